This design comes from an exercise in tuning for small area on the open sky130 flow, not from production work.
Where RTL was checked, it was by simulation tests only, not by an equivalence proof against the original.
Runs are listed by start time; runs that overlapped did not see each other's results, and the first one shown may already differ from the original design.
Some runs may be left out. An edit can pass the tests and still lose a function that they never use.
For run 1, only the layout was checked, not whether the RTL still works.
The clock cells of runs 5 to 9 come from the design's own scripts or RTL, not from TritonCTS.
No driver is modelled on the clock port, so clock power and skew are understated where the tree is cut down; a real chip needs a root buffer or a tree.
Power and IR drop assume default switching activity.

**design.v**
```verilog
package memory_sub_system_param;
    localparam byte WORD_SIZE           = 32;        
    localparam integer CACHE_SIZE       = 1024;      
    localparam byte CACHE_LINE_SIZE     = 16;        
    localparam integer NUM_CACHE_LINES  = CACHE_SIZE / CACHE_LINE_SIZE;
    localparam integer MEMORY_SIZE      = 64 * 1024;     
    localparam byte ADDR_LENGTH     = $clog2(MEMORY_SIZE);       
    localparam byte INDEX_LENGTH    = $clog2(NUM_CACHE_LINES);
    localparam byte TAG_LENGTH      = $clog2(MEMORY_SIZE / CACHE_SIZE);
    localparam byte OFFSET_LENGTH   = ADDR_LENGTH - INDEX_LENGTH - TAG_LENGTH;
endpackage
import memory_sub_system_param::*;
module tag_mem #(
    parameter byte INDEX_LEN        = INDEX_LENGTH,
    parameter byte TAG_LEN          = TAG_LENGTH,
    parameter integer NUM_CACHE_L   = NUM_CACHE_LINES
    )(
    input                       clk,   
    input                       resetn,  
    input                       write,
    input [INDEX_LEN-1:0]       index,
    input [TAG_LEN-1:0]         tag_in,
    output logic [TAG_LEN-1:0]  tag_out
    );
    logic [NUM_CACHE_L-1:0][TAG_LEN-1:0] tag_memory;
    always_ff @(posedge clk)
    begin
        if (!resetn) begin       
            tag_memory = 0;
        end
        else begin
            if (write) begin
                tag_memory[index] = tag_in;
            end
            else begin
                tag_out = tag_memory[index];
            end
        end
    end
endmodule
import memory_sub_system_param::*;
module valid_mem #(
    parameter byte INDEX_LEN        = INDEX_LENGTH,
    parameter byte TAG_LEN          = TAG_LENGTH,
    parameter integer NUM_CACHE_L   = NUM_CACHE_LINES
    )(
    input                       clk,   
    input                       resetn,  
    input                       write,
    input [INDEX_LEN-1:0]    index,
    output logic                valid_out
    );
    logic [NUM_CACHE_L-1:0]     valid_memory;
    always_ff @(posedge clk)
    begin
        if (!resetn) begin       
            valid_memory = 0;
        end
        else begin
            if (write) begin
                valid_memory[index] = 1'b1;
            end
            else begin
                valid_out = valid_memory[index];
            end
        end
    end
endmodule
import memory_sub_system_param::*;
module cache #(
    parameter byte INDEX_LEN        = INDEX_LENGTH,
    parameter byte OFFSET_LEN       = OFFSET_LENGTH,
    parameter byte WORD_S           = WORD_SIZE,
    parameter integer NUM_CACHE_L   = NUM_CACHE_LINES,
    parameter integer CACHE_L_SIZE  = CACHE_LINE_SIZE
    )(
    input                       clk,   
    input                       resetn,  
    input                       select,
    input                       write,
    input [INDEX_LEN-1:0]       index,
    input [OFFSET_LEN-1:0]      offset,
    input [WORD_S-1:0]          mem_write,
    input [CACHE_L_SIZE-1:0]    mem_read,
    output logic [CACHE_L_SIZE-1:0] dout
    );
    logic [NUM_CACHE_L-1:0][CACHE_L_SIZE-1:0] cache_memory;
    always_ff @(posedge clk)
    begin
        if (!resetn) begin       
            cache_memory = 0;
        end
        else begin
            if (write) begin
                if (select) begin
                    cache_memory[index] = mem_read;      
                end
                else begin
                    cache_memory[index] = mem_write[CACHE_L_SIZE-1:0];     
                end
            end
            else begin
                dout = cache_memory[index];
            end
        end
    end
endmodule
import memory_sub_system_param::*;
module dm_cache (
    input                       clk,
    input                       resetn,
    input                       write,
    input                       select,
    input  [INDEX_LENGTH-1:0]   index,
    input  [TAG_LENGTH-1:0]     tag_in,
    input  [CACHE_LINE_SIZE-1:0] mem_write,
    input  [CACHE_LINE_SIZE-1:0] mem_read,
    output [CACHE_LINE_SIZE-1:0] dout,
    output [TAG_LENGTH-1:0]     tag_out,
    output                      valid_out
    );
    cache c0 (
        .clk(clk),
        .resetn(resetn),
        .select(select),
        .write(write),
        .index(index),
        .offset('0),
        .mem_write({{(WORD_SIZE-CACHE_LINE_SIZE){1'b0}}, mem_write}),
        .mem_read(mem_read),
        .dout(dout)
    );
    tag_mem tm0 (
        .clk(clk),
        .resetn(resetn),
        .write(write),
        .index(index),
        .tag_in(tag_in),
        .tag_out(tag_out)
    );
    valid_mem vm0 (
        .clk(clk),
        .resetn(resetn),
        .write(write),
        .index(index),
        .valid_out(valid_out)
    );
endmodule
```
**run.sh**
```bash
#!/bin/bash
# synth_recipe.tcl (not shown) runs the flow's synth.tcl, then flattens the netlist and writes it again
# the make line also repeats each setting of config.mk as NAME=value (left out here)
make -C /OpenROAD-flow-scripts/flow DESIGN_CONFIG=/design/flow/config.mk WORK_HOME=/design/flow/orfs CLKGATE_MAP_FILE= SYNTH_SCRIPT=/design/flow/synth_recipe.tcl finish
```
**config.mk**
```make
export PLATFORM = sky130hd
export DESIGN_NAME = dm_cache
export DESIGN_NICKNAME = dm_cache
export VERILOG_FILES = /design/flow/design.v
export SDC_FILE = /design/flow/constraint.sdc
export NUM_CORES = 4
export LEC_CHECK = 0
export CAP_MARGIN = 20
export CORE_MARGIN = 2
export CORE_UTILIZATION = 35
export SLEW_MARGIN = 20
```
**constraint.sdc**
```tcl
create_clock -name core_clock -period 6.0 [get_ports {clk}]
set_input_delay 1.2000 -clock core_clock [delete_from_list [all_inputs] [get_ports {clk}]]
set_output_delay 1.2000 -clock core_clock [all_outputs]
set_load 0.01 [all_outputs]
```
==> run_results.csv, run 1 <==
group,metric,value,unit
outcome,outcome,"no timing/DRC/antenna violations",
hold_path,min_path_type,"reg -> reg",
synthesis,avgSynthCellArea,9.64,um2
critical_path,worst-r2r-setup-slack,3.56,ns
synthesis,synth-seq-cells,1495,
synthesis,syn-num-nets,6854,
layout,drive_gt1_share,16.1,%
hold_path,whs_path_depth,2,
synthesis,synth_edf_count,23,
global_route,antenna_found_initial,27,
global_route,grt_first_pass_wirelength,391000,um
cts,cts_tree,"yes",
global_route,grt_pass1_vias,54314,
power_and_ir_drop,clockPowerShare,44.6,%
cts,clock-sinks,1495,
cts,cts_buffers,162,
sta,tns,0,ns
drt,wl_per_cell,29.2,um
hold_path,min_to,"tm0.tag_memory[215]",
layout,nFillCells,17879,
die,fp.dieW,436,um
cts,clk_pin_slew,0.06,ns
global_route,overflow,0,
critical_path,criticalPathCategory,"in -> reg",
critical_path,crit_required,6.71,ns
synthesis,async_flop_share,0,%
critical_path,r2r-start,"tm0.tag_memory[173]",
sta,period_minus_slack,5.14,ns
layout,finalInstanceArea,74800,um2
synthesis,synth-main-ff-cell,"dfxtp_1",
sta,clock_skew,0.0612,ns
placed_design,preCtsSetupSlack,0.281,ns
critical_path,arrival,5.84,ns
global_route,grt_max_degree,224,
die,rows,158,
synthesis,synth_warnings,3,
placed_design,numPortBuffers,70,
synthesis,synthTopCellsByArea,"dfxtp_1 (45%), mux4_2 (17%), a22oi_1 (11%), nor2_1 (9.6%), clkbuf_1 (3.1%)",
sta,fin_crit_sh,85.7,%
synthesis,ys_seq_area_share,46.1,%
sta,drv_slew,0,
synthesis,synth_top_area_share,45.1,%
run,maxCapViolCount,0,
power_and_ir_drop,intPower,16400,uW
power_and_ir_drop,combPwrFrac,11.1,%
die,io_pins,71,
synthesis,synthCells,6787,
power_and_ir_drop,pwr-share-seq,44.3,%
power_and_ir_drop,power_density,304,nW/um2
cts,clock_latency,0.85,ns
placed_design,dpl.hpwl,180000,um
cts,hold_buffers,0,
die,start_util,35.2,%
cts,root_buffer,"clkbuf_16",
synthesis,yosysTopAreaCell,"dfxtp_1",
cts,clockBufferDepth,3,
drt,drt_pass1_iterations,9,
power_and_ir_drop,finalPower,22700,uW
synthesis,synth_cell_types,80,
sta,setup_viol,0,
sta,setup_ws,0.861,ns
synthesis,syn_area,65400,um2
critical_path,timing.critical_path.from_type,"primary input",
sta,fmax,195,MHz
power_and_ir_drop,sw_frac_of_total,27.7,%
cts,ctsResizeCount,0,
sta,hold_ws,0.451,ns
layout,layout.nets,6747,
drt,drtIter0Drc,9211,
global_route,grt_usage,27.6,%
sta,finalHoldViolations,0,
drt,ant_nets,0,
placed_design,place_area,69400,um2
sta,grt_setup_unrepaired,"false",
critical_path,r2r_cells,3,
cts,post_cts_buffers,0,
power_and_ir_drop,p_switching,6300,uW
sta,max_slew_margin,16.6,%
drt,vias_per_cell,6.30,
critical_path,path_max_fanout,18,
cts,cts_max_level,4,
die,chipHeight,436,um
drt,drc,0,
die,core_area,186000,um2
placed_design,finalWeightedCongestion,0.980,
hold_path,hold_start,"tm0.tag_memory[215]",
sta,worstMarginPinSlew,1.25,ns
drt,vias,58570,
power_and_ir_drop,total_leakage_power,0.0252,uW
die,design.die.area,190000,um2
critical_path,cp-end-kind,"register",
power_and_ir_drop,max-vdd-ir-drop,0.314,mV
layout,area.growth.synth_to_final,14.3,%
critical_path,r2r_end,"tm0.tag_out[5]",
drt,totalWireLength,272000,um
==> logic make-up (layout without fill, tap and decap cells) <==
kind of cell,Yosys count,count (layout),share of synthesized area (%)
simple gates,2437,2437,14.9
compound gates,1679,1679,17.6
flops,1495,1495,46.1
buf+inv,640,654,3.76
mux,501,501,16.9
fa+ha+maj,19,19,0.375
xor+xnor,16,16,0.270
other cells,0,12,0
==> worst max-delay path, stage by stage <==
cell and delay (ns):
clkdlybuf4s50_1 0.67, inv_6 0.07, ha_1 0.23, nand3b_1 0.21, inv_1 0.09, ha_1 0.21, o21bai_1 0.36, nand2b_1 0.38
nor2_1 0.94, nand2_1 0.94, a22oi_1 0.43, nor2_1 0.07
==> how the worst max path moves through the flow <==
stage	startpoint	to	cells past startpoint
final	index[2]	c0.cache_memory[357]	12
after global routing	index[2]	c0.cache_memory[357]	12
after floorplan	index[1]	tm0.tag_memory[10]	16
after detailed placement	index[2]	c0.cache_memory[357]	12
after CTS	index[2]	c0.cache_memory[357]	12
after global placement	index[2]	tm0.tag_memory[254]	13
==> registers in the layout, summed over array words and instances, names as in the netlist <==
name / flops
c0.cache_memory: 1024
tm0.tag_memory: 384
vm0.valid_out: 1
c0.dout: 16
vm0.valid_memory: 64
tm0.tag_out: 6
==> cells in the mapped netlist, types with 4 or more instances <==
library cell	instances
a211oi_1	18
a21o_1	4
a21oi_1	275
a22oi_1	964
a2bb2oi_1	10
a311oi_1	6
a31oi_1	11
a32o_1	8
a32oi_1	39
and2_0	9
and2_1	11
and3_1	16
buf_1	45
buf_2	45
clkbuf_1	534
dfxtp_1	1472
edfxtp_1	23
ha_1	18
inv_1	13
mux2_2	15
mux4_2	483
nand2_1	451
nand2b_1	13
nand3_1	142
nand4_1	11
nor2_1	1681
nor2b_1	11
nor3_1	46
nor3b_1	5
nor4_1	13
o211ai_1	37
o21ai_0	146
o21ai_1	53
o22ai_1	43
o311ai_0	4
o31ai_1	18
o32ai_1	13
or2_2	4
or3_1	5
xnor2_1	9
==> cell usage in the layout (no fill, tap or decap), drive strengths merged, types with 20 or more instances in the layout <==
master         netlist  final
a211oi              21     21
a21oi              277    277
a22oi              964    964
a32oi               39     39
and2                20     20
buf                 90    288
clkbuf             534    243
clkdlybuf4s50        0     65
clkinv               1     29
dfxtp             1472   1472
edfxtp              23     23
inv                 15     20
mux4               483    483
nand2              454    454
nand3              142    142
nor2              1685   1685
nor3                47     47
o211ai              37     37
o21ai              199    199
o22ai               43     43
==> layer usage <==
metal | vias up | global-route usage [%] | routed length, um
li1 | 24632 | - | -
met1 | 29215 | 37.1 | 106000
met2 | 3955 | 39.7 | 114000
met3 | 750 | 9.27 | 37300
met4 | 18 | 13.1 | 14500
met5 | - | 0 | 115
==> power groups by stage <==
stage	logic, uW	clock network (uW)	registers, uW
final	2520	10100	10100
after global routing	2550	10600	10100
after CTS	2410	10200	10100
after detailed placement	2400	0	10300
after global placement	2410	0	10300
after floorplan	1280	0	10300
==> final cells by class <==
| cell class | count | area, um2 | share of cell area (%) |
|---|---|---|---|
| diodes | 12 | 30.0 | 0.0402 |
| well taps | 2480 | 3100 | 4.15 |
| flip-flops and latches | 1495 | 30200 | 40.3 |
| inverters | 16 | 72.6 | 0.0971 |
| multi-input cells | 4652 | 33000 | 44.1 |
| repair buffers | 353 | 3050 | 4.09 |
| clock inverters | 42 | 542 | 0.725 |
| clock buffers | 243 | 4800 | 6.42 |
==> metrics by stage <==
step                      instances  util [%]
final                          9293      40.3
after global routing           9282      40.3
after CTS                      9280      40.2
after detailed placement       8995      37.4
after global placement         8995      37.4
after floorplan                6787         -
==> inputs of run 2 (changes only) <==
==> design.v (replaced) <==
package memory_sub_system_param;
    localparam byte WORD_SIZE           = 32;        
    localparam integer CACHE_SIZE       = 1024;      
    localparam byte CACHE_LINE_SIZE     = 16;        
    localparam integer NUM_CACHE_LINES  = CACHE_SIZE / CACHE_LINE_SIZE;
    localparam integer MEMORY_SIZE      = 64 * 1024;     
    localparam byte ADDR_LENGTH     = $clog2(MEMORY_SIZE);       
    localparam byte INDEX_LENGTH    = $clog2(NUM_CACHE_LINES);
    localparam byte TAG_LENGTH      = $clog2(MEMORY_SIZE / CACHE_SIZE);
    localparam byte OFFSET_LENGTH   = ADDR_LENGTH - INDEX_LENGTH - TAG_LENGTH;
endpackage
import memory_sub_system_param::*;
module tag_mem #(
    parameter byte TAG_LEN          = TAG_LENGTH,
    parameter integer NUM_CACHE_L   = NUM_CACHE_LINES
    )(
    input                       clk,
    input [NUM_CACHE_L-1:0]     we_line,     
    input [NUM_CACHE_L-1:0]     we_line_n,   
    input [TAG_LEN-1:0]         tag_in,
    output logic [NUM_CACHE_L-1:0][TAG_LEN-1:0] tag_memory
    );
    logic [NUM_CACHE_L-1:0][TAG_LEN-1:0] nxt;
    for (genvar i = 0; i < NUM_CACHE_L; i++) begin : g_line
        for (genvar b = 0; b < TAG_LEN; b++) begin : g_bit
            hold_cell hc (.we(we_line[i]), .we_n(we_line_n[i]), .d(tag_in[b]), .q(tag_memory[i][b]), .nxt(nxt[i][b]));
        end
    end
    always_ff @(posedge clk)
        tag_memory <= nxt;
endmodule
import memory_sub_system_param::*;
module valid_mem #(
    parameter integer NUM_CACHE_L   = NUM_CACHE_LINES
    )(
    input                       clk,
    input                       resetn,
    input [NUM_CACHE_L-1:0]     we_line,     
    output logic [NUM_CACHE_L-1:0] valid_memory
    );
    logic [NUM_CACHE_L-1:0] nxt;
    for (genvar i = 0; i < NUM_CACHE_L; i++) begin : g_line
        valid_cell vc (.resetn(resetn), .we(we_line[i]), .q(valid_memory[i]), .nxt(nxt[i]));
    end
    always_ff @(posedge clk)
        valid_memory <= nxt;
endmodule
module valid_cell (
    input  resetn,
    input  we,
    input  q,
    output nxt
    );
    assign nxt = resetn & (q | we);
endmodule
import memory_sub_system_param::*;
module cache #(
    parameter integer NUM_CACHE_L   = NUM_CACHE_LINES,
    parameter integer CACHE_L_SIZE  = CACHE_LINE_SIZE
    )(
    input                       clk,
    input [NUM_CACHE_L-1:0]     we_line,     
    input [NUM_CACHE_L-1:0]     we_line_n,   
    input [CACHE_L_SIZE-1:0]    din,
    output logic [NUM_CACHE_L-1:0][CACHE_L_SIZE-1:0] cache_memory
    );
    logic [NUM_CACHE_L-1:0][CACHE_L_SIZE-1:0] nxt;
    for (genvar i = 0; i < NUM_CACHE_L; i++) begin : g_line
        for (genvar b = 0; b < CACHE_L_SIZE; b++) begin : g_bit
            hold_cell hc (.we(we_line[i]), .we_n(we_line_n[i]), .d(din[b]), .q(cache_memory[i][b]), .nxt(nxt[i][b]));
        end
    end
    always_ff @(posedge clk)
        cache_memory <= nxt;
endmodule
module hold_cell (
    input  we,
    input  we_n,
    input  d,
    input  q,
    output nxt
    );
    assign nxt = (we & d) | (we_n & q);
endmodule
import memory_sub_system_param::*;
module dm_cache (
    input                       clk,
    input                       resetn,
    input                       write,
    input                       select,
    input  [INDEX_LENGTH-1:0]   index,
    input  [TAG_LENGTH-1:0]     tag_in,
    input  [CACHE_LINE_SIZE-1:0] mem_write,
    input  [CACHE_LINE_SIZE-1:0] mem_read,
    output logic [CACHE_LINE_SIZE-1:0] dout,
    output logic [TAG_LENGTH-1:0]     tag_out,
    output logic                      valid_out
    );
    localparam integer N = NUM_CACHE_LINES;
    localparam integer W = CACHE_LINE_SIZE + TAG_LENGTH + 1;    
    wire       wr = resetn & write;
    wire [3:0] pa = 4'b1 << index[1:0];
    wire [3:0] pb = 4'b1 << index[3:2];
    wire [3:0] pc = 4'b1 << index[5:4];
    wire [3:0] pcw = pc & {4{wr}};
    logic [N-1:0] line, we_line, we_line_n;
    for (genvar i = 0; i < N; i++) begin : g_dec
        assign line[i]    = pa[i%4] & pb[(i/4)%4] & pc[i/16];
        assign we_line[i] = pa[i%4] & pb[(i/4)%4] & pcw[i/16];
        assign we_line_n[i] = ~we_line[i];
    end
    logic [N-1:0][CACHE_LINE_SIZE-1:0] cache_memory;
    logic [N-1:0][TAG_LENGTH-1:0] tag_memory;
    logic [N-1:0]               valid_memory;
    cache c0 (
        .clk(clk),
        .we_line(we_line),
        .we_line_n(we_line_n),
        .din(select ? mem_read : mem_write),
        .cache_memory(cache_memory)
    );
    tag_mem tm0 (
        .clk(clk),
        .we_line(we_line),
        .we_line_n(we_line_n),
        .tag_in(tag_in),
        .tag_memory(tag_memory)
    );
    valid_mem vm0 (
        .clk(clk),
        .resetn(resetn),
        .we_line(we_line),
        .valid_memory(valid_memory)
    );
    logic [W-1:0] rd;
    for (genvar b = 0; b < W; b++) begin : g_col
        logic [N-1:0] col;
        for (genvar i = 0; i < N; i++) begin : g_row
            if (b < CACHE_LINE_SIZE)                 assign col[i] = cache_memory[i][b];
            else if (b < CACHE_LINE_SIZE+TAG_LENGTH) assign col[i] = tag_memory[i][b-CACHE_LINE_SIZE];
            else                                     assign col[i] = valid_memory[i];
        end
        logic [5:0] part;
        read_col rc (.sel(line), .col(col), .part(part));
        assign rd[b] = |part;
    end
    wire v = rd[W-1];
    always_ff @(posedge clk)
        if (resetn && !write) begin
            dout      <= rd[CACHE_LINE_SIZE-1:0] & {CACHE_LINE_SIZE{v}};
            tag_out   <= rd[W-2:CACHE_LINE_SIZE] & {TAG_LENGTH{v}};
            valid_out <= v;
        end
endmodule
module read_col (
    input  [63:0] sel,
    input  [63:0] col,
    output [5:0]  part
    );
    logic [21:0] n;      
    for (genvar k = 0; k < 21; k++) begin : g_aoi
        aoi222 a (.a0(sel[3*k]), .b0(col[3*k]), .a1(sel[3*k+1]), .b1(col[3*k+1]),
                  .a2(sel[3*k+2]), .b2(col[3*k+2]), .y(n[k]));
    end
    nand2 n63 (.a(sel[63]), .b(col[63]), .y(n[21]));
    for (genvar j = 0; j < 5; j++) begin : g_nand
        nand4 g (.a(n[4*j]), .b(n[4*j+1]), .c(n[4*j+2]), .d(n[4*j+3]), .y(part[j]));
    end
    nand2 n5 (.a(n[20]), .b(n[21]), .y(part[5]));
endmodule
module aoi222 (
    input  a0, b0, a1, b1, a2, b2,
    output y
    );
    assign y = ~((a0 & b0) | (a1 & b1) | (a2 & b2));
endmodule
module nand4 (
    input  a, b, c, d,
    output y
    );
    assign y = ~(a & b & c & d);
endmodule
module nand2 (
    input  a, b,
    output y
    );
    assign y = ~(a & b);
endmodule
--- a/config.mk
+++ b/config.mk
@@ -8,4 +8,6 @@
 export CAP_MARGIN = 20
 export CORE_MARGIN = 2
-export CORE_UTILIZATION = 35
+export CORE_UTILIZATION = 60
 export SLEW_MARGIN = 20
+export SYNTH_HIERARCHICAL = 1
+export SYNTH_MINIMUM_KEEP_SIZE = 0
==> run 2 against run 1 <==
Against the previous run: combinational power down 47%; setup slack improved by 0.15 ns; critical path depth decreased by 4; wire length is 32% lower; global-route usage rose by 14 points.
==> run_results.csv, run 2 <==
group,metric,value,unit
run,maxCapViolCount,0,
drt,highest_layer,"met5",
global_route,grt_max_degree,65,
power_and_ir_drop,combPwrFrac,6.1,%
synthesis,synth_cell_types,31,
cts,clockBufferDepth,3,
die,rows,106,
power_and_ir_drop,clockPowerShare,42.6,%
critical_path,timing.critical_path.from_type,"primary input",
drt,drc,0,
synthesis,yosysTopAreaCell,"dfxtp_1",
sta,period_minus_slack,4.99,ns
cts,clock-sinks,1495,
placed_design,dp_cells,5296,
drt,totalWireLength,186000,um
die,core_area,83800,um2
cts,cts_buffers,148,
critical_path,cp.depth,8,
synthesis,syn-num-nets,4034,
critical_path,arrival,5.48,ns
cts,root_buffer,"clkbuf_16",
outcome,outcome,"no timing/DRC/antenna violations",
global_route,overflow,0,
cts,post_cts_buffers,0,
critical_path,path_max_fanout,32,
power_and_ir_drop,power_density,373,nW/um2
critical_path,cp-end-kind,"register",
sta,grt_setup_unrepaired,"false",
synthesis,syn_area,50900,um2
sta,setup_viol,0,
cts,clk_pin_slew,0.06,ns
global_route,grt_usage,41.2,%
synthesis,avgSynthCellArea,12.8,um2
synthesis,synthTopCellsByCount,"dfxtp_1 (1472), a22o_1 (1408), a222oi_1 (483), nand4_1 (117)",
placed_design,numPortBuffers,70,
synthesis,async_flop_share,0,%
critical_path,crit_required,6.49,ns
die,design.die.area,87100,um2
cts,cts_tree,"yes",
critical_path,max_stage_delay,1.13,ns
layout,drive_gt1_share,11.1,%
drt,drt_pass1_iterations,13,
drt,vias_per_cell,7.71,
global_route,antenna_found_initial,15,
drt,vias,42961,
power_and_ir_drop,sw_frac_of_total,23.3,%
layout,largest_reg_flops,1024,
synthesis,synth_top_area_share,57.9,%
placed_design,finalWeightedCongestion,0.995,
layout,layout.nets,4362,
drt,wl_met1,74700,um
layout,area.growth.synth_to_final,16.0,%
layout,final_common_cell,"dfxtp_1",
synthesis,synthCells,3986,
die,start_util,60.7,%
critical_path,crit_family,"simple AND/OR/NAND/NOR gates",
sta,worstMarginPinSlew,1.32,ns
die,chipHeight,295,um
drt,wl_met2,75500,um
synthesis,synth.most_common_cell,"dfxtp_1",
sta,clock_skew,0.0205,ns
global_route,grt_pass1_vias,38945,
sta,tns,0,ns
layout,nFillCells,6082,
drt,drtIter0Drc,7912,
synthesis,synth-main-ff-cell,"dfxtp_1",
synthesis,synth_warnings,10,
cts,ctsResizeCount,0,
power_and_ir_drop,intPower,16900,uW
cts,clock_latency,0.77,ns
power_and_ir_drop,total_leakage_power,0.0228,uW
critical_path,worst-r2r-setup-slack,3.31,ns
critical_path,worstPathCellList,"clkdlybuf4s50_1 > nand4bb_1 > nor2_1 > buf_4 > a222oi_1 > nand4_1 > nor4_1 > a22oi_1",
critical_path,criticalPathCategory,"in -> reg",
sta,fin_crit_sh,83.2,%
sta,drv_slew,0,
synthesis,synthTopCellsByArea,"dfxtp_1 (58%), a22o_1 (24%), a222oi_1 (9.5%), nand4_1 (1.4%), edfxtp_1 (1.4%)",
drt,ant_nets,0,
placed_design,dpl.hpwl,113000,um
synthesis,synth_edf_count,23,
sta,finalHoldViolations,0,
cts,hold_buffers,0,
power_and_ir_drop,max-vdd-ir-drop,0.301,mV
synthesis,ys_seq_area_share,59.3,%
power_and_ir_drop,pwr-share-seq,51.4,%
global_route,grt_first_pass_wirelength,270000,um
power_and_ir_drop,p_switching,5110,uW
critical_path,r2r_cells,4,
layout,final_cell_mix,"dfxtp_1 (1472), a22o_1 (1408), a222oi_1 (483)",
die,fp.dieW,295,um
drt,route.met3.wl,26200,um
cts,cts_max_level,4,
hold_path,whs_path_depth,1,
hold_path,min_path_type,"reg -> reg",
critical_path,slowest_stage,"clkdlybuf4s50_1",
sta,max_slew_margin,12.0,%
synthesis,synth-seq-cells,1495,
sta,fmax,200,MHz
drt,wl_per_cell,33.3,um
die,io_pins,71,
critical_path,crit_buf_inv,2,
layout,final-instance-count-excl-fill,5571,
## run 2: changes by cell type after synthesis, moves of 63 or more
| cell | before | now |
|---|---|---|
| nor2_1 | 1681 | 112 |
| a22o_1 | 0 | 1408 |
| a22oi_1 | 964 | 22 |
| clkbuf_1 | 534 | 18 |
| a222oi_1 | 0 | 483 |
| mux4_2 | 483 | 0 |
| nand2_1 | 451 | 112 |
| a21oi_1 | 275 | 0 |
| o21ai_0 | 146 | 0 |
| nand3_1 | 142 | 0 |
| nand4_1 | 11 | 117 |
| o21a_1 | 1 | 64 |
## run 2: Yosys stat by module (local to each module, per instance), a selection
module      copies in the design  cell area (um2)
cache                          1            20500
tag_mem                        1             7690
dm_cache                       1             2850
valid_mem                      1             1280
aoi222                       483             10.0
hold_cell                   1408             8.76
valid_cell                    64             7.51
nand4                        115             6.26
nand2                         46             3.75
## run 2: path summary, 6_finish.rpt
| check | start | end |
|---|---|---|
| setup / recovery | index[1] | dout[13] |
| hold / removal | vm0.valid_memory[4] | vm0.valid_memory[4] |
| setup reg to reg | c0.cache_memory[733] | dout[13] |
| hold reg to reg | vm0.valid_memory[4] | vm0.valid_memory[4] |
## run 2: kinds of logic after synthesis
family	Yosys count	share of synthesized area [%]
compound gates	1977	35.0
simple gates	445	4.76
mux	16	0.354
flops	1495	59.3
buf+inv	53	0.554
## run 2: through the flow
| stage | instance area, um2 | hold slack (ns) | setup slack [ns] | total power (uW) | util, % |
|---|---|---|---|---|---|
| final | 59000 | 0.455 | 1.01 | 22000 | 70.4 |
| after global routing | 59000 | 0.466 | 1.07 | 22600 | 70.4 |
| after CTS | 58900 | 0.454 | 1.26 | 21900 | 70.3 |
| after detailed placement | 54000 | 0.441 | 0.474 | 12700 | 64.5 |
| after global placement | 54000 | 0.435 | 0.551 | 12700 | 64.4 |
| after floorplan | 50900 | 0.427 | 2.29 | 12200 | - |
## run 2: final cells by class
class / count / area, um2 / share of cell area (%)
Timing Repair Buffer: 231 / 1900 / 3.22
Antenna cell: 7 / 17.5 / 0.0297
Clock inverter: 39 / 440 / 0.747
Clock buffer: 227 / 4450 / 7.54
Sequential cell: 1495 / 30200 / 51.1
Multi-Input combinational cell: 2438 / 20600 / 34.9
Tap cell: 1134 / 1420 / 2.41
## run 2: power groups by stage
stage	Sequential (uW)	Combinational [uW]	Clock, uW
floorplan	11300	870	0
global placement	11500	1240	0
detailed placement	11500	1290	0
CTS	11300	1290	9360
global route	11400	1410	9790
finish	11300	1330	9350
## run 2: layer usage
| layer | up-vias | track usage [%] |
|---|---|---|
| li1 | 18035 | - |
| met1 | 21281 | 59.7 |
| met2 | 3177 | 55.7 |
| met3 | 454 | 13.1 |
| met4 | 14 | 18.6 |
| met5 | - | 0 |
==> inputs of run 3 (changes only) <==
--- a/config.mk
+++ b/config.mk
@@ -8,5 +8,9 @@
 export CAP_MARGIN = 20
 export CORE_MARGIN = 2
-export CORE_UTILIZATION = 60
+export CORE_UTILIZATION = 70
+export CTS_BUF_LIST = sky130_fd_sc_hd__clkbuf_16
+export CTS_CLUSTER_DIAMETER = 60
+export CTS_CLUSTER_SIZE = 25
+export PLACE_DENSITY = 0.75
 export SLEW_MARGIN = 20
 export SYNTH_HIERARCHICAL = 1
==> run 3 against run 2 <==
Against the previous run: still clean; critical path depth grew 2; final cell count shrank 6.3%; design area shrank 4.6%; flip-flop and latch count is the same; critical path type unchanged; largest power group unchanged.
==> run_results.csv, run 3 <==
group,metric,value,unit
outcome,outcome,"no timing/DRC/antenna violations",
drt,vias,43595,
power_and_ir_drop,intPower,14100,uW
cts,root_buffer,"clkbuf_16",
cts,cts_tree,"yes",
sta,fin_crit_sh,85.8,%
hold_path,whs_path_depth,1,
drt,wl_met1,66400,um
sta,clock_skew,0.0369,ns
power_and_ir_drop,total_leakage_power,0.0216,uW
die,core_area,71700,um2
global_route,grt_first_pass_wirelength,268000,um
synthesis,avgSynthCellArea,12.8,um2
sta,finalHoldViolations,0,
power_and_ir_drop,combPwrFrac,7.1,%
cts,clock_latency,0.69,ns
power_and_ir_drop,power_density,334,nW/um2
drt,highest_layer,"met5",
layout,finalInstanceArea,56300,um2
die,chipHeight,274,um
drt,ant_nets,0,
drt,route.met3.wl,30000,um
layout,final_core_util,78.4,%
die,design.die.area,74800,um2
power_and_ir_drop,sw_frac_of_total,24.8,%
cts,clock-sinks,1495,
synthesis,synth_cell_types,31,
power_and_ir_drop,clockPowerShare,32.7,%
cts,ctsResizeCount,0,
layout,multi_input_area,20700,um2
layout,area.growth.synth_to_final,10.6,%
synthesis,synthTopCellsByCount,"dfxtp_1 (1472), a22o_1 (1408), a222oi_1 (483), nand4_1 (117)",
synthesis,syn_area,50900,um2
drt,drtIter0Drc,9344,
layout,nFillCells,4611,
sta,max_slew_margin,18.6,%
drt,drt_pass1_iterations,14,
die,rows,98,
die,io_pins,71,
sta,worstMarginPinSlew,1.22,ns
placed_design,finalWeightedCongestion,1.02,
drt,wl_per_cell,35.0,um
critical_path,r2r_cells,5,
drt,totalWireLength,183000,um
critical_path,arrival,5.53,ns
critical_path,timing.critical_path.from_type,"primary input",
sta,tns,0,ns
layout,final_cell_mix,"dfxtp_1 (1472), a22o_1 (1408), a222oi_1 (483)",
power_and_ir_drop,max-vdd-ir-drop,0.375,mV
die,start_util,70.9,%
layout,seqCellArea,30200,um2
cts,cts_max_level,3,
global_route,grt_max_degree,74,
layout,final_common_cell,"dfxtp_1",
synthesis,synth-main-ff-cell,"dfxtp_1",
drt,drc,0,
sta,setup_viol,0,
cts,clk_pin_slew,0.09,ns
critical_path,criticalPathCategory,"in -> reg",
layout,largest_reg_flops,1024,
power_and_ir_drop,p_switching,4660,uW
synthesis,ys_seq_area_share,59.3,%
critical_path,crit_required,6.38,ns
synthesis,yosysTopAreaCell,"dfxtp_1",
synthesis,synthCells,3986,
sta,hold_ws,0.463,ns
cts,post_cts_buffers,0,
drt,vias_per_cell,8.35,
sta,fmax,194,MHz
run,maxCapViolCount,0,
synthesis,async_flop_share,0,%
placed_design,dpl.hpwl,109000,um
layout,drive_gt1_share,8.74,%
placed_design,place_area,53700,um2
synthesis,synth-seq-cells,1495,
placed_design,numPortBuffers,70,
cts,clockBufferDepth,3,
hold_path,min_path_type,"reg -> reg",
drt,wl_met2,75600,um
global_route,grt_pass1_vias,40051,
synthesis,syn-num-nets,4034,
cts,cts_buffers,80,
power_and_ir_drop,pwr-share-seq,60.2,%
global_route,antenna_found_initial,17,
synthesis,synth_warnings,10,
cts,hold_buffers,0,
synthesis,synthTopCellsByArea,"dfxtp_1 (58%), a22o_1 (24%), a222oi_1 (9.5%), nand4_1 (1.4%), edfxtp_1 (1.4%)",
layout,layout.nets,4271,
sta,drv_slew,0,
critical_path,cp-end-kind,"register",
synthesis,synth_edf_count,23,
global_route,grt_usage,46.9,%
die,fp.dieW,274,um
power_and_ir_drop,finalPower,18800,uW
sta,grt_setup_unrepaired,"false",
critical_path,path_max_fanout,23,
global_route,overflow,0,
sta,period_minus_slack,5.15,ns
critical_path,worst-r2r-setup-slack,3.30,ns
synthesis,synth_top_area_share,57.9,%
synthesis,synth.most_common_cell,"dfxtp_1",
-- run 3: cell counts after synthesis --
Identical to the previous run, type by type.
-- run 3: final timing paths --
kind / from / to
worst min register to register: vm0.valid_memory[10] / vm0.valid_memory[10]
worst min-delay path: vm0.valid_memory[10] / vm0.valid_memory[10]
worst max-delay path: index[2] / tag_out[4]
worst max register to register: tm0.tag_memory[94] / tag_out[4]
-- run 3: area by class of cell --
type	instances	area share (%)
Timing Repair Buffer	208	3.08
Sequential cell	1495	53.6
Tap cell	950	2.11
Clock inverter	47	0.876
Multi-Input combinational cell	2438	36.7
Antenna cell	3	0.0133
Clock buffer	81	3.60
-- run 3: power groups by stage --
stage          combinational [uW]  clock [uW]  sequential [uW]
6_report                     1340        6130            11300
5_1_grt                      1400        6450            11400
4_1_cts                      1290        6080            11300
3_5_place_dp                 1280           0            11500
3_3_place_gp                 1220           0            11500
2_1_floorplan                 870           0            11300
-- run 3: logic make-up (layout without fill, tap and decap cells) --
kind of cell | Yosys count | in the layout | synth area share (%)
flip-flops | 1495 | 1495 | 59.3
AO/OA/AOI/OAI | 1977 | 1977 | 35.0
AND/OR/NAND/NOR | 445 | 445 | 4.76
multiplexers | 16 | 16 | 0.354
buffers and inverters | 53 | 336 | 0.554
other | 0 | 3 | 0
-- run 3: per-module statistics from Yosys (local to each module, per instance), excerpt --
| module | flip-flops and latches | cells |
|---|---|---|
| nand4 | 0 | 1 |
| nand2 | 0 | 1 |
| aoi222 | 0 | 1 |
| tag_mem | 384 | 384 |
| dm_cache | 23 | 398 |
| valid_mem | 64 | 64 |
| cache | 1024 | 1024 |
| hold_cell | 0 | 1 |
-- run 3: worst max-delay path, stage by stage --
cell	delay, ns
clkdlybuf4s50_1	0.85
buf_4	0.39
nand4_1	0.54
nor2_1	0.09
buf_4	0.27
a222oi_1	0.95
nand4_1	0.47
nor4_1	0.48
buf_4	0.18
a22oi_1	0.06
-- run 3: metrics by stage --
stage | cells | setup WS [ns]
finish | 5222 | 0.854
global placement | 5088 | 0.587
global route | 5219 | 0.939
floorplan | 3986 | 2.29
detailed placement | 5090 | 0.617
CTS | 5218 | 1.29
-- run 3: metal layers --
metal / GRT usage, % / up-vias
met4: 21.1 / 28
met5: 0 / -
met1: 64.0 / 21200
li1: - / 17812
met2: 66.7 / 3840
met3: 17.1 / 715
==> inputs of run 4 (changes only) <==
==> flow/run.sh (new file) <==
#!/bin/bash
# The standard layout (standard.sh: the standard flow's synthesis and ORFS flow), with two changes:
#  - port buffers use the smallest buffer cell instead of clkdlybuf4s50_1;
#  - the clock tree uses clkbuf_16 only, larger sink clusters and no dummy loads.
# make's full output goes to finish.log; each ORFS step keeps its own log under orfs/logs/.
set -euo pipefail
B=sky130_fd_sc_hd__clkbuf
bash standard.sh finish \
  "BUFFER_PORTS_ARGS=-buffer_cell sky130_fd_sc_hd__buf_1" \
  "CTS_ARGS=-sink_clustering_enable -repair_clock_nets -dont_use_dummy_load -sink_clustering_size 25 -sink_clustering_max_diameter 60 -buf_list ${B}_16" \
  > finish.log 2>&1
==> standard.sh (new file) <==
#!/bin/bash
# synth_recipe.tcl (not shown) runs the flow's synth.tcl, then flattens the netlist and writes it again
# the make line also repeats each setting of config.mk as NAME=value (left out here)
make -C /OpenROAD-flow-scripts/flow DESIGN_CONFIG=/design/flow/config.mk WORK_HOME=/design/flow/orfs CLKGATE_MAP_FILE= SYNTH_SCRIPT=/design/flow/synth_recipe.tcl "${@:-finish}"
--- a/config.mk
+++ b/config.mk
@@ -9,7 +9,4 @@
 export CORE_MARGIN = 2
 export CORE_UTILIZATION = 70
-export CTS_BUF_LIST = sky130_fd_sc_hd__clkbuf_16
-export CTS_CLUSTER_DIAMETER = 60
-export CTS_CLUSTER_SIZE = 25
 export PLACE_DENSITY = 0.75
 export SLEW_MARGIN = 20
removed: run.sh
==> run 4 against run 3 <==
Against the previous run: still clean; final cell count fell by 0.96%; setup slack improved by 0.74 ns; first-iteration DRC count up 6.6%; utilization is 1.3 points lower; flip-flop and latch count unchanged; critical endpoint is now tag_out[1]; highest routed layer unchanged.
==> run_results.csv, run 4 <==
group,metric,value,unit
die,design.die.area,74800,um2
critical_path,r2r-start,"tm0.tag_memory[271]",
drt,wl_per_cell,35.0,um
layout,drive_gt1_share,7.90,%
critical_path,cp-end-kind,"register",
cts,ctsResizeCount,0,
power_and_ir_drop,finalPower,18200,uW
critical_path,criticalPathCategory,"in -> reg",
die,rows,98,
synthesis,synth-main-ff-cell,"dfxtp_1",
drt,vias,43405,
sta,period_minus_slack,4.40,ns
critical_path,crit_end,"tag_out[1]",
global_route,grt_pass1_vias,39404,
cts,post_cts_buffers,0,
power_and_ir_drop,total_leakage_power,0.0211,uW
cts,cts_buffers,81,
die,core_area,71700,um2
sta,tns,0,ns
critical_path,path_max_fanout,12,
critical_path,startpoint,"index[4]",
critical_path,worst-r2r-setup-slack,3.27,ns
cts,hold_buffers,0,
global_route,grt_max_degree,74,
cts,clk_pin_slew,0.08,ns
layout,largest_reg_flops,1024,
synthesis,async_flop_share,0,%
synthesis,synth_top_area_share,57.9,%
placed_design,numPortBuffers,70,
synthesis,synth_edf_count,23,
outcome,outcome,"no timing/DRC/antenna violations",
sta,fmax,227,MHz
cts,cts_tree,"yes",
drt,vias_per_cell,8.39,
die,start_util,70.9,%
global_route,grt_usage,46.5,%
synthesis,ys_seq_area_share,59.3,%
sta,max_slew_margin,19.5,%
layout,final_common_cell,"dfxtp_1",
layout,area.growth.synth_to_final,8.80,%
layout,nFillCells,4695,
global_route,overflow,0,
synthesis,synth.most_common_cell,"dfxtp_1",
synthesis,synth-seq-cells,1495,
synthesis,syn_area,50900,um2
drt,drt_pass1_iterations,9,
placed_design,dpl.hpwl,108000,um
synthesis,synthTopCellsByCount,"dfxtp_1 (1472), a22o_1 (1408), a222oi_1 (483), nand4_1 (117)",
synthesis,avgSynthCellArea,12.8,um2
critical_path,crit_required,6.33,ns
sta,worstMarginPinSlew,1.20,ns
cts,cts_max_level,3,
synthesis,yosysTopAreaCell,"dfxtp_1",
die,fp.dieW,274,um
drt,drtIter0Drc,9962,
cts,clock_latency,0.68,ns
sta,fin_crit_sh,73.4,%
critical_path,r2r_end,"tag_out[1]",
cts,clockBufferDepth,3,
sta,drv_slew,0,
drt,ant_nets,0,
sta,hold_ws,0.458,ns
sta,grt_setup_unrepaired,"false",
cts,root_buffer,"clkbuf_16",
die,chipHeight,274,um
die,io_pins,71,
sta,finalHoldViolations,0,
sta,clock_skew,0.0629,ns
hold_path,min_path_type,"reg -> reg",
layout,layout.nets,4267,
drt,drc,0,
critical_path,timing.critical_path.from_type,"primary input",
critical_path,r2r_cells,5,
synthesis,synth_cell_types,31,
cts,clock-sinks,1495,
synthesis,synthCells,3986,
synthesis,syn-num-nets,4034,
power_and_ir_drop,power_density,328,nW/um2
power_and_ir_drop,max-vdd-ir-drop,0.344,mV
sta,setup_viol,0,
synthesis,synthTopCellsByArea,"dfxtp_1 (58%), a22o_1 (24%), a222oi_1 (9.5%), nand4_1 (1.4%), edfxtp_1 (1.4%)",
layout,final_cell_mix,"dfxtp_1 (1472), a22o_1 (1408), a222oi_1 (483)",
run,maxCapViolCount,0,
drt,totalWireLength,181000,um
placed_design,finalWeightedCongestion,1.01,
critical_path,arrival,4.73,ns
global_route,antenna_found_initial,15,
global_route,grt_first_pass_wirelength,265000,um
synthesis,synth_warnings,10,
[run 4: cell counts after synthesis]
No cell type changed its count.
[run 4: how the worst min path moves through the flow]
stage	startpoint	endpoint	depth (start not counted)
global placement	vm0.valid_memory[6]	vm0.valid_memory[6]	1
CTS	vm0.valid_memory[2]	vm0.valid_memory[2]	1
finish	vm0.valid_memory[29]	vm0.valid_memory[29]	1
detailed placement	vm0.valid_memory[29]	vm0.valid_memory[29]	1
global route	vm0.valid_memory[33]	vm0.valid_memory[33]	1
floorplan	vm0.valid_memory[0]	vm0.valid_memory[0]	1
[run 4: routing by layer]
layer | track usage [%] | part of all wire, % | up-vias
li1 | - | - | 17748
met1 | 65.0 | 37 | 21228
met2 | 65.2 | 41 | 3804
met3 | 14.0 | 16 | 597
met4 | 23.6 | 5.9 | 28
met5 | 0 | 0.11 | -
[run 4: logic make-up (layout without fill, tap and decap cells)]
group	Yosys count	in the layout	synth area share, %
compound gates	1977	1977	35.0
buf+inv	53	284	0.554
flops	1495	1495	59.3
mux	16	16	0.354
other cells	0	5	0
simple gates	445	445	4.76
[run 4: area by class of cell]
| type | count | area [um2] | share of cell area (%) |
|---|---|---|---|
| well taps | 950 | 1190 | 2.15 |
| diodes | 5 | 12.5 | 0.0226 |
| flip-flops and latches | 1495 | 30200 | 54.5 |
| repair buffers | 203 | 1310 | 2.37 |
| clock buffers | 81 | 2030 | 3.66 |
| multi-input cells | 2438 | 20600 | 37.3 |
[run 4: per-module statistics from Yosys (local to each module, per instance), a selection]
| module | area [um2] | times used | cells |
|---|---|---|---|
| aoi222 | 10.0 | 483 | 1 |
| nand2 | 3.75 | 46 | 1 |
| valid_mem | 1280 | 1 | 64 |
| dm_cache | 2850 | 1 | 398 |
| cache | 20500 | 1 | 1024 |
| valid_cell | 7.51 | 64 | 1 |
| tag_mem | 7690 | 1 | 384 |
| hold_cell | 8.76 | 1408 | 1 |
| nand4 | 6.26 | 115 | 1 |
[run 4: worst max-delay path: stages]
cell and delay, ns:
buf_1 0.41, nand2b_1 0.43, buf_4 0.29, nor2_1 0.23, a222oi_1 0.93, nand4_1 0.54, nor4_1 0.46, buf_4 0.18
a22oi_1 0.05
[run 4: power breakdown]
group / internal [uW] / switching, uW
clock network: 2410 / 3140
logic: 619 / 694
registers: 10800 / 517
total: 13800 / 4350
[run 4: per-stage QoR]
| stage | utilization (%) | instances | area, um2 | setup WS, ns |
|---|---|---|---|---|
| 3_3_place_gp | 74.1 | 5081 | 53200 | 1.09 |
| 5_1_grt | 77.1 | 5167 | 55300 | 1.48 |
| 3_5_place_dp | 74.2 | 5083 | 53200 | 1.27 |
| 6_report | 77.1 | 5172 | 55300 | 1.60 |
| 4_1_cts | 77.0 | 5164 | 55200 | 1.92 |
| 2_1_floorplan | - | 3986 | 50900 | 2.29 |
==> inputs of run 5 (changes only) <==
==> flow/run.sh (replaced) <==
#!/bin/bash
# The standard layout (standard.sh: the standard flow's synthesis and ORFS flow), with two changes:
#  - port buffers use the smallest buffer cell instead of clkdlybuf4s50_1;
#  - the clock tree is built by flow/clock_tree.tcl (a balanced three-stage tree over a
#    recursive bisection of the registers' placement) in place of TritonCTS.
# make's full output goes to finish.log; each ORFS step keeps its own log under orfs/logs/.
set -euo pipefail
here=$(pwd)
bash standard.sh finish \
  "BUFFER_PORTS_ARGS=-buffer_cell sky130_fd_sc_hd__buf_1" \
  "PRE_CTS_TCL=$here/flow/clock_tree.tcl" \
  > finish.log 2>&1
==> flow/clock_tree.tcl (new file) <==
# Builds the clock tree in place of TritonCTS (sourced as PRE_CTS_TCL by ORFS's cts.tcl).
# The clock sinks are split by recursive bisection of their placement. Each level of the
# tree is a bisection depth with one buffer (or inverter) per group at that depth, placed
# at the centre of the group's sinks; a group's buffer drives the buffers of its subgroups
# at the next level, and the last level drives the sinks. Every sink sits behind the same
# number of stages, with an even number of inverters. clock_tree_synthesis is then replaced
# by a no-op so the rest of cts.tcl (legalisation, timing repair) runs as usual.

# {bisection depth, cell} per level, root first
if { ![info exists ::clock_tree_levels] } {
  set ::clock_tree_levels {
    {0 sky130_fd_sc_hd__inv_16}
    {3 sky130_fd_sc_hd__clkbuf_16}
    {6 sky130_fd_sc_hd__inv_12}
  }
}

set block [ord::get_db_block]
set clk_port_net [[$block findBTerm clk] getNet]

set sinks {}
foreach it [$clk_port_net getITerms] {
  set bb [[$it getInst] getBBox]
  lappend sinks [list [expr {([$bb xMin] + [$bb xMax]) / 2}] [expr {([$bb yMin] + [$bb yMax]) / 2}] $it]
}
puts "clock_tree: [llength $sinks] sinks"

proc ct_bisect { items depth } {
  if { $depth == 0 || [llength $items] < 2 } { return [list $items] }
  set xs [lmap s $items { lindex $s 0 }]
  set ys [lmap s $items { lindex $s 1 }]
  set dx [expr {[tcl::mathfunc::max {*}$xs] - [tcl::mathfunc::min {*}$xs]}]
  set dy [expr {[tcl::mathfunc::max {*}$ys] - [tcl::mathfunc::min {*}$ys]}]
  set sorted [lsort -integer -index [expr {$dx >= $dy ? 0 : 1}] $items]
  set h [expr {[llength $sorted] / 2}]
  return [concat [ct_bisect [lrange $sorted 0 [expr {$h - 1}]] [expr {$depth - 1}]] \
                 [ct_bisect [lrange $sorted $h end] [expr {$depth - 1}]]]
}

proc ct_centre { items } {
  set sx 0; set sy 0
  foreach s $items { set sx [expr {$sx + [lindex $s 0]}]; set sy [expr {$sy + [lindex $s 1]}] }
  return [list [expr {$sx / [llength $items]}] [expr {$sy / [llength $items]}]]
}

# a new cell with its centre at (x, y), input on in_net, output on a new clock net
proc ct_add { name master_name x y in_net } {
  set block [ord::get_db_block]
  set master [[ord::get_db] findMaster $master_name]
  set inst [odb::dbInst_create $block $master $name]
  $inst setLocation [expr {$x - [$master getWidth] / 2}] [expr {$y - [$master getHeight] / 2}]
  $inst setPlacementStatus PLACED
  set out_net [odb::dbNet_create $block "${name}_net"]
  $out_net setSigType CLOCK
  foreach it [$inst getITerms] {
    set mt [$it getMTerm]
    if { [$mt getSigType] ne "SIGNAL" } { continue }
    if { [$mt getIoType] eq "INPUT" } { $it connect $in_net } else { $it connect $out_net }
  }
  return $out_net
}

# build the subtree for group items at level lv, fed by net in_net
proc ct_build { items lv in_net name } {
  lassign [lindex $::clock_tree_levels $lv] depth master
  set out [ct_add $name $master {*}[ct_centre $items] $in_net]
  if { $lv == [llength $::clock_tree_levels] - 1 } {
    foreach s $items { [lindex $s 2] connect $out }
    return 1
  }
  set next_depth [lindex [lindex $::clock_tree_levels [expr {$lv + 1}]] 0]
  set n 1
  set k 0
  foreach g [ct_bisect $items [expr {$next_depth - $depth}]] {
    incr n [ct_build $g [expr {$lv + 1}] $out "${name}_$k"]
    incr k
  }
  return $n
}

foreach s $sinks { [lindex $s 2] disconnect }
set n [ct_build $sinks 0 $clk_port_net clkt]
$clk_port_net setSigType CLOCK
puts "clock_tree: $n cells"

set_propagated_clock [all_clocks]

# the tree is built: skip TritonCTS, and keep repair_clock_inverters from cloning the
# tree's inverters at every register
rename clock_tree_synthesis __unused_clock_tree_synthesis
proc clock_tree_synthesis { args } { puts "clock_tree: TritonCTS skipped" }
rename repair_clock_inverters __unused_repair_clock_inverters
proc repair_clock_inverters { args } { puts "clock_tree: repair_clock_inverters skipped" }
==> run 5 against run 4 <==
Against the previous run: hold slack gained 0.0051 ns; largest cell class unchanged; power shrank 6.1%; via count shrank 0.54%; register-to-register slack gained 0.03 ns; design area shrank 1.4%; synthesized cell count is the same; wire length shrank 1.8%; still clean on timing, DRC and antenna; sequential power is essentially flat; flip-flop and latch count is the same; maximum frequency shrank 4.1%; critical path depth grew 1; die area is the same.
==> run_results.csv, run 5 <==
group,metric,value,unit
power_and_ir_drop,power_density,313,nW/um2
placed_design,dpl.hpwl,108000,um
synthesis,async_flop_share,0,%
layout,final_common_cell,"dfxtp_1",
power_and_ir_drop,pwr-share-seq,66.2,%
sta,finalHoldViolations,0,
sta,period_minus_slack,4.59,ns
drt,wl_per_cell,34.4,um
critical_path,crit_buf_inv,4,
critical_path,timing.critical_path.from_type,"primary input",
layout,area.growth.synth_to_final,7.29,%
synthesis,synth-main-ff-cell,"dfxtp_1",
critical_path,crit_required,6.19,ns
synthesis,synthTopCellsByArea,"dfxtp_1 (58%), a22o_1 (24%), a222oi_1 (9.5%), nand4_1 (1.4%), edfxtp_1 (1.4%)",
sta,drv_slew,0,
global_route,grt_first_pass_wirelength,261000,um
cts,clock_latency,0.50,ns
global_route,antenna_found_initial,20,
sta,setup_viol,0,
layout,nFillCells,4786,
critical_path,cp-end-kind,"register",
hold_path,min_path_type,"reg -> reg",
synthesis,synth-seq-cells,1495,
sta,max_slew_margin,19.2,%
die,start_util,70.9,%
synthesis,synth_warnings,10,
synthesis,ys_seq_area_share,59.3,%
cts,clk_pin_slew,0.10,ns
sta,grt_setup_unrepaired,"false",
drt,vias_per_cell,8.36,
power_and_ir_drop,p_switching,4870,uW
synthesis,syn-num-nets,4034,
synthesis,synth_top_area_share,57.9,%
global_route,overflow,0,
sta,tns,0,ns
die,io_pins,71,
sta,fmax,218,MHz
layout,final_core_util,76.1,%
drt,drtIter0Drc,10001,
power_and_ir_drop,max-vdd-ir-drop,0.327,mV
drt,vias,43171,
critical_path,path_max_fanout,23,
critical_path,cp_common_cell,"buf_4",
placed_design,numPortBuffers,70,
power_and_ir_drop,sw_frac_of_total,28.5,%
die,design.die.area,74800,um2
layout,largest_reg_flops,1024,
critical_path,arrival,4.78,ns
die,chipHeight,274,um
run,maxCapViolCount,0,
sta,worstMarginPinSlew,1.21,ns
layout,layout.nets,4259,
drt,drc,0,
synthesis,synth_edf_count,23,
critical_path,max_stage_delay,0.78,ns
global_route,grt_pass1_vias,38698,
synthesis,synth_cell_types,31,
synthesis,synthCells,3986,
die,core_area,71700,um2
sta,clock_skew,0.0295,ns
synthesis,yosysTopAreaCell,"dfxtp_1",
placed_design,finalWeightedCongestion,1.01,
global_route,grt_max_degree,74,
cts,post_cts_buffers,0,
power_and_ir_drop,total_leakage_power,0.0207,uW
synthesis,syn_area,50900,um2
global_route,grt_usage,45.3,%
synthesis,synth.most_common_cell,"dfxtp_1",
critical_path,crit_family,"simple AND/OR/NAND/NOR gates",
critical_path,criticalPathCategory,"in -> reg",
die,rows,98,
power_and_ir_drop,intPower,12200,uW
sta,fin_crit_sh,76.6,%
power_and_ir_drop,clockPowerShare,26.2,%
cts,ctsResizeCount,0,
die,fp.dieW,274,um
layout,drive_gt1_share,7.75,%
synthesis,avgSynthCellArea,12.8,um2
layout,final_cell_mix,"dfxtp_1 (1472), a22o_1 (1408), a222oi_1 (483)",
power_and_ir_drop,combPwrFrac,7.6,%
drt,drt_pass1_iterations,12,
drt,ant_nets,0,
cts,hold_buffers,0,
drt,totalWireLength,178000,um
critical_path,slowest_stage,"nor4_1",
synthesis,synthTopCellsByCount,"dfxtp_1 (1472), a22o_1 (1408), a222oi_1 (483), nand4_1 (117)",
outcome,outcome,"no timing/DRC/antenna violations",
critical_path,worstPathCellList,"buf_1 > buf_4 > nand2b_1 > buf_4 > nor2_1 > buf_4 > a222oi_1 > nand4_1 > nor4_1 > a22oi_1",
## run 5: kinds of logic after synthesis
group	after synthesis	share of synthesized area, %
compound gates	1977	35.0
buf+inv	53	0.554
flops	1495	59.3
mux	16	0.354
simple gates	445	4.76
## run 5: metrics by stage
step	power, uW	cells	hold WS, ns	setup WS [ns]	area [um2]
3_5_place_dp	12700	5083	0.440	1.27	53200
3_3_place_gp	12700	5081	0.434	1.09	53200
5_1_grt	17500	5159	0.475	1.40	54500
4_1_cts	17000	5156	0.463	1.77	54500
2_1_floorplan	12200	3986	0.427	2.29	50900
6_report	17100	5164	0.463	1.41	54600
## run 5: worst reg2reg max path, stage by stage (launching register included)
cell,delay (ns)
dfxtp_1,0.33
a222oi_1,0.58
nand4_1,0.55
nor4_1,0.78
a22oi_1,0.16
## run 5: area by class of cell
class                      count  area, um2  area share, %
sequential                  1495      30200           55.3
antenna                        5       12.5         0.0229
tap                          950       1190           2.18
multi-input combinational   2438      20600           37.8
buffer                         8        200          0.367
inverter                      65       1060           1.94
timing repair buffer         203       1310           2.39
## run 5: power by group through the flow
stage	Sequential, uW	Clock, uW	Combinational [uW]
after floorplan	11300	0	870
after global placement	11500	0	1200
after detailed placement	11500	0	1260
after CTS	11300	4440	1260
after global routing	11400	4770	1370
final	11300	4460	1300
## run 5: worst paths after layout
kind                   startpoint              endpoint  slack, ns  cells after the start
max reg2reg   tm0.tag_memory[166]            tag_out[4]       3.30                      4
min          vm0.valid_memory[42]  vm0.valid_memory[42]       0.46                      1
min reg2reg  vm0.valid_memory[42]  vm0.valid_memory[42]       0.46                      1
max                      index[5]            tag_out[4]       1.41                     10
## run 5: modules after synthesis (local to each module, per instance), a selection
module      cell area, um2  copies in the design
tag_mem               7690                     1
valid_cell            7.51                    64
valid_mem             1280                     1
hold_cell             8.76                  1408
dm_cache              2850                     1
cache                20500                     1
nand2                 3.75                    46
nand4                 6.26                   115
aoi222                10.0                   483
## run 5: routing by layer
| layer | GRT usage (%) | vias up | share of wire [%] |
|---|---|---|---|
| met5 | 0 | - | 0.079 |
| met4 | 20.5 | 24 | 5.7 |
| met3 | 12.7 | 598 | 16 |
| met2 | 63.8 | 3848 | 41 |
| met1 | 64.8 | 20943 | 37 |
| li1 | - | 17758 | - |
==> inputs of run 6 (changes only) <==
--- a/design.v
+++ b/design.v
@@ -99,14 +99,30 @@
     localparam integer N = NUM_CACHE_LINES;
     localparam integer W = CACHE_LINE_SIZE + TAG_LENGTH + 1;    
-    wire       wr = resetn & write;
-    wire [3:0] pa = 4'b1 << index[1:0];
-    wire [3:0] pb = 4'b1 << index[3:2];
-    wire [3:0] pc = 4'b1 << index[5:4];
-    wire [3:0] pcw = pc & {4{wr}};
+    wire [5:0] ix_n;
+    for (genvar k = 0; k < 6; k++) begin : g_inv
+        inv1 u (.a(index[k]), .y(ix_n[k]));
+    end
+    wire wr_n, wr;
+    nand2 u_wrn (.a(resetn), .b(write), .y(wr_n));
+    inv1  u_wr  (.a(wr_n), .y(wr));
+    wire [3:0] pa, pb, pc, pc_n, pcw, pcw_n;
+    for (genvar k = 0; k < 4; k++) begin : g_pre
+        nor2  ua (.a(k[0] ? ix_n[0] : index[0]), .b(k[1] ? ix_n[1] : index[1]), .y(pa[k]));
+        nor2  ub (.a(k[0] ? ix_n[2] : index[2]), .b(k[1] ? ix_n[3] : index[3]), .y(pb[k]));
+        nor2  uc (.a(k[0] ? ix_n[4] : index[4]), .b(k[1] ? ix_n[5] : index[5]), .y(pc[k]));
+        nand2 ucn (.a(k[0] ? index[4] : ix_n[4]), .b(k[1] ? index[5] : ix_n[5]), .y(pc_n[k]));
+        nand2 uwn (.a(pc[k]), .b(wr), .y(pcw_n[k]));
+        nor2  uw  (.a(pc_n[k]), .b(wr_n), .y(pcw[k]));
+    end
+    wire [15:0] ab, ab_n;
+    for (genvar j = 0; j < 16; j++) begin : g_ab
+        nand2 un (.a(pa[j%4]), .b(pb[j/4]), .y(ab_n[j]));
+        inv1  ui (.a(ab_n[j]), .y(ab[j]));
+    end
     logic [N-1:0] line, we_line, we_line_n;
     for (genvar i = 0; i < N; i++) begin : g_dec
-        assign line[i]    = pa[i%4] & pb[(i/4)%4] & pc[i/16];
-        assign we_line[i] = pa[i%4] & pb[(i/4)%4] & pcw[i/16];
-        assign we_line_n[i] = ~we_line[i];
+        nor2  ul (.a(ab_n[i%16]), .b(pc_n[i/16]),  .y(line[i]));
+        nor2  uw (.a(ab_n[i%16]), .b(pcw_n[i/16]), .y(we_line[i]));
+        nand2 un (.a(ab[i%16]),   .b(pcw[i/16]),   .y(we_line_n[i]));
     end
     logic [N-1:0][CACHE_LINE_SIZE-1:0] cache_memory;
@@ -133,5 +149,5 @@
         .valid_memory(valid_memory)
     );
-    logic [W-1:0] rd;
+    logic [W-1:0] q0, q1;        
     for (genvar b = 0; b < W; b++) begin : g_col
         logic [N-1:0] col;
@@ -143,11 +159,18 @@
         logic [5:0] part;
         read_col rc (.sel(line), .col(col), .part(part));
-        assign rd[b] = |part;
-    end
-    wire v = rd[W-1];
+        nor3 u0 (.a(part[0]), .b(part[1]), .c(part[2]), .y(q0[b]));
+        nor3 u1 (.a(part[3]), .b(part[4]), .c(part[5]), .y(q1[b]));
+    end
+    wire v, v_n;                 
+    nand2 u_v  (.a(q0[W-1]), .b(q1[W-1]), .y(v));
+    and2  u_vn (.a(q0[W-1]), .b(q1[W-1]), .y(v_n));
+    logic [W-2:0] rd;            
+    for (genvar b = 0; b < W-1; b++) begin : g_mask
+        aoi21 u (.a1(q0[b]), .a2(q1[b]), .b1(v_n), .y(rd[b]));
+    end
     always_ff @(posedge clk)
         if (resetn && !write) begin
-            dout      <= rd[CACHE_LINE_SIZE-1:0] & {CACHE_LINE_SIZE{v}};
-            tag_out   <= rd[W-2:CACHE_LINE_SIZE] & {TAG_LENGTH{v}};
+            dout      <= rd[CACHE_LINE_SIZE-1:0];
+            tag_out   <= rd[W-2:CACHE_LINE_SIZE];
             valid_out <= v;
         end
@@ -187,2 +210,32 @@
     assign y = ~(a & b);
 endmodule
+module nor2 (
+    input  a, b,
+    output y
+    );
+    assign y = ~(a | b);
+endmodule
+module nor3 (
+    input  a, b, c,
+    output y
+    );
+    assign y = ~(a | b | c);
+endmodule
+module and2 (
+    input  a, b,
+    output y
+    );
+    assign y = a & b;
+endmodule
+module inv1 (
+    input  a,
+    output y
+    );
+    assign y = ~a;
+endmodule
+module aoi21 (
+    input  a1, a2, b1,
+    output y
+    );
+    assign y = ~((a1 & a2) | b1);
+endmodule
==> run 6 against run 5 <==
Against the previous run: hold slack is essentially flat; design area is essentially flat; setup slack gained 0.41 ns; maximum frequency grew 9.7%; global-route usage shrank 1.0 points; wire length shrank 2.7%.
==> run_results.csv, run 6 <==
group,metric,value,unit
outcome,outcome,"no timing/DRC/antenna violations",
layout,final-instance-count-excl-fill,5200,
power_and_ir_drop,max-vdd-ir-drop,0.331,mV
synthesis,synthCells,3956,
critical_path,max_stage_delay,0.73,ns
placed_design,dp_cells,5123,
critical_path,slowest_stage,"nor3_2",
global_route,grt_max_degree,65,
cts,clock_latency,0.48,ns
synthesis,synthTopCellsByCount,"dfxtp_1 (1472), a22o_1 (1408), a222oi_1 (483), nor2_1 (144), nand2_1 (136)",
synthesis,synth_cell_types,17,
critical_path,cp.depth,10,
cts,ctsResizeCount,0,
drt,drc,0,
synthesis,yosysTopAreaCell,"dfxtp_1",
global_route,antenna_found_initial,5,
layout,final_cell_mix,"dfxtp_1 (1472), a22o_1 (1408), a222oi_1 (483)",
layout,final_core_util,76.3,%
sta,clock_skew,0.0174,ns
critical_path,arrival,4.42,ns
layout,largest_reg_flops,1024,
die,rows,98,
drt,vias,42445,
synthesis,avgSynthCellArea,12.8,um2
placed_design,dpl.hpwl,101000,um
drt,vias_per_cell,8.16,
drt,drtIter0Drc,9400,
sta,fmax,239,MHz
critical_path,worstPathCellList,"buf_1 > inv_1 > nand2_1 > buf_4 > nor2_1 > buf_4 > a222oi_1 > nand4_1 > nor3_2 > a21oi_2",
global_route,grt_first_pass_wirelength,253000,um
placed_design,place_area,53200,um2
global_route,grt_usage,44.3,%
sta,tns,0,ns
drt,ant_nets,0,
synthesis,syn-num-nets,4004,
synthesis,synth-seq-cells,1495,
cts,post_cts_buffers,0,
synthesis,synth.most_common_cell,"dfxtp_1",
die,design.die.area,74400,um2
critical_path,crit_required,6.23,ns
drt,drt_pass1_iterations,12,
layout,drive_gt1_share,8.03,%
synthesis,synth_warnings,10,
die,io_pins,71,
critical_path,crit_buf_inv,4,
critical_path,crit_family,"simple AND/OR/NAND/NOR gates",
critical_path,cp_common_cell,"buf_4",
sta,finalHoldViolations,0,
cts,clk_pin_slew,0.10,ns
hold_path,whs_path_depth,1,
sta,drv_slew,0,
sta,grt_setup_unrepaired,"false",
synthesis,synthTopCellsByArea,"dfxtp_1 (58%), a22o_1 (24%), a222oi_1 (9.6%), nand4_1 (1.4%), edfxtp_1 (1.4%)",
synthesis,synth-main-ff-cell,"dfxtp_1",
critical_path,timing.critical_path.from_type,"primary input",
global_route,grt_pass1_vias,38170,
hold_path,min_path_type,"reg -> reg",
placed_design,preCtsSetupSlack,1.48,ns
synthesis,synth_edf_count,23,
layout,layout.nets,4297,
power_and_ir_drop,total_leakage_power,0.0210,uW
placed_design,finalWeightedCongestion,0.990,
critical_path,cp-end-kind,"register",
layout,final_common_cell,"dfxtp_1",
sta,worstMarginPinSlew,1.16,ns
placed_design,numPortBuffers,70,
synthesis,ys_seq_area_share,59.6,%
die,fp.dieW,273,um
drt,wl_per_cell,33.2,um
power_and_ir_drop,power_density,313,nW/um2
sta,setup_ws,1.81,ns
global_route,overflow,0,
sta,period_minus_slack,4.19,ns
cts,hold_buffers,0,
synthesis,syn_area,50600,um2
critical_path,criticalPathCategory,"in -> reg",
die,chipHeight,273,um
drt,totalWireLength,173000,um
critical_path,path_max_fanout,23,
sta,max_slew_margin,22.8,%
sta,setup_viol,0,
layout,area.growth.synth_to_final,7.85,%
synthesis,async_flop_share,0,%
layout,finalInstanceArea,54500,um2
critical_path,r2r_cells,6,
die,start_util,70.8,%
synthesis,synth_top_area_share,58.3,%
run,maxCapViolCount,0,
sta,fin_crit_sh,69.8,%
die,core_area,71500,um2
-- run 6: cell count changes after synthesis, sizes merged, moves of 6 or more --
cell,delta
and4b,-6
inv,+23
and4bb,-6
nand4b,-6
a21oi,+22
nor4,-24
nand4bb,-7
nor2,-7
buf,-33
nand2,+24
clkbuf,-18
a22oi,-22
nor3,+46
-- run 6: routing by layer --
layer / routed length [um] / part of all wire (%) / track usage, % / vias to the layer above
met2: 72400 / 42 / 63.1 / 3494
met4: 10700 / 6.2 / 21.1 / 4
met3: 24700 / 14 / 10.9 / 509
met1: 65100 / 38 / 63.3 / 20724
li1: - / - / - / 17714
met5: 19 / 0.011 / 0 / -
-- run 6: cell families after synthesis --
logic type	after synthesis	synth area share, %
AO/OA/AOI/OAI	1977	35.3
flip-flops	1495	59.6
buffers and inverters	25	0.233
AND/OR/NAND/NOR	443	4.44
multiplexers	16	0.430
-- run 6: worst paths after layout --
kind	to	slack [ns]	startpoint
worst min-delay path	vm0.valid_memory[58]	0.46	vm0.valid_memory[58]
worst max-delay path	dout[6]	1.81	index[5]
worst min register to register	vm0.valid_memory[58]	0.46	vm0.valid_memory[58]
worst max register to register	tag_out[3]	3.54	vm0.valid_memory[57]
-- run 6: stage by stage --
step | hold slack (ns) | power [uW]
finish | 0.463 | 17100
global route | 0.473 | 17500
CTS | 0.463 | 17000
detailed placement | 0.440 | 12700
global placement | 0.433 | 12700
floorplan | 0.427 | 12200
-- run 6: worst register-to-register path, stage by stage (launching register included) --
cell      delay [ns]
dfxtp_1         0.33
a222oi_1        0.76
nand4_1         0.33
nor3_2          0.26
and2_1          0.14
buf_4           0.33
a21oi_2         0.06
-- run 6: final cells by class --
| type | count | area (um2) |
|---|---|---|
| flip-flops and latches | 1495 | 30200 |
| multi-input cells | 2436 | 20400 |
| fillers | 4864 | 16900 |
| diodes | 3 | 7.51 |
| repair buffers | 220 | 1430 |
| plain buffers | 8 | 200 |
| well taps | 950 | 1190 |
| inverters | 88 | 1150 |
-- run 6: where the power goes --
| part | switching [uW] | internal [uW] | leakage [uW] |
|---|---|---|---|
| Combinational | 702 | 613 | 0.00814 |
| Clock | 3690 | 790 | 0.000575 |
| Sequential | 480 | 10800 | 0.0122 |
| Total | 4870 | 12200 | 0.0210 |
-- run 6: modules after synthesis, one instance, submodules excluded, excerpt --
| module | times used | area, um2 |
|---|---|---|
| inv1 | 23 | 3.75 |
| cache | 1 | 20500 |
| nor3 | 46 | 10.0 |
| aoi21 | 22 | 8.76 |
| and2 | 1 | 6.26 |
| aoi222 | 483 | 10.0 |
| valid_mem | 1 | 1280 |
| valid_cell | 64 | 7.51 |
==> inputs of run 7 (changes only) <==
--- a/design.v
+++ b/design.v
@@ -57,8 +57,10 @@
 module cache #(
     parameter integer NUM_CACHE_L   = NUM_CACHE_LINES,
-    parameter integer CACHE_L_SIZE  = CACHE_LINE_SIZE
+    parameter integer CACHE_L_SIZE  = CACHE_LINE_SIZE,
+    parameter integer HALF          = 11
     )(
     input                       clk,
-    input [NUM_CACHE_L-1:0]     we_line,     
+    input [NUM_CACHE_L-1:0]     we_lo,       
+    input [NUM_CACHE_L-1:0]     we_hi,       
     input [NUM_CACHE_L-1:0]     we_line_n,   
     input [CACHE_L_SIZE-1:0]    din,
@@ -68,5 +70,6 @@
     for (genvar i = 0; i < NUM_CACHE_L; i++) begin : g_line
         for (genvar b = 0; b < CACHE_L_SIZE; b++) begin : g_bit
-            hold_cell hc (.we(we_line[i]), .we_n(we_line_n[i]), .d(din[b]), .q(cache_memory[i][b]), .nxt(nxt[i][b]));
+            wire we = (b < HALF) ? we_lo[i] : we_hi[i];
+            hold_cell hc (.we(we), .we_n(we_line_n[i]), .d(din[b]), .q(cache_memory[i][b]), .nxt(nxt[i][b]));
         end
     end
@@ -120,9 +123,12 @@
         inv1  ui (.a(ab_n[j]), .y(ab[j]));
     end
-    logic [N-1:0] line, we_line, we_line_n;
+    localparam integer HALF = 11;    
+    logic [N-1:0] line_lo, line_hi, we_lo, we_hi, we_line_n;
     for (genvar i = 0; i < N; i++) begin : g_dec
-        nor2  ul (.a(ab_n[i%16]), .b(pc_n[i/16]),  .y(line[i]));
-        nor2  uw (.a(ab_n[i%16]), .b(pcw_n[i/16]), .y(we_line[i]));
-        nand2 un (.a(ab[i%16]),   .b(pcw[i/16]),   .y(we_line_n[i]));
+        nor2  ul0 (.a(ab_n[i%16]), .b(pc_n[i/16]),  .y(line_lo[i]));
+        nor2  ul1 (.a(ab_n[i%16]), .b(pc_n[i/16]),  .y(line_hi[i]));
+        nor2  uw0 (.a(ab_n[i%16]), .b(pcw_n[i/16]), .y(we_lo[i]));
+        nor2  uw1 (.a(ab_n[i%16]), .b(pcw_n[i/16]), .y(we_hi[i]));
+        nand2 un  (.a(ab[i%16]),   .b(pcw[i/16]),   .y(we_line_n[i]));
     end
     logic [N-1:0][CACHE_LINE_SIZE-1:0] cache_memory;
@@ -131,5 +137,6 @@
     cache c0 (
         .clk(clk),
-        .we_line(we_line),
+        .we_lo(we_lo),
+        .we_hi(we_hi),
         .we_line_n(we_line_n),
         .din(select ? mem_read : mem_write),
@@ -138,5 +145,5 @@
     tag_mem tm0 (
         .clk(clk),
-        .we_line(we_line),
+        .we_line(we_hi),
         .we_line_n(we_line_n),
         .tag_in(tag_in),
@@ -146,5 +153,5 @@
         .clk(clk),
         .resetn(resetn),
-        .we_line(we_line),
+        .we_line(we_hi),
         .valid_memory(valid_memory)
     );
@@ -158,5 +165,6 @@
         end
         logic [5:0] part;
-        read_col rc (.sel(line), .col(col), .part(part));
+        wire [N-1:0] sel = (b < HALF) ? line_lo : line_hi;
+        read_col rc (.sel(sel), .col(col), .part(part));
         nor3 u0 (.a(part[0]), .b(part[1]), .c(part[2]), .y(q0[b]));
         nor3 u1 (.a(part[3]), .b(part[4]), .c(part[5]), .y(q1[b]));
==> run 7 against run 6 <==
Against the previous run: still clean on timing, DRC and antenna; via count rose by 0.48%; synthesized cell count grew 3.2%; critical path depth unchanged; clock skew fell by 0.0016 ns; design area shrank 0.37%; sequential share of layout area is 0.21 points higher; clock power about the same; final cell count increased by 1.2%; combinational power barely moved; maximum frequency fell by 5.8%; largest power group unchanged; highest routed layer is now met4.
==> run_results.csv, run 7 <==
group,metric,value,unit
layout,largest_reg_flops,1024,
drt,drt_pass1_iterations,9,
synthesis,syn-num-nets,4132,
sta,hold_ws,0.463,ns
synthesis,yosysTopAreaCell,"dfxtp_1",
cts,clock_latency,0.49,ns
die,rows,99,
layout,final_cell_mix,"dfxtp_1 (1472), a22o_1 (1408), a222oi_1 (483)",
synthesis,avgSynthCellArea,12.5,um2
drt,totalWireLength,169000,um
die,design.die.area,75100,um2
layout,final_common_cell,"dfxtp_1",
critical_path,cp-end-kind,"register",
synthesis,synth.most_common_cell,"dfxtp_1",
layout,layout.nets,4349,
power_and_ir_drop,sw_frac_of_total,28.5,%
synthesis,syn_area,51100,um2
cts,hold_buffers,0,
power_and_ir_drop,power_density,314,nW/um2
drt,drtIter0Drc,8894,
sta,clock_skew,0.0157,ns
synthesis,ys_seq_area_share,59.1,%
drt,wl_per_cell,32.1,um
sta,tns,0,ns
sta,fin_crit_sh,74.1,%
layout,final-instance-count-excl-fill,5262,
drt,vias_per_cell,8.10,
power_and_ir_drop,intPower,12200,uW
critical_path,arrival,4.67,ns
sta,period_minus_slack,4.45,ns
drt,ant_nets,0,
global_route,grt_usage,42.9,%
global_route,antenna_found_initial,2,
sta,grt_setup_unrepaired,"false",
power_and_ir_drop,total_leakage_power,0.0206,uW
global_route,grt_pass1_vias,38320,
power_and_ir_drop,max-vdd-ir-drop,0.299,mV
sta,finalHoldViolations,0,
layout,nFillCells,5017,
die,core_area,72600,um2
power_and_ir_drop,p_switching,4860,uW
synthesis,synthTopCellsByArea,"dfxtp_1 (58%), a22o_1 (24%), a222oi_1 (9.5%), nor2_1 (2.0%), nand4_1 (1.4%)",
sta,setup_viol,0,
synthesis,async_flop_share,0,%
drt,vias,42647,
placed_design,dp_cells,5185,
hold_path,whs_path_depth,1,
layout,drive_gt1_share,5.56,%
global_route,grt_max_degree,65,
critical_path,worst-r2r-setup-slack,3.69,ns
synthesis,synth_top_area_share,57.7,%
power_and_ir_drop,pwr-share-seq,66.1,%
die,fp.dieW,274,um
sta,drv_slew,0,
die,io_pins,71,
synthesis,synth_cell_types,17,
outcome,outcome,"no timing/DRC/antenna violations",
cts,post_cts_buffers,0,
critical_path,r2r_cells,6,
sta,fmax,225,MHz
cts,ctsResizeCount,0,
critical_path,criticalPathCategory,"in -> reg",
synthesis,synth_edf_count,23,
global_route,overflow,0,
critical_path,crit_required,6.22,ns
die,chipHeight,274,um
synthesis,synth_warnings,10,
synthesis,synthTopCellsByCount,"dfxtp_1 (1472), a22o_1 (1408), a222oi_1 (483), nor2_1 (272), nand2_1 (136)",
placed_design,numPortBuffers,70,
global_route,grt_first_pass_wirelength,249000,um
hold_path,min_path_type,"reg -> reg",
power_and_ir_drop,clockPowerShare,26.2,%
die,start_util,70.3,%
placed_design,finalWeightedCongestion,0.961,
cts,clk_pin_slew,0.10,ns
sta,worstMarginPinSlew,1.19,ns
critical_path,path_max_fanout,22,
drt,drc,0,
placed_design,dpl.hpwl,105000,um
run,maxCapViolCount,0,
critical_path,timing.critical_path.from_type,"primary input",
synthesis,synthCells,4084,
synthesis,synth-main-ff-cell,"dfxtp_1",
power_and_ir_drop,combPwrFrac,7.7,%
layout,area.growth.synth_to_final,6.44,%
sta,max_slew_margin,20.7,%
synthesis,synth-seq-cells,1495,
-- run 7: cell types whose count changed in the layout (fill, tap and decap cells not counted), moves of 2 or more --
cell	before	now
nor2_1	120	272
mux2_4	16	11
mux2_2	0	5
buf_8	2	0
clkbuf_4	5	0
nor2_4	5	0
buf_4	148	73
nor2_2	19	0
buf_2	2	7
-- run 7: cell type report --
type                    instances  area [um2]  area share, %
flip-flops and latches       1495       30200           55.5
multi-input cells            2564       20800           38.3
well taps                     959        1200           2.21
inverters                      88        1150           2.11
repair buffers                144         840           1.54
plain buffers                   8         200          0.368
diodes                          4        10.0         0.0184
-- run 7: routing by layer --
metal | track usage [%] | routed length [um]
met3 | 9.54 | 24200
met1 | 63.7 | 66600
met2 | 60.4 | 69500
met4 | 17.6 | 8750
met5 | 0 | 0
-- run 7: logic make-up after synthesis --
kind of cell           after synthesis  share of synthesized area (%)
and+or+nand+nor                    571                           5.33
DFF                               1495                           59.1
buffers and inverters               25                          0.230
muxes                               16                          0.426
AOI/OAI and AO/OA                 1977                           34.9
-- run 7: worst max-delay path, stage by stage --
cell      delay (ns)
buf_1           0.20
inv_1           0.12
nand2_1         0.88
nor2_1          0.45
a222oi_1        0.55
nand4_1         0.28
nor3_2          0.33
and2_1          0.19
buf_4           0.38
a21oi_2         0.06
-- run 7: worst paths after layout --
kind | startpoint | endpoint
setup / recovery | index[4] | dout[6]
hold / removal | vm0.valid_memory[23] | vm0.valid_memory[23]
setup reg to reg | vm0.valid_memory[21] | dout[6]
hold reg to reg | vm0.valid_memory[23] | vm0.valid_memory[23]
-- run 7: power groups by stage --
stage,logic (uW),registers [uW],clock network (uW)
after floorplan,877,11300,0
after global placement,1210,11500,0
after detailed placement,1270,11500,0
after CTS,1270,11300,4450
after global routing,1380,11400,4790
final,1310,11300,4470
-- run 7: Yosys stat by module, one instance, submodules excluded, excerpt --
module      area, um2  flops+latches  times used  cells inside
nand2            3.75              0         136             1
hold_cell        8.76              0        1408             1
valid_mem        1280             64           1            64
tag_mem          7690            384           1           384
dm_cache          946             23           1            42
aoi222           10.0              0         483             1
nor2             3.75              0         272             1
and2             6.26              0           1             1
inv1             3.75              0          23             1
cache           20500           1024           1          1024
valid_cell       7.51              0          64             1
nor3             10.0              0          46             1
-- run 7: through the flow --
step	setup WS, ns	power (uW)	area, um2	util [%]
2_1_floorplan	2.09	12200	51100	-
3_3_place_gp	1.36	12700	53100	73.1
3_5_place_dp	1.29	12700	53100	73.1
4_1_cts	1.79	17000	54300	74.9
5_1_grt	1.55	17500	54300	74.9
6_report	1.55	17100	54300	74.9
==> inputs of run 8 (changes only) <==
--- a/design.v
+++ b/design.v
@@ -156,5 +156,5 @@
         .valid_memory(valid_memory)
     );
-    logic [W-1:0] q0, q1;        
+    logic [W-1:0] orn;           
     for (genvar b = 0; b < W; b++) begin : g_col
         logic [N-1:0] col;
@@ -165,15 +165,18 @@
         end
         logic [5:0] part;
+        logic [2:0] m;
         wire [N-1:0] sel = (b < HALF) ? line_lo : line_hi;
         read_col rc (.sel(sel), .col(col), .part(part));
-        nor3 u0 (.a(part[0]), .b(part[1]), .c(part[2]), .y(q0[b]));
-        nor3 u1 (.a(part[3]), .b(part[4]), .c(part[5]), .y(q1[b]));
+        for (genvar k = 0; k < 3; k++) begin : g_m
+            nor2 u (.a(part[2*k]), .b(part[2*k+1]), .y(m[k]));
+        end
+        and3 u_orn (.a(m[0]), .b(m[1]), .c(m[2]), .y(orn[b]));
     end
     wire v, v_n;                 
-    nand2 u_v  (.a(q0[W-1]), .b(q1[W-1]), .y(v));
-    and2  u_vn (.a(q0[W-1]), .b(q1[W-1]), .y(v_n));
+    assign v_n = orn[W-1];
+    inv1 u_v (.a(v_n), .y(v));
     logic [W-2:0] rd;            
     for (genvar b = 0; b < W-1; b++) begin : g_mask
-        aoi21 u (.a1(q0[b]), .a2(q1[b]), .b1(v_n), .y(rd[b]));
+        nor2 u (.a(orn[b]), .b(v_n), .y(rd[b]));
     end
     always_ff @(posedge clk)
@@ -224,15 +227,9 @@
     assign y = ~(a | b);
 endmodule
-module nor3 (
+module and3 (
     input  a, b, c,
     output y
     );
-    assign y = ~(a | b | c);
-endmodule
-module and2 (
-    input  a, b,
-    output y
-    );
-    assign y = a & b;
+    assign y = a & b & c;
 endmodule
 module inv1 (
@@ -242,8 +239,2 @@
     assign y = ~a;
 endmodule
-module aoi21 (
-    input  a1, a2, b1,
-    output y
-    );
-    assign y = ~((a1 & a2) | b1);
-endmodule
==> run 8 against run 7 <==
Against the previous run: register-to-register slack got worse by 0.21 ns; final cell count increased by 0.67%; maximum frequency fell by 4.4%; critical path depth fell by 1; synthesized cell count up 1.1%; critical path type unchanged; highest routed layer is now met5; die area shrank 0.34%; first-iteration DRC count rose by 3.5%; via count grew 1.8%; clock power about the same.
==> run_results.csv, run 8 <==
group,metric,value,unit
outcome,outcome,"no timing/DRC/antenna violations",
layout,drive_gt1_share,3.96,%
synthesis,synth_top_area_share,57.9,%
cts,ctsResizeCount,0,
cts,post_cts_buffers,0,
layout,largest_reg_flops,1024,
critical_path,cp_common_cell,"nor2_1",
synthesis,synthTopCellsByCount,"dfxtp_1 (1472), a22o_1 (1408), a222oi_1 (483), nor2_1 (363), nand2_1 (135)",
die,io_pins,71,
sta,fin_crit_sh,77.6,%
synthesis,synth-main-ff-cell,"dfxtp_1",
drt,vias_per_cell,8.20,
drt,vias,43423,
drt,drtIter0Drc,9208,
sta,grt_setup_unrepaired,"false",
critical_path,slowest_stage,"nand2_1",
synthesis,synthCells,4129,
critical_path,criticalPathCategory,"in -> reg",
layout,final_cell_mix,"dfxtp_1 (1472), a22o_1 (1408), a222oi_1 (483)",
synthesis,avgSynthCellArea,12.3,um2
die,design.die.area,74900,um2
layout,area.growth.synth_to_final,6.42,%
placed_design,dp_cells,5220,
sta,setup_viol,0,
drt,totalWireLength,175000,um
sta,clock_skew,0.0204,ns
critical_path,path_max_fanout,22,
global_route,grt_first_pass_wirelength,256000,um
power_and_ir_drop,p_switching,4940,uW
die,core_area,71700,um2
power_and_ir_drop,total_leakage_power,0.0206,uW
hold_path,min_path_type,"reg -> reg",
power_and_ir_drop,power_density,316,nW/um2
die,rows,98,
critical_path,startpoint,"index[4]",
critical_path,crit_required,6.22,ns
power_and_ir_drop,pwr-share-seq,66.0,%
synthesis,syn-num-nets,4177,
sta,drv_slew,0,
power_and_ir_drop,intPower,12200,uW
placed_design,dpl.hpwl,111000,um
synthesis,synthTopCellsByArea,"dfxtp_1 (58%), a22o_1 (24%), a222oi_1 (9.5%), nor2_1 (2.7%), nand4_1 (1.4%)",
critical_path,timing.critical_path.from_type,"primary input",
hold_path,hold_start,"vm0.valid_memory[25]",
placed_design,finalWeightedCongestion,1.03,
synthesis,async_flop_share,0,%
layout,final_core_util,75.5,%
drt,wl_per_cell,32.9,um
drt,ant_nets,0,
synthesis,synth.most_common_cell,"dfxtp_1",
layout,layout.nets,4394,
synthesis,synth_cell_types,15,
synthesis,synth_warnings,10,
sta,worstMarginPinSlew,1.18,ns
synthesis,synth_compound_gate_area_share,34.7,%
drt,drt_pass1_iterations,10,
synthesis,yosysTopAreaCell,"dfxtp_1",
synthesis,synth_xor_area_share,0,%
global_route,antenna_found_initial,6,
placed_design,numPortBuffers,70,
critical_path,cp-end-kind,"register",
placed_design,place_area,52900,um2
global_route,overflow,0,
layout,final_common_cell,"dfxtp_1",
die,fp.dieW,274,um
layout,finalInstanceArea,54200,um2
run,maxCapViolCount,0,
synthesis,synth-seq-cells,1495,
critical_path,arrival,4.88,ns
sta,setup_ws,1.35,ns
die,start_util,70.9,%
sta,period_minus_slack,4.65,ns
critical_path,r2r-start,"vm0.valid_memory[36]",
cts,clock_latency,0.49,ns
sta,max_slew_margin,21.1,%
critical_path,worstPathCellList,"buf_1 > inv_1 > nand2_1 > nor2_1 > a222oi_1 > nand4_1 > nor2_1 > and3_1 > nor2_1",
layout,final-instance-count-excl-fill,5297,
synthesis,synth_edf_count,23,
sta,finalHoldViolations,0,
global_route,grt_usage,44.3,%
cts,hold_buffers,0,
sta,tns,0,ns
power_and_ir_drop,sw_frac_of_total,28.8,%
synthesis,syn_area,50900,um2
die,chipHeight,274,um
placed_design,preCtsSetupSlack,1.17,ns
sta,fmax,215,MHz
power_and_ir_drop,combPwrFrac,7.9,%
synthesis,synth.mux.area_fraction,0.428,%
synthesis,ys_seq_area_share,59.3,%
global_route,grt_pass1_vias,38970,
synthesis,synth_top_family_by_area,"compound AO/OA/AOI/OAI gates",
drt,drc,0,
global_route,grt_max_degree,65,
cts,clk_pin_slew,0.10,ns
synthesis,synthSimpleGateAreaFrac,5.38,%
power_and_ir_drop,clockPowerShare,26.1,%
critical_path,max_stage_delay,0.81,ns
power_and_ir_drop,max-vdd-ir-drop,0.305,mV
synthesis,synth-adder-area-share,0,%
[run 8: per-module statistics from Yosys (local to each module, per instance), a selection]
module / times used / flops+latches / cells inside
cache: 1 / 1024 / 1024
tag_mem: 1 / 384 / 384
valid_mem: 1 / 64 / 64
dm_cache: 1 / 23 / 42
aoi222: 483 / 0 / 1
hold_cell: 1408 / 0 / 1
valid_cell: 64 / 0 / 1
and3: 23 / 0 / 1
nand4: 115 / 0 / 1
inv1: 24 / 0 / 1
nand2: 135 / 0 / 1
nor2: 363 / 0 / 1
[run 8: final timing paths]
| kind | end | slack [ns] | cells past startpoint |
|---|---|---|---|
| setup / recovery | tag_out[0] | 1.35 | 9 |
| hold / removal | vm0.valid_memory[25] | 0.47 | 1 |
| setup reg to reg | tag_out[0] | 3.48 | 6 |
| hold reg to reg | vm0.valid_memory[25] | 0.47 | 1 |
[run 8: cells by family after synthesis]
kind of cell    count (synthesis)
flops                        1495
compound gates               1955
buf+inv                        26
simple gates                  637
mux                            16
[run 8: power groups by stage]
stage	logic, uW	registers [uW]	clock network [uW]
after global routing	1410	11400	4790
after global placement	1250	11500	0
final	1350	11300	4480
after detailed placement	1300	11500	0
after floorplan	873	11300	0
after CTS	1300	11300	4440
[run 8: area by class of cell]
type / instances / area, um2
flip-flops and latches: 1495 / 30200
multi-input cells: 2608 / 20600
fillers: 4908 / 17600
well taps: 950 / 1190
inverters: 89 / 1150
repair buffers: 144 / 827
plain buffers: 8 / 200
diodes: 3 / 7.51
[run 8: layer usage]
metal | up-vias | routed length (um) | GRT usage, %
met1 | 20966 | 66400 | 64.3
met3 | 593 | 25700 | 9.33
met4 | 2 | 10400 | 20.7
met2 | 3780 | 72000 | 63.2
li1 | 18082 | - | -
met5 | - | 13 | 0
[run 8: critical path: cells and delay by family]
| kind | cells | cell delay (ns) |
|---|---|---|
| compound gates | 1 | 0.67 |
| simple gates | 6 | 2.63 |
| buf+inv | 2 | 0.35 |
[run 8: through the flow]
stage | hold WS [ns] | total power [uW]
2_1_floorplan | 0.427 | 12200
3_3_place_gp | 0.434 | 12700
3_5_place_dp | 0.440 | 12800
4_1_cts | 0.462 | 17000
5_1_grt | 0.472 | 17600
6_report | 0.466 | 17100
==> inputs of run 9 (changes only) <==
--- a/config.mk
+++ b/config.mk
@@ -8,6 +8,6 @@
 export CAP_MARGIN = 20
 export CORE_MARGIN = 2
-export CORE_UTILIZATION = 70
-export PLACE_DENSITY = 0.75
+export CORE_UTILIZATION = 78
+export PLACE_DENSITY = 0.82
 export SLEW_MARGIN = 20
 export SYNTH_HIERARCHICAL = 1
==> run 9 against run 8 <==
Against the previous run: final cell count is 2.2% lower; sequential power hardly changed; design area is 0.48% lower; clock power hardly changed; wire length is 1.0% higher; flip-flop and latch count stayed put; area after synthesis stayed put; sequential share of layout area is 0.27 points higher; setup slack better by 0.16 ns; power hardly changed; die area is 10% lower.
==> run_results.csv, run 9 <==
group,metric,value,unit
cts,hold_buffers,0,
synthesis,syn_area,50900,um2
layout,drive_gt1_share,3.56,%
synthesis,syn-num-nets,4177,
die,core_area,64500,um2
synthesis,avgSynthCellArea,12.3,um2
die,fp.dieW,259,um
drt,drc,0,
synthesis,synth.most_common_cell,"dfxtp_1",
synthesis,synth_edf_count,23,
hold_path,whs_path_depth,1,
hold_path,min_path_type,"reg -> reg",
layout,final_cell_mix,"dfxtp_1 (1472), a22o_1 (1408), a222oi_1 (483)",
global_route,grt_usage,49.6,%
drt,vias_per_cell,8.59,
cts,post_cts_buffers,0,
critical_path,timing.critical_path.from_type,"primary input",
synthesis,ys_seq_area_share,59.3,%
sta,clock_skew,0.0227,ns
synthesis,synth_warnings,10,
sta,grt_setup_unrepaired,"false",
die,chipHeight,259,um
sta,period_minus_slack,4.49,ns
global_route,overflow,0,
cts,ctsResizeCount,0,
die,design.die.area,67300,um2
synthesis,synth-main-ff-cell,"dfxtp_1",
sta,setup_viol,0,
synthesis,synthTopCellsByArea,"dfxtp_1 (58%), a22o_1 (24%), a222oi_1 (9.5%), nor2_1 (2.7%), nand4_1 (1.4%)",
global_route,antenna_found_initial,8,
layout,multi_input_area,20600,um2
global_route,grt_first_pass_wirelength,258000,um
synthesis,synthTopCellsByCount,"dfxtp_1 (1472), a22o_1 (1408), a222oi_1 (483), nor2_1 (363), nand2_1 (135)",
drt,vias,44509,
power_and_ir_drop,finalPower,17100,uW
sta,fmax,223,MHz
layout,largest_reg_flops,1024,
synthesis,async_flop_share,0,%
layout,layout.nets,4373,
critical_path,crit_required,6.24,ns
run,maxCapViolCount,0,
power_and_ir_drop,max-vdd-ir-drop,0.298,mV
die,start_util,78.9,%
die,io_pins,71,
outcome,outcome,"no timing/DRC/antenna violations",
cts,clk_pin_slew,0.10,ns
sta,worstMarginPinSlew,1.20,ns
power_and_ir_drop,total_leakage_power,0.0205,uW
synthesis,synth_top_area_share,57.9,%
drt,drt_pass1_iterations,12,
layout,final_common_cell,"dfxtp_1",
layout,seqCellArea,30200,um2
sta,max_slew_margin,19.4,%
critical_path,arrival,4.73,ns
sta,tns,0,ns
die,rows,93,
sta,finalHoldViolations,0,
synthesis,yosysTopAreaCell,"dfxtp_1",
layout,nFillCells,3663,
drt,drtIter0Drc,10609,
cts,clock_latency,0.49,ns
placed_design,finalWeightedCongestion,1.05,
sta,fin_crit_sh,74.8,%
synthesis,synth_cell_types,15,
drt,ant_nets,0,
critical_path,path_max_fanout,23,
synthesis,synth-seq-cells,1495,
sta,drv_slew,0,
critical_path,criticalPathCategory,"in -> reg",
layout,area.growth.synth_to_final,5.91,%
layout,final_core_util,83.6,%
critical_path,cp-end-kind,"register",
global_route,grt_max_degree,65,
placed_design,numPortBuffers,70,
critical_path,r2r_cells,6,
power_and_ir_drop,power_density,318,nW/um2
drt,totalWireLength,176000,um
drt,wl_per_cell,34.0,um
placed_design,dpl.hpwl,109000,um
global_route,grt_pass1_vias,40064,
synthesis,synthCells,4129,
[run 9: cell counts after synthesis]
No cell type changed its count.
[run 9: logic make-up after synthesis]
group           synth area share (%)
flops                           59.3
mux                            0.428
buf+inv                        0.239
compound gates                  34.7
simple gates                    5.38
[run 9: power by group]
part / internal [uW] / switching [uW]
combinational: 618 / 752
clock: 790 / 3680
sequential: 10800 / 516
total: 12200 / 4950
[run 9: path summary, 6_finish.rpt]
kind	startpoint	to	slack (ns)
setup / recovery	index[5]	tag_out[5]	1.51
hold / removal	vm0.valid_memory[46]	vm0.valid_memory[46]	0.46
setup reg to reg	vm0.valid_memory[6]	tag_out[5]	3.51
hold reg to reg	vm0.valid_memory[46]	vm0.valid_memory[46]	0.46
[run 9: Yosys stat by module (local to each module, per instance), a selection]
| module | cells | cell area (um2) | flip-flops and latches | times used |
|---|---|---|---|---|
| cache | 1024 | 20500 | 1024 | 1 |
| tag_mem | 384 | 7690 | 384 | 1 |
| valid_mem | 64 | 1280 | 64 | 1 |
| dm_cache | 42 | 946 | 23 | 1 |
| aoi222 | 1 | 10.0 | 0 | 483 |
| hold_cell | 1 | 8.76 | 0 | 1408 |
| valid_cell | 1 | 7.51 | 0 | 64 |
| and3 | 1 | 6.26 | 0 | 23 |
| nand4 | 1 | 6.26 | 0 | 115 |
| inv1 | 1 | 3.75 | 0 | 24 |
| nand2 | 1 | 3.75 | 0 | 135 |
| nor2 | 1 | 3.75 | 0 | 363 |
[run 9: cell type report]
class	count	area share, %
diodes	3	0.0139
plain buffers	8	0.371
inverters	89	2.14
multi-input cells	2608	38.3
flip-flops and latches	1495	56.0
well taps	855	1.99
repair buffers	123	1.27
[run 9: worst max-delay path, stage by stage]
cell      delay (ns)
buf_1           0.26
inv_1           0.15
nand2_1         0.62
buf_4           0.43
nor2_1          0.31
a222oi_1        0.51
nand4_1         0.19
nor2_1          0.42
and3_1          0.23
buf_4           0.28
nor2_1          0.10
[run 9: metrics by stage]
| stage | instances | setup WS (ns) | hold slack, ns | cell area, um2 |
|---|---|---|---|---|
| floorplan | 4129 | 2.45 | 0.427 | 50900 |
| global placement | 5103 | 1.16 | 0.434 | 52600 |
| detailed placement | 5103 | 1.20 | 0.442 | 52600 |
| CTS | 5176 | 1.70 | 0.463 | 53900 |
| global route | 5179 | 1.52 | 0.474 | 53900 |
| finish | 5181 | 1.51 | 0.464 | 53900 |
[run 9: layer usage]
layer  wire length, um  global-route usage, %  part of all wire, %
met5                30                      0                0.017
met4             13200                   27.3                  7.5
met3             30500                   16.1                   17
met2             70600                   68.8                   40
met1             62100                   68.4                   35

afterwards: timing with drivers on the ports:
How much do the figures lean on ideal ports? The routed layouts below were timed once more, with nothing changed but the port constraints.
Step 1 (the two cells are an assumption about what drives the block):
set clk [get_ports {clk}]
set_driving_cell -lib_cell sky130_fd_sc_hd__clkbuf_16 $clk
set_driving_cell -lib_cell sky130_fd_sc_hd__buf_2 [delete_from_list [all_inputs] $clk]
Step 2, shift: input delay + t, output delay - t, t = (earliest + latest rising clock arrival at the registers) / 2. This alone moves slack from input paths to output paths.
Three values: ideal, step 1, step 2; two values: the first two.
run | t (ns) | setup WS [ns] | worst register clock-pin slew, ns
run 1 | 0.895 | 0.861 / 0.912 / 0.018 | 0.06 / 0.06
run 2 | 0.831 | 1.011 / 0.924 / 0.093 | 0.06 / 0.06
run 3 | 0.748 | 0.854 / 0.905 / 0.156 | 0.10 / 0.10
run 4 | 0.718 | 1.597 / 1.558 / 0.841 | 0.10 / 0.10
run 5 | 0.586 | 1.406 / 1.451 / 0.865 | 0.11 / 0.11
run 6 | 0.575 | 1.812 / 1.784 / 1.208 | 0.10 / 0.10
run 7 | 0.583 | 1.552 / 1.518 / 0.936 | 0.10 / 0.10
run 8 | 0.579 | 1.346 / 1.412 / 0.833 | 0.11 / 0.11
run 9 | 0.585 | 1.511 / 1.574 / 0.989 | 0.10 / 0.10
After both steps every run listed still meets setup and hold. The setup slack of run 2, which loses most, moves by -0.087 ns with the drivers and by -0.918 ns with both steps.
